From an optimization exercise on the open Yosys and OpenROAD flow, aimed at small area; shortcuts taken in it are not production practice.
RTL that was checked went through simulation tests only; none was proved equivalent to the original.
Runs are listed by start time; runs that overlapped did not see each other's results, and the first one shown may already differ from the original design.
The series may have gaps, and a smaller design here may also do less where the tests do not look.
The RTL of runs 9 and 10 was laid out without a check of its function.
In runs 8 to 14 and 16 the design's own scripts or RTL, not TritonCTS, make the clock network.
The clock port is modelled as an ideal driver, which makes a skipped or thinned clock tree look cheaper than it is; a real chip needs a root buffer or a tree.
No activity file was given, so power comes from the tool's default toggle rates.

`config.mk`:
```
export PLATFORM = sky130hd
export DESIGN_NAME = final_eight_adc
export DESIGN_NICKNAME = final_eight_adc
export VERILOG_FILES = /design/flow/design.v
export SDC_FILE = /design/flow/constraint.sdc
export NUM_CORES = 4
export LEC_CHECK = 0
export CAP_MARGIN = 20
export CORE_MARGIN = 2
export CORE_UTILIZATION = 40
export SLEW_MARGIN = 20
```
`design.v`:
```
module final_eight_adc(
	input clk,
	input rst,
	output TxD,
	output TxD_busy,
	output SCK,
	output SS1,
	output MOSI,
	input MISO,
	output SCK1,
	output SS2,
	output MOSI1,
	input MISO1,
	output SCK2,
	output SS3,
	output MOSI2,
	input MISO2,
	output SCK3,
	output SS4,
	output MOSI3,
	input MISO3,
	output SCK4,
	output SS5,
	output MOSI4,
	input MISO4,
	output SCK5,
	output SS6,
	output MOSI5,
	input MISO5,
	output SCK6,
	output SS7,
	output MOSI6,
	input MISO6,
	output SCK7,
	output SS8,
	output MOSI7,
	input MISO7
);
reg [2:0] m;
reg [4:0] tl;
reg [10:0] th;
wire [8:0] lo_inc = {1'b0, tl, m} + 9'd1;
wire th_zero = (th == 11'd0);
wire tf_end = (th == 11'b11101110111) & (tl == 5'd22);  
wire fall = (m == 3'd7);
wire rise = (m == 3'd3);
always @(posedge clk) begin
	if (rst) begin
		m <= 3'd0;
		tl <= 5'd0;
		th <= 11'd0;
	end else begin
		m <= lo_inc[2:0];
		if (fall & tf_end) begin
			tl <= 5'd0;
			th <= 11'd0;
		end else begin
			tl <= lo_inc[7:3];
			if (lo_inc[8])
				th <= {th[9:0], ~(th[10] ^ th[8])};
		end
	end
end
assign SCK = m[2];
assign SCK1 = m[2];
assign SCK2 = m[2];
assign SCK3 = m[2];
assign SCK4 = m[2];
assign SCK5 = m[2];
assign SCK6 = m[2];
assign SCK7 = m[2];
wire tl_ge26 = tl[4] & tl[3] & (tl[2] | tl[1]);
wire ss = (~th_zero | tl_ge26) & ~(m[2] & tf_end)
	| (th_zero & (tl == 5'd25) & m[2]);
assign SS1 = ss;
assign SS2 = ss;
assign SS3 = ss;
assign SS4 = ss;
assign SS5 = ss;
assign SS6 = ss;
assign SS7 = ss;
assign SS8 = ss;
wire mosi = th_zero & ((tl == 5'd8) | (tl == 5'd9) | (tl == 5'd12));
assign MOSI = mosi;
assign MOSI1 = mosi;
assign MOSI2 = mosi;
assign MOSI3 = mosi;
assign MOSI4 = mosi;
assign MOSI5 = mosi;
assign MOSI6 = mosi;
assign MOSI7 = mosi;
wire samp = rise & th_zero & (tl >= 5'd15) & (tl <= 5'd24);
reg [9:0] mem0, mem1, mem2, mem3, mem4, mem5, mem6, mem7;
always @(posedge clk) begin
	if (samp) begin
		mem0 <= {mem0[8:0], MISO};
		mem1 <= {mem1[8:0], MISO1};
		mem2 <= {mem2[8:0], MISO2};
		mem3 <= {mem3[8:0], MISO3};
		mem4 <= {mem4[8:0], MISO4};
		mem5 <= {mem5[8:0], MISO5};
		mem6 <= {mem6[8:0], MISO6};
		mem7 <= {mem7[8:0], MISO7};
	end
end
reg [18:0] p;
wire p_end = (p == 19'b1100010011100100100);
always @(posedge clk) begin
	if (rst | p_end)
		p <= 19'd0;
	else
		p <= {p[17:0], ~(p[18] ^ p[5])};
end
reg [7:0] bd;
wire tick = (bd == 8'b00100010);
reg [3:0] st;
wire ready = (st == 4'd0);
assign TxD_busy = ~ready;
always @(posedge clk) begin
	if (ready)
		bd <= 8'd0;
	else if (tick)
		bd <= 8'd1;
	else
		bd <= {bd[6:0], ~(bd[7] ^ bd[1] ^ bd[0])};
end
reg [4:0] cnt;
wire [4:0] cnt_now = p_end ? 5'd0 : cnt;
wire start = ~cnt_now[4];
wire [9:0] word = cnt_now[3:1] == 3'd0 ? mem0 :
	cnt_now[3:1] == 3'd1 ? mem1 :
	cnt_now[3:1] == 3'd2 ? mem2 :
	cnt_now[3:1] == 3'd3 ? mem3 :
	cnt_now[3:1] == 3'd4 ? mem4 :
	cnt_now[3:1] == 3'd5 ? mem5 :
	cnt_now[3:1] == 3'd6 ? mem6 : mem7;
wire [7:0] txd_data = cnt_now[0] ? {6'b0, word[9:8]} : word[7:0];
reg [7:0] sh;
always @(posedge clk)
	if (ss & ready & start)
		sh <= txd_data;
always @(posedge clk) begin
	if (rst) begin
		cnt <= 5'd0;
		st <= 4'd0;
	end else begin
		cnt <= cnt_now;
		if (ss) begin
			case (st)
			4'b0000: if (start) st <= 4'b0100;
			4'b0100: if (tick) st <= 4'b1000;
			4'b1000: if (tick) st <= 4'b1001;
			4'b1001: if (tick) st <= 4'b1010;
			4'b1010: if (tick) st <= 4'b1011;
			4'b1011: if (tick) st <= 4'b1100;
			4'b1100: if (tick) st <= 4'b1101;
			4'b1101: if (tick) st <= 4'b1110;
			4'b1110: if (tick) st <= 4'b1111;
			4'b1111: if (tick) st <= 4'b0010;
			4'b0010: if (tick) st <= 4'b0011;
			4'b0011: if (tick) begin
				st <= 4'b0000;
				cnt <= cnt_now + 5'd1;
			end
			default: if (tick) st <= 4'b0000;
			endcase
		end
	end
end
assign TxD = (st < 4'd4) | (st[3] & sh[st[2:0]]);
endmodule
```
`constraint.sdc`:
```
create_clock -name core_clock -period 10.0 [get_ports {clk}]
set_input_delay 2.0000 -clock core_clock [delete_from_list [all_inputs] [get_ports {clk}]]
set_output_delay 2.0000 -clock core_clock [all_outputs]
set_load 0.01 [all_outputs]
```
`run.sh`:
```
#!/bin/bash
# synth_recipe.tcl (not shown) runs the flow's synth.tcl, then flattens the netlist and writes it again
# the make line also repeats each setting of config.mk as NAME=value (left out here)
make -C /OpenROAD-flow-scripts/flow DESIGN_CONFIG=/design/flow/config.mk WORK_HOME=/design/flow/orfs CLKGATE_MAP_FILE= SYNTH_SCRIPT=/design/flow/synth_recipe.tcl finish
```
==> results of run 1 <==
## synth_stat cells (all sizes together) (2+ instances only)
cell type  number  area, µm²
a2111oi         2       36.3
a211o           4       35.0
a211oi          3       22.5
a21o            3       22.5
a21oi          21        109
a221oi          8       70.1
a22oi           2       15.0
a31oi           3       18.8
a32oi           4       35.0
and2           17        106
and3            3       18.8
buf            27        194
clkbuf         12       46.3
dfxtp          55       1100
edfxtp         88       2640
ha              4       50.1
inv            12       45.0
mux2i          16        160
mux4            2       52.6
nand2          25       93.8
nand2b          5       31.3
nand3          10       50.1
nand4           4       25.0
nand4bb         2       22.5
nor2           44        165
nor2b           8       50.1
nor3            8       45.0
nor3b           2       15.0
nor4           10       68.8
nor4b           3       26.3
nor4bb          3       30.0
o2111ai         2       23.8
o21ai          26        134
o22ai           6       37.5
or3             3       18.8
or4             4       33.8
xnor2          11       96.3
xor2            2       17.5
## logic make-up (layout without fill, tap and decap cells)
logic type	count (synthesis)	count (layout)	synth area share (%)
mux	18	18	3.66
compound gates	88	88	10.3
xor+xnor	13	13	1.96
flops	143	143	64.3
fa+ha+maj	4	4	0.860
buf+inv	52	80	5.05
simple gates	152	152	13.9
## final timing paths
check                                      endpoint  slack [ns]
worst max-delay path                          MOSI6        5.26
worst min-delay path              mem3[5]$_DFFE_PP_        0.44
worst max register to register  sh[3]$_SDFFCE_PP0P_        6.92
worst min register to register    mem3[5]$_DFFE_PP_        0.44
## through the flow
step	std cells	util, %	area (µm²)
after floorplan	470	-	5820
after global placement	651	43.0	6180
after detailed placement	651	43.0	6180
after CTS	682	47.2	6780
after global routing	682	47.2	6780
final	682	47.2	6780
## layer usage
layer	global-route usage, %	share of wire [%]
met5	0	0
met4	5.68	1.5
met3	5.07	5.8
met2	22.1	45
met1	20.0	47
## worst max-delay path: stages, from the launching register on
cell,delay (ns)
dfxtp_1,0.33
nor4_1,0.41
nand3_1,0.22
a2111oi_2,0.70
clkdlybuf4s50_1,0.67
## cells in the final DEF, fill, tap and decap left out, types with 4 or more instances in the layout
master / netlist / layout
a21oi_1: 20 / 20
nand4_1: 4 / 4
clkbuf_16: 0 / 17
o21ai_0: 14 / 14
inv_1: 9 / 9
o21ai_1: 11 / 11
a211o_1: 4 / 4
mux2i_1: 16 / 16
clkdlybuf4s50_1: 0 / 35
nor4_1: 9 / 9
o22ai_1: 6 / 6
nand3_1: 10 / 10
nand2_1: 25 / 25
clkinv_2: 0 / 4
nor2b_1: 8 / 8
nor2_1: 44 / 44
and2_1: 17 / 17
dfxtp_1: 55 / 55
xnor2_1: 11 / 11
ha_1: 4 / 4
nor3_1: 7 / 6
edfxtp_1: 88 / 88
nand2b_1: 5 / 5
bufinv_16: 0 / 4
a221oi_1: 8 / 8
a32oi_1: 4 / 4
## cell type report
cell class              count  area share (%)
clock buffers              18            6.33
repair buffers             37            5.39
inverters                  12           0.664
multi-input cells         275            26.5
flip-flops and latches    143            55.2
well taps                 184            3.39
clock inverters            13            2.53
## power groups by stage
stage	clock (W)	combinational (W)	sequential (W)
after detailed placement	0	0.0000209	0.000638
after global placement	0	0.0000206	0.000638
after global routing	0.000688	0.0000229	0.000626
after floorplan	0	0.0000130	0.000638
final	0.000645	0.0000209	0.000626
after CTS	0.000658	0.0000209	0.000626
==> impl_metrics.toml, run 1 <==
[timing]
slew_headroom_pct = 30.5
setup_viol = 0
rsz0062_at_grt = "false"
fin_crit_ns = 4.74
layout_setup_ws_ns = 5.26
skew_ns = 0.0102
tightest_slew_ns = 1.04
fin_crit_sh_pct = 47.4
hold_viol = 0
final_max_slew_viol_count = 0
fin_tns_setup_ns = 0
hold_slack_ns = 0.442
clock.fmax_mhz = 211

[die]
die_h_um = 125
row_count = 44
fp.dieArea_um2 = 15500
core_area_um2 = 14400
start_util_pct = 40.5
die_w_um = 125
io_pins = 36

[synth]
synth_cell_types = 56
synthArstFlopShare_pct = 0
yosysWarnings = 1
yosysSeqAreaShare_pct = 64.3
syn_area_um2 = 5820
ys_ff_latch = 143
synth_ff_type = "edfxtp_1"
syn_avg_cell_area_um2 = 12.4
synthCells = 470
synth_edf_count = 88
syn-num-nets = 484

[critical_path]
cp-start-kind = "flip-flop"
startpoint = "th[5]$_SDFFE_PP0P_"
cp_data_arrival_time_ns = 2.74
required_ns = 8.00
crit_type = "reg -> out"
critical_path_peak_fanout = 8
worstRegToRegCells = 7
worstReg2RegStart = "p[9]$_SDFF_PP0_"
end_kind = "output port"

[power]
swShare_pct = 19.1
p_int_w = 0.00105
ir_drop_mv = 0.118
power_frac_clock_pct = 49.9
p_per_area_nw_per_um2 = 191
seqPwrFrac_pct = 48.4
switchingPower_w = 0.000246
power_w = 0.00129
pwr-share-comb_pct = 1.6
p_leak_nw = 2.18

[grt]
antenna_found_initial = 0
grt_max_degree = 81
grt_pass1_wl_mm = 18.1
gr-usage-all-layers_pct = 14.8
grt_overflow_total = 0
grt_pass1_vias = 3491

[final_layout]
largest_reg_flops = 19
multi_input_area_um2 = 1800
area_growth_pct = 16.6
fill_cells = 1258
regMostFlops = "p"
nets = 500
antenna_cells = 0
drive_gt1_share_pct = 8.63
reg_top3 = "p: 19 flops, th: 11 flops"
regArea_um2 = 3740

[cts]
cts_hold_buffers = 0
clock-sinks = 143
cts_resized = 0
clock-root-buffer = "clkbuf_16"
cts_tree = "yes"
cts_setup_buffers = 0
clk_path_buf_depth = 2
clk_pin_slew_worst_paths_ns = 0.05
clock_latency_ns = 0.42
htreeDepth = 4
numCtsBuffers = 17

[routing]
drt-total-wl_mm = 11.0
drtIter0Drc = 361
routedWlPerCell_um = 16.1
drt-pass1-iter-count = 5
ant_nets = 0
drt-vias-per-instance = 5.29
drc = 0
vias = 3609

[place]
dp_slack_ns = 5.35
gp_congestion = 0.817
io_buffers = 35
hpwl_mm = 7.30

[status]
status = "no timing/DRC/antenna violations"

[flow_run]
cap_violations = 0

[hold_path]
min-delay-start = "mem3[4]$_DFFE_PP_"
whs_path_depth = 0
hold_path.class = "reg -> reg"
==> run 2: changes to the inputs <==
--- a/design.v
+++ b/design.v
@@ -92,14 +92,23 @@
 wire samp = rise & th_zero & (tl >= 5'd15) & (tl <= 5'd24);
-reg [9:0] mem0, mem1, mem2, mem3, mem4, mem5, mem6, mem7;
+wire we_even = samp & tl[0];
+wire we_odd = samp & ~tl[0];
+reg [9:0] rg0, rg1, rg2, rg3, rg4, rg5, rg6, rg7;
 always @(posedge clk) begin
-	if (samp) begin
-		mem0 <= {mem0[8:0], MISO};
-		mem1 <= {mem1[8:0], MISO1};
-		mem2 <= {mem2[8:0], MISO2};
-		mem3 <= {mem3[8:0], MISO3};
-		mem4 <= {mem4[8:0], MISO4};
-		mem5 <= {mem5[8:0], MISO5};
-		mem6 <= {mem6[8:0], MISO6};
-		mem7 <= {mem7[8:0], MISO7};
-	end
+	rg0 <= {rg0[8:5], we_odd ? MISO : rg0[4], rg0[3:0], we_even ? MISO : rg0[9]};
+	rg1 <= {rg1[8:5], we_odd ? MISO1 : rg1[4], rg1[3:0], we_even ? MISO1 : rg1[9]};
+	rg2 <= {rg2[8:5], we_odd ? MISO2 : rg2[4], rg2[3:0], we_even ? MISO2 : rg2[9]};
+	rg3 <= {rg3[8:5], we_odd ? MISO3 : rg3[4], rg3[3:0], we_even ? MISO3 : rg3[9]};
+	rg4 <= {rg4[8:5], we_odd ? MISO4 : rg4[4], rg4[3:0], we_even ? MISO4 : rg4[9]};
+	rg5 <= {rg5[8:5], we_odd ? MISO5 : rg5[4], rg5[3:0], we_even ? MISO5 : rg5[9]};
+	rg6 <= {rg6[8:5], we_odd ? MISO6 : rg6[4], rg6[3:0], we_even ? MISO6 : rg6[9]};
+	rg7 <= {rg7[8:5], we_odd ? MISO7 : rg7[4], rg7[3:0], we_even ? MISO7 : rg7[9]};
+end
+reg [3:0] q;
+always @(posedge clk) begin
+	if (samp & (tl == 5'd15))
+		q <= 4'd0;
+	else if (q == 4'd9)
+		q <= 4'd0;
+	else
+		q <= q + 4'd1;
 end
@@ -116,3 +125,3 @@
 reg [3:0] st;
-wire ready = (st == 4'd0);
+wire ready = (st == 4'd10);
 assign TxD_busy = ~ready;
@@ -126,42 +135,26 @@
 end
-reg [4:0] cnt;
-wire [4:0] cnt_now = p_end ? 5'd0 : cnt;
+reg [4:0] c;
+reg f;
+wire [4:0] cnt_now = p_end ? 5'd0 : c;
 wire start = ~cnt_now[4];
-wire [9:0] word = cnt_now[3:1] == 3'd0 ? mem0 :
-	cnt_now[3:1] == 3'd1 ? mem1 :
-	cnt_now[3:1] == 3'd2 ? mem2 :
-	cnt_now[3:1] == 3'd3 ? mem3 :
-	cnt_now[3:1] == 3'd4 ? mem4 :
-	cnt_now[3:1] == 3'd5 ? mem5 :
-	cnt_now[3:1] == 3'd6 ? mem6 : mem7;
-wire [7:0] txd_data = cnt_now[0] ? {6'b0, word[9:8]} : word[7:0];
-reg [7:0] sh;
-always @(posedge clk)
-	if (ss & ready & start)
-		sh <= txd_data;
+wire byte_end = ss & tick & (st == 4'd9);
 always @(posedge clk) begin
 	if (rst) begin
-		cnt <= 5'd0;
-		st <= 4'd0;
+		c <= 5'd0;
+		f <= 1'b0;
+		st <= 4'd10;
 	end else begin
-		cnt <= cnt_now;
+		if (ready) begin
+			c <= cnt_now;
+			f <= 1'b0;
+		end else if (byte_end) begin
+			c <= (f | p_end) ? 5'd1 : c + 5'd1;
+			f <= 1'b0;
+		end else if (p_end)
+			f <= 1'b1;
 		if (ss) begin
-			case (st)
-			4'b0000: if (start) st <= 4'b0100;
-			4'b0100: if (tick) st <= 4'b1000;
-			4'b1000: if (tick) st <= 4'b1001;
-			4'b1001: if (tick) st <= 4'b1010;
-			4'b1010: if (tick) st <= 4'b1011;
-			4'b1011: if (tick) st <= 4'b1100;
-			4'b1100: if (tick) st <= 4'b1101;
-			4'b1101: if (tick) st <= 4'b1110;
-			4'b1110: if (tick) st <= 4'b1111;
-			4'b1111: if (tick) st <= 4'b0010;
-			4'b0010: if (tick) st <= 4'b0011;
-			4'b0011: if (tick) begin
-				st <= 4'b0000;
-				cnt <= cnt_now + 5'd1;
-			end
-			default: if (tick) st <= 4'b0000;
-			endcase
+			if (ready) begin
+				if (start) st <= 4'd15;
+			end else if (tick)
+				st <= st + 4'd1;
 		end
@@ -169,3 +162,26 @@
 end
-assign TxD = (st < 4'd4) | (st[3] & sh[st[2:0]]);
+reg cap;
+always @(posedge clk)
+	cap <= ready | (cap & ~samp);
+wire tap = c[3:1] == 3'd0 ? rg0[9] :
+	c[3:1] == 3'd1 ? rg1[9] :
+	c[3:1] == 3'd2 ? rg2[9] :
+	c[3:1] == 3'd3 ? rg3[9] :
+	c[3:1] == 3'd4 ? rg4[9] :
+	c[3:1] == 3'd5 ? rg5[9] :
+	c[3:1] == 3'd6 ? rg6[9] : rg7[9];
+reg [7:0] sh;
+always @(posedge clk) begin
+	if (cap) begin
+		if (q == (c[0] ? 4'd2 : 4'd6)) sh[0] <= tap;
+		if (q == (c[0] ? 4'd9 : 4'd3)) sh[1] <= tap;
+		if (q == 4'd0) sh[2] <= tap;
+		if (q == 4'd7) sh[3] <= tap;
+		if (q == 4'd4) sh[4] <= tap;
+		if (q == 4'd1) sh[5] <= tap;
+		if (q == 4'd8) sh[6] <= tap;
+		if (q == 4'd5) sh[7] <= tap;
+	end
+end
+assign TxD = st[3] ? ~st[2] : sh[st[2:0]] & ~(c[0] & (st[2] | st[1]));
 endmodule
--- a/config.mk
+++ b/config.mk
@@ -9,3 +9,6 @@
 export CORE_MARGIN = 2
-export CORE_UTILIZATION = 40
+export CORE_UTILIZATION = 70
+export CTS_CLUSTER_DIAMETER = 100
+export CTS_CLUSTER_SIZE = 40
+export PLACE_DENSITY = 0.8
 export SLEW_MARGIN = 20
==> run 2 against run 1 <==
Still clean on timing, DRC and antenna. Fmax up 1.6%. Cell count down 20%. Routed wire length down 11%. Global-route usage up 12 points. Non-clock buffer count down 2. Sequential share of layout area down 2.4 points. Cell area down 14%. Synthesized cell count down 11%. Die area down 49%. Critical path depth up 1. Sequential cell count up 6. Clock skew up 0.0029 ns. Largest power group is now registers.
==> impl_metrics.toml, run 2 <==
[critical_path]
crit_type = "reg -> out"
required_ns = 8.00
startpoint = "tl[1]$_SDFF_PP0_"
worstReg2RegStart = "tl[1]$_SDFF_PP0_"
cp-start-kind = "flip-flop"
end_kind = "output port"
cp_data_arrival_time_ns = 2.67
reg2reg_slack_ns = 7.73
critical_path_peak_fanout = 12

[routing]
routedWlPerCell_um = 18.0
drc = 0
drt-total-wl_mm = 9.79
drt-vias-per-instance = 5.59
ant_nets = 0
drt-pass1-iter-count = 7
drtIter0Drc = 303
vias = 3045

[timing]
rsz0062_at_grt = "false"
layout_setup_ws_ns = 5.33
final_max_slew_viol_count = 0
slew_headroom_pct = 44.7
tightest_slew_ns = 0.827
fin_crit_sh_pct = 46.7
hold_viol = 0
clock.fmax_mhz = 214
fin_crit_ns = 4.67
setup_viol = 0
fin_tns_setup_ns = 0
skew_ns = 0.0131

[die]
fp.dieArea_um2 = 7870
row_count = 30
start_util_pct = 73.2
die_w_um = 88.7
core_area_um2 = 6870
die_h_um = 88.7
io_pins = 36

[synth]
yosysWarnings = 1
yosysTopAreaCellShare_pct = 56.2
yosys.cell_count.top_type = "dfxtp_1"
yosysSeqAreaShare_pct = 61.0
synthArstFlopShare_pct = 0
synth_edf_count = 8
synthTopCellsByArea = "dfxtp_1, edfxtp_1, mux2_1"
synthTopCellsByCount = "dfxtp_1, nor2_1, buf_4"
synth_top_area_cell = "dfxtp_1"
synth_cell_types = 56
syn-num-nets = 439
synth_ff_type = "dfxtp_1"
synthCells = 418
syn_avg_cell_area_um2 = 12.0
ys_ff_latch = 149
syn_area_um2 = 5020

[grt]
grt_pass1_wl_mm = 15.4
antenna_found_initial = 0
grt_pass1_vias = 2953
grt_overflow_total = 0
gr-usage-all-layers_pct = 27.1
grt_max_degree = 22

[cts]
numCtsBuffers = 17
clk_pin_slew_worst_paths_ns = 0.07
clock-root-buffer = "clkbuf_8"
clock-sinks = 149
cts_tree = "yes"
htreeDepth = 4
clock_latency_ns = 0.52
cts_hold_buffers = 0
clk_path_buf_depth = 2
cts_setup_buffers = 0
cts_resized = 0

[final_layout]
layout_commonest_cell = "dfxtp_1"
regMostFlops = "p"
drive_gt1_share_pct = 11.1
instances_no_fill = 545
nets = 457
area_growth_pct = 15.4
reg_top3 = "p: 19 flops, th: 11 flops"
largest_reg_flops = 19
mostFrequentLayoutCells = "dfxtp_1, nor2_1, clkdlybuf4s50_1"
postLayoutCellArea_um2 = 5800
antenna_cells = 0
post-route-util_pct = 84.4

[power]
p_per_area_nw_per_um2 = 219
p_leak_nw = 2.24
ir_drop_mv = 0.181

[place]
io_buffers = 35
placed_cell_area_um2 = 5240
dp_slack_ns = 5.90
place_inst = 513
gp_congestion = 0.858
hpwl_mm = 5.68

[status]
status = "no timing/DRC/antenna violations"

[hold_path]
min-delay-start = "rg7[8]$_DFF_P_"
hold_path.class = "reg -> reg"

[flow_run]
cap_violations = 0
[run 2: cell types whose count changed in the layout (fill, tap and decap cells not counted), moves of 9 or more]
| cell | before | now |
|---|---|---|
| dfxtp_1 | 55 | 141 |
| nand2_1 | 25 | 9 |
| a21oi_1 | 20 | 5 |
| edfxtp_1 | 88 | 8 |
| nor4_1 | 9 | 0 |
| o21ai_0 | 14 | 2 |
| o21ai_1 | 11 | 1 |
| mux2_1 | 0 | 16 |
[run 2: cell families after synthesis]
logic type / Yosys count / share of synthesized area (%)
adders and majority gates: 11 / 2.74
muxes: 33 / 7.77
and+or+nand+nor: 138 / 16.5
xor gates and xnor gates: 13 / 2.27
buffers and inverters: 47 / 5.88
AOI/OAI and AO/OA: 27 / 3.86
DFF: 149 / 61.0
[run 2: worst paths after layout]
kind / to / cells after the start
max: SS1 / 5
min: rg7[9]$_DFF_P_ / 0
max reg2reg: f$_SDFFE_PP0P_ / 5
min reg2reg: rg7[9]$_DFF_P_ / 0
[run 2: critical path, stage by stage (launching register included)]
cell and delay (ns):
dfxtp_1 0.53, nand4bb_1 0.18, nor4_2 0.40, a21oi_2 0.13, or2_1 0.37, clkdlybuf4s50_1 0.53
[run 2: per-stage QoR]
stage	hold WS (ns)	total power [W]
2_1_floorplan	0.310	0.000676
3_3_place_gp	0.310	0.000686
3_5_place_dp	0.312	0.000689
4_1_cts	0.318	0.00128
5_1_grt	0.321	0.00131
6_report	0.317	0.00127
[run 2: per-layer routing]
metal  GRT usage (%)  part of all wire, %  wire length [µm]
met1            35.1                   43              4240
met2            44.3                   51              4960
met3            7.09                  4.7               459
met4            9.64                  1.2               118
met5               0                    0                 0
[run 2: where the power goes]
part | switching [W] | internal, W | total, W
Combinational | 0.0000247 | 0.0000246 | 0.0000494
Clock | 0.000272 | 0.000318 | 0.000590
Sequential | 0.0000181 | 0.000613 | 0.000631
Total | 0.000315 | 0.000956 | 0.00127
[run 2: area by class of cell]
type / count / area (µm²)
sequential: 149 / 3060
multi-input combinational: 222 / 1670
fill: 363 / 1070
clock buffer: 18 / 418
timing repair buffer: 35 / 350
clock inverter: 14 / 138
tap: 96 / 120
inverter: 11 / 41.3
==> run 3: changes to the inputs <==
--- a/config.mk
+++ b/config.mk
@@ -9,6 +9,3 @@
 export CORE_MARGIN = 2
-export CORE_UTILIZATION = 70
-export CTS_CLUSTER_DIAMETER = 100
-export CTS_CLUSTER_SIZE = 40
-export PLACE_DENSITY = 0.8
+export CORE_UTILIZATION = 40
 export SLEW_MARGIN = 20
==> run 3 against run 2 <==
Non-clock buffer count is the same. Cell area is 2.1% higher. Cell count up 13%. Sequential cell count is the same. Die area grew 71%. Fmax is 1.7% higher. Clock skew is 0.0050 ns lower. Largest cell class unchanged.
==> impl_metrics.toml, run 3 <==
[status]
status = "no timing/DRC/antenna violations"

[cts]
htreeDepth = 4
clock_latency_ns = 0.41
numCtsBuffers = 17
cts_tree = "yes"
cts_hold_buffers = 0
clock-sinks = 149
clock-root-buffer = "clkbuf_16"
cts_setup_buffers = 0
cts_resized = 0
clk_path_buf_depth = 2
clk_pin_slew_worst_paths_ns = 0.06

[timing]
fin_crit_sh_pct = 45.9
hold_viol = 0
clock.fmax_mhz = 218
fin_tns_setup_ns = 0
fin_crit_ns = 4.59
rsz0062_at_grt = "false"
skew_ns = 0.00811
slew_headroom_pct = 27.6
setup_viol = 0
hold_slack_ns = 0.325
layout_setup_ws_ns = 5.41
tightest_slew_ns = 1.08
final_max_slew_viol_count = 0

[grt]
antenna_found_initial = 0
grt_pass1_wl_mm = 13.2
grt_pass1_vias = 2774
gr-usage-all-layers_pct = 13.0
grt_overflow_total = 0
grt_max_degree = 22

[final_layout]
regArea_um2 = 3060
area_growth_pct = 17.9
antenna_cells = 0
multi_input_area_um2 = 1670
reg_top3 = "p: 19 flops, th: 11 flops"
regMostFlops = "p"
mostFrequentLayoutCells = "dfxtp_1, nor2_1, clkdlybuf4s50_1"
instances_no_fill = 617
largest_reg_flops = 19
drive_gt1_share_pct = 10.7
fill_cells = 1106
nets = 457
layout_commonest_cell = "dfxtp_1"

[die]
start_util_pct = 41.3
die_h_um = 116
fp.dieArea_um2 = 13500
io_pins = 36
row_count = 40
die_w_um = 116
core_area_um2 = 12200

[power]
ir_drop_mv = 0.139
power_frac_clock_pct = 48.1
p_leak_nw = 2.26
p_int_w = 0.00102
seqPwrFrac_pct = 48.5
p_per_area_nw_per_um2 = 220
swShare_pct = 21.8
pwr-share-comb_pct = 3.4
switchingPower_w = 0.000283

[critical_path]
crit_path_top_delay_cell = "clkdlybuf4s50_1"
reg2reg_slack_ns = 7.80
regToRegEndpoint = "st[2]$_SDFFE_PP0P_"
end_kind = "output port"
cp_data_arrival_time_ns = 2.59
crit_type = "reg -> out"
critical_path_peak_fanout = 12
cp-start-kind = "flip-flop"
required_ns = 8.00
crit_buf_inv = 1
path_delay_family = "simple AND/OR/NAND/NOR gates"
crit_chain = "nor4_4, nand3_2, nor4_4, or2_1, clkdlybuf4s50_1"
max_stage_delay_ns = 0.62
worstReg2RegStart = "st[0]$_SDFFE_PP0P_"
path_common_cell = "nor4_4"
worstRegToRegCells = 7

[place]
hpwl_mm = 5.44
io_buffers = 35
place_inst = 585
dp_slack_ns = 5.84
gp_congestion = 0.794

[routing]
drt-pass1-iter-count = 5
drt-total-wl_mm = 7.92
drt-vias-per-instance = 4.64
ant_nets = 0
drc = 0
drtIter0Drc = 141
routedWlPerCell_um = 12.8
vias = 2865

[hold_path]
hold_path.class = "reg -> reg"
whs_path_depth = 0
min-delay-start = "rg6[6]$_DFF_P_"
min_to = "rg6[7]$_DFF_P_"

[synth]
syn_area_um2 = 5020
yosysSeqAreaShare_pct = 61.0
yosysWarnings = 1
synthArstFlopShare_pct = 0
synth_edf_count = 8
synth_cell_types = 56
synth_ff_type = "dfxtp_1"
yosys.cell_count.top_type = "dfxtp_1"
yosysTopAreaCellShare_pct = 56.2
syn_avg_cell_area_um2 = 12.0
synthTopCellsByCount = "dfxtp_1, nor2_1, buf_4"
synthCells = 418
ys_ff_latch = 149
synth_top_area_cell = "dfxtp_1"
synthTopCellsByArea = "dfxtp_1, edfxtp_1, mux2_1"
syn-num-nets = 439

[flow_run]
cap_violations = 0
==> run 3: worst reg2reg max path: cells and delay by family, from the launching register on <==
family	cells	cell delay [ns]
AND/OR/NAND/NOR	2	0.58
flip-flops	1	0.51
buffers and inverters	2	0.41
AO/OA/AOI/OAI	2	0.39
adder cells (fa/ha/maj)	1	0.23
==> run 3: per-stage QoR <==
step / total power, W / area [µm²] / utilization, %
floorplan: 0.000676 / 5020 / -
detailed placement: 0.000689 / 5330 / 43.8
CTS: 0.00132 / 5920 / 48.7
finish: 0.00130 / 5920 / 48.7
global placement: 0.000687 / 5330 / 43.8
global route: 0.00135 / 5920 / 48.7
==> run 3: worst max path at each step <==
stage                                  start   to  slack [ns]  depth (start not counted)
after floorplan           th[4]$_SDFFE_PP0P_  SS2        6.28                          6
after global placement    th[9]$_SDFFE_PP0P_  SS1        5.91                          5
after detailed placement  th[9]$_SDFFE_PP0P_  SS7        5.84                          5
after CTS                 th[9]$_SDFFE_PP0P_  SS7        5.37                          5
after global routing      th[9]$_SDFFE_PP0P_  SS7        5.23                          5
final                     th[9]$_SDFFE_PP0P_  SS7        5.41                          5
==> run 3: logic make-up (layout without fill, tap and decap cells) <==
kind of cell | Yosys count | count (layout) | synth area share (%)
DFF | 149 | 149 | 61.0
xor gates and xnor gates | 13 | 13 | 2.27
AOI/OAI and AO/OA | 27 | 27 | 3.86
adders and majority gates | 11 | 11 | 2.74
and+or+nand+nor | 138 | 138 | 16.5
buffers and inverters | 47 | 78 | 5.88
muxes | 33 | 33 | 7.77
==> run 3: power groups by stage <==
stage               clock network (W)  logic (W)  registers, W
finish                       0.000625  0.0000446      0.000631
global route                 0.000669  0.0000505      0.000634
CTS                          0.000641  0.0000453      0.000631
detailed placement                  0  0.0000450      0.000644
global placement                    0  0.0000440      0.000643
floorplan                           0  0.0000437      0.000632
==> run 3: layout make-up <==
cell class | instances | area share (%)
flip-flops and latches | 149 | 51.7
multi-input cells | 222 | 28.1
clock buffers | 20 | 7.54
repair buffers | 35 | 5.91
well taps | 168 | 3.55
clock inverters | 12 | 2.45
inverters | 11 | 0.697
==> run 3: routing by layer <==
metal  GRT usage [%]  wire length (µm)  part of all wire, %
met5               0                 0                    0
met4            6.67                63                 0.80
met3            5.07               282                  3.6
met2            19.7              3820                   48
met1            16.2              3750                   47
==> run 4: changes to the inputs <==
--- a/design.v
+++ b/design.v
@@ -105,11 +105,11 @@
 end
-reg [3:0] q;
+reg [4:0] q;
 always @(posedge clk) begin
 	if (samp & (tl == 5'd15))
-		q <= 4'd0;
-	else if (q == 4'd9)
-		q <= 4'd0;
+		q <= 5'd0;
 	else
-		q <= q + 4'd1;
+		q <= {q[3:0], ~q[4]};
 end
+wire [9:0] qk = {q[4] & ~q[3], q[3] & ~q[2], q[2] & ~q[1], q[1] & ~q[0], q[4] & q[0],
+	~q[4] & q[3], ~q[3] & q[2], ~q[2] & q[1], ~q[1] & q[0], ~q[4] & ~q[0]};
 reg [18:0] p;
@@ -136,3 +136,2 @@
 reg [4:0] c;
-reg f;
 wire [4:0] cnt_now = p_end ? 5'd0 : c;
@@ -143,13 +142,8 @@
 		c <= 5'd0;
-		f <= 1'b0;
 		st <= 4'd10;
 	end else begin
-		if (ready) begin
+		if (ready)
 			c <= cnt_now;
-			f <= 1'b0;
-		end else if (byte_end) begin
-			c <= (f | p_end) ? 5'd1 : c + 5'd1;
-			f <= 1'b0;
-		end else if (p_end)
-			f <= 1'b1;
+		else if (byte_end)
+			c <= c + 5'd1;
 		if (ss) begin
@@ -175,10 +169,10 @@
 	if (cap) begin
-		if (q == (c[0] ? 4'd2 : 4'd6)) sh[0] <= tap;
-		if (q == (c[0] ? 4'd9 : 4'd3)) sh[1] <= tap;
-		if (q == 4'd0) sh[2] <= tap;
-		if (q == 4'd7) sh[3] <= tap;
-		if (q == 4'd4) sh[4] <= tap;
-		if (q == 4'd1) sh[5] <= tap;
-		if (q == 4'd8) sh[6] <= tap;
-		if (q == 4'd5) sh[7] <= tap;
+		if (c[0] ? qk[2] : qk[6]) sh[0] <= tap;
+		if (c[0] ? qk[9] : qk[3]) sh[1] <= tap;
+		if (qk[0]) sh[2] <= tap;
+		if (qk[7]) sh[3] <= tap;
+		if (qk[4]) sh[4] <= tap;
+		if (qk[1]) sh[5] <= tap;
+		if (qk[8]) sh[6] <= tap;
+		if (qk[5]) sh[7] <= tap;
 	end
==> flow/run.sh (new file) <==
#!/bin/bash
# Standard layout, with one-cell port buffers (buf_1) and a clock tree
# without dummy loads. Each tool's output goes to its own log under
# orfs/logs; the whole run's output also goes to standard.log here.
set -euo pipefail
export BUFFER_PORTS_ARGS="-buffer_cell sky130_fd_sc_hd__buf_1"
export CTS_ARGS="-sink_clustering_enable -repair_clock_nets -dont_use_dummy_load -buf_list sky130_fd_sc_hd__clkbuf_16 -sink_clustering_size 80 -sink_clustering_max_diameter 300 -sink_buffer_max_cap_derate 1.0"
bash standard.sh > standard.log 2>&1
==> standard.sh (new file) <==
#!/bin/bash
# synth_recipe.tcl (not shown) runs the flow's synth.tcl, then flattens the netlist and writes it again
# the make line also repeats each setting of config.mk as NAME=value (left out here)
make -C /OpenROAD-flow-scripts/flow DESIGN_CONFIG=/design/flow/config.mk WORK_HOME=/design/flow/orfs CLKGATE_MAP_FILE= SYNTH_SCRIPT=/design/flow/synth_recipe.tcl "${@:-finish}"
--- a/config.mk
+++ b/config.mk
@@ -9,3 +9,4 @@
 export CORE_MARGIN = 2
-export CORE_UTILIZATION = 40
+export CORE_UTILIZATION = 70
+export PLACE_DENSITY = 0.8
 export SLEW_MARGIN = 20
removed: run.sh
==> run 4 against run 3 <==
Combinational power down 64%. Sequential cell count unchanged. Die area down 43%. Still clean on timing, DRC and antenna. First-iteration DRC count up 3.5%. Setup slack better by 0.27 ns. Routed wire length up 8.1%. Sequential power down 3.5%. Power down 14%. Highest routed layer unchanged. Fmax up 6.2%. Clock skew up 0.018 ns. Cell area down 9.3%.
==> impl_metrics.toml, run 4 <==
[routing]
ant_nets = 0
drc = 0
drt-vias-per-instance = 5.48
drt-pass1-iter-count = 4
highest_layer = "met4"
drtIter0Drc = 146
wl_met3_um = 298
routed-wl-met2_mm = 4.42
wl_met1_mm = 3.72
drt-total-wl_mm = 8.56
routedWlPerCell_um = 16.5
vias = 2846

[synth]
synthTopCellsByCount = "dfxtp_1, nor2_1, and2_1"
syn_area_um2 = 4910
yosysWarnings = 1
ys_ff_latch = 149
syn-num-nets = 420
yosysTopAreaCellShare_pct = 57.5
synth_ff_type = "dfxtp_1"
syn_avg_cell_area_um2 = 12.2
synth_cell_types = 53
synth_top_area_cell = "dfxtp_1"
synthCells = 403
yosys.cell_count.top_type = "dfxtp_1"
synthArstFlopShare_pct = 0
synth_edf_count = 8
yosysSeqAreaShare_pct = 62.4
synthTopCellsByArea = "dfxtp_1, edfxtp_1, mux2_2"

[final_layout]
fill_cells = 401
layout_commonest_cell = "dfxtp_1"
regMostFlops = "p"
antenna_cells = 0
instances_no_fill = 519
nets = 442
reg_top3 = "p: 19 flops, th: 11 flops"
largest_reg_flops = 19
drive_gt1_share_pct = 11.3
area_growth_pct = 9.46
mostFrequentLayoutCells = "dfxtp_1, buf_1, nor2_1"

[power]
ir_drop_mv = 0.155
p_per_area_nw_per_um2 = 208
p_leak_nw = 2.09

[cts]
cts_setup_buffers = 0
clock-root-buffer = "clkbuf_16"
clock_latency_ns = 0.42
cts_resized = 0
clk_pin_slew_worst_paths_ns = 0.06
cts_tree = "yes"
htreeDepth = 4
clk_path_buf_depth = 2
clock-sinks = 149
numCtsBuffers = 17
cts_hold_buffers = 0

[critical_path]
required_ns = 8.00
crit_path_top_delay_cell = "nor3b_1"
critical_path_peak_fanout = 13
path_common_cell = "inv_1"
crit_chain = "inv_1, ha_1, nor3b_1, inv_1, buf_1"
end_kind = "output port"
cp-start-kind = "flip-flop"
crit_type = "reg -> out"
cp_data_arrival_time_ns = 2.33
max_stage_delay_ns = 0.65

[grt]
grt_max_degree = 24
gr-usage-all-layers_pct = 24.9
grt_overflow_total = 0
antenna_found_initial = 0
grt_pass1_wl_mm = 14.3
grt_pass1_vias = 2933

[timing]
hold_slack_ns = 0.312
clock.fmax_mhz = 231
tightest_slew_ns = 0.770
fin_crit_ns = 4.33
fin_crit_sh_pct = 43.3
slew_headroom_pct = 48.5
fin_tns_setup_ns = 0
hold_viol = 0
rsz0062_at_grt = "false"
final_max_slew_viol_count = 0
setup_viol = 0
skew_ns = 0.0258
layout_setup_ws_ns = 5.67

[die]
fp.dieArea_um2 = 7690
io_pins = 36
row_count = 30
die_h_um = 87.7
die_w_um = 87.7
core_area_um2 = 6790
start_util_pct = 72.2

[status]
status = "no timing/DRC/antenna violations"

[place]
dp_slack_ns = 6.16
gp_congestion = 0.818
place_inst = 502
io_buffers = 35
hpwl_mm = 5.32

[hold_path]
hold_path.class = "reg -> reg"

[flow_run]
cap_violations = 0
-- run 4: layer usage --
metal	vias to the layer above	global-route usage, %
met5	-	0
met2	82	42.1
li1	1394	-
met1	1356	30.2
met4	0	10.8
met3	14	6.50
-- run 4: logic make-up (layout without fill, tap and decap cells) --
kind of cell	count (synthesis)	after routing	share of synthesized area, %
buffers and inverters	38	58	4.92
adder cells (fa/ha/maj)	7	7	1.79
XOR/XNOR	10	10	1.79
multiplexers	38	38	9.00
AO/OA/AOI/OAI	30	30	4.26
AND/OR/NAND/NOR	131	131	15.8
flip-flops	149	149	62.4
-- run 4: final cells by class --
| cell class | instances | area [µm²] | share of cell area [%] |
|---|---|---|---|
| multi-input combinational | 216 | 1600 | 29.9 |
| sequential | 149 | 3060 | 57.0 |
| tap | 96 | 120 | 2.24 |
| clock buffer | 17 | 425 | 7.92 |
| inverter | 5 | 18.8 | 0.349 |
| timing repair buffer | 36 | 139 | 2.59 |
-- run 4: where the power goes --
part	switching, W	internal, W	leakage, nW
Sequential	0.00000379	0.000605	1.22
Clock	0.000196	0.000293	0.209
Combinational	0.00000903	0.00000697	0.656
-- run 4: critical path: cells and delay by family, from the launching register on --
kind	cells	cell delay (ns)
buffers and inverters	3	0.69
AND/OR/NAND/NOR	1	0.65
flip-flops	1	0.39
adder cells (fa/ha/maj)	1	0.20
-- run 4: final timing paths --
kind,start,endpoint,slack (ns),cells after the start
worst max-delay path,st[0]$_SDFFE_PP0P_,TxD_busy,5.67,5
worst min-delay path,rg0[7]$_DFF_P_,rg0[8]$_DFF_P_,0.31,0
worst max register to register,st[0]$_SDFFE_PP0P_,c[0]$_SDFFE_PP0P_,7.69,7
worst min register to register,rg0[7]$_DFF_P_,rg0[8]$_DFF_P_,0.31,0
-- run 4: stage by stage --
step | utilization (%) | power, W | area [µm²]
after floorplan | - | 0.000633 | 4910
after global placement | 72.7 | 0.000636 | 4940
after detailed placement | 72.7 | 0.000637 | 4940
after CTS | 79.0 | 0.00112 | 5370
after global routing | 79.0 | 0.00115 | 5370
final | 79.0 | 0.00111 | 5370
==> run 5: changes to the inputs <==
==> flow/run.sh (replaced) <==
#!/bin/bash
# Standard layout, with one-cell port buffers (buf_1) and a clock tree
# without dummy loads. Each tool's output goes to its own log under
# orfs/logs; the whole run's output also goes to standard.log here.
set -euo pipefail
export BUFFER_PORTS_ARGS="-buffer_cell sky130_fd_sc_hd__buf_1"
export CTS_ARGS="-sink_clustering_enable -repair_clock_nets -dont_use_dummy_load -buf_list {sky130_fd_sc_hd__clkbuf_4 sky130_fd_sc_hd__clkbuf_8 sky130_fd_sc_hd__clkbuf_16} -sink_clustering_size 50 -sink_clustering_max_diameter 200 -sink_buffer_max_cap_derate 1.0"
bash standard.sh > standard.log 2>&1
==> run 5 against run 4 <==
Still clean. Setup slack got worse by 0.26 ns. Clock skew decreased by 0.0025 ns. Cell count unchanged. Largest cell class unchanged.
==> impl_metrics.toml, run 5 <==
[critical_path]
end_kind = "output port"
crit_type = "reg -> out"
cp-start-kind = "flip-flop"
worstReg2RegStart = "st[0]$_SDFFE_PP0P_"
regToRegEndpoint = "c[0]$_SDFFE_PP0P_"
critical_path_peak_fanout = 13
required_ns = 8.00
reg2reg_slack_ns = 7.64
cp_data_arrival_time_ns = 2.59
worstRegToRegCells = 7

[routing]
drt-total-wl_mm = 8.67
routedWlPerCell_um = 16.7
drc = 0
drt-pass1-iter-count = 4
drt-vias-per-instance = 5.51
ant_nets = 0
drtIter0Drc = 130
vias = 2860

[power]
p_leak_nw = 2.08
ir_drop_mv = 0.183
p_per_area_nw_per_um2 = 205
power_w = 0.00110

[cts]
htreeDepth = 4
cts_hold_buffers = 0
cts_setup_buffers = 0
cts_tree = "yes"
clock-root-buffer = "clkbuf_4"
clk_pin_slew_worst_paths_ns = 0.07
clk_path_buf_depth = 2
clock-sinks = 149
clock_latency_ns = 0.69
numCtsBuffers = 17
cts_resized = 0

[grt]
grt_pass1_vias = 2843
grt_max_degree = 24
antenna_found_initial = 0
gr-usage-all-layers_pct = 24.7
grt_pass1_wl_mm = 14.2
grt_overflow_total = 0

[timing]
tightest_slew_ns = 0.753
clock.fmax_mhz = 218
skew_ns = 0.0233
hold_viol = 0
rsz0062_at_grt = "false"
fin_crit_sh_pct = 45.9
fin_tns_setup_ns = 0
final_max_slew_viol_count = 0
slew_headroom_pct = 49.7
fin_crit_ns = 4.59
setup_viol = 0

[final_layout]
regMostFlops = "p"
reg_top3 = "p: 19 flops, th: 11 flops"
nets = 442
drive_gt1_share_pct = 11.3
layout_commonest_cell = "dfxtp_1"
regArea_um2 = 3060
fill_cells = 413
mostFrequentLayoutCells = "dfxtp_1, buf_1, nor2_1"
antenna_cells = 0
instances_no_fill = 519
area_growth_pct = 9.10
multi_input_area_um2 = 1600
largest_reg_flops = 19

[synth]
yosysSeqAreaShare_pct = 62.4
synthArstFlopShare_pct = 0
yosys.cell_count.top_type = "dfxtp_1"
syn_avg_cell_area_um2 = 12.2
synth_cell_types = 53
synth_ff_type = "dfxtp_1"
syn-num-nets = 420
yosysTopAreaCellShare_pct = 57.5
synth_top_area_cell = "dfxtp_1"
ys_ff_latch = 149
yosysWarnings = 1
synthTopCellsByCount = "dfxtp_1, nor2_1, and2_1"
syn_area_um2 = 4910
synthCells = 403
synthTopCellsByArea = "dfxtp_1, edfxtp_1, mux2_2"
synth_edf_count = 8

[die]
io_pins = 36
start_util_pct = 72.2
fp.dieArea_um2 = 7690
die_h_um = 87.7
row_count = 30
core_area_um2 = 6790
die_w_um = 87.7

[place]
hpwl_mm = 5.32
place_inst = 502
gp_congestion = 0.818
io_buffers = 35

[hold_path]
min_to = "rg0[8]$_DFF_P_"
whs_path_depth = 0
hold_path.class = "reg -> reg"
min-delay-start = "rg0[7]$_DFF_P_"

[status]
status = "no timing/DRC/antenna violations"

[flow_run]
cap_violations = 0
==> run 5: how the worst max path moves through the flow <==
stage | slack [ns] | to | from
6_report | 5.41 | TxD_busy | st[0]$_SDFFE_PP0P_
5_1_grt | 5.20 | SS3 | tl[4]$_SDFF_PP0_
4_1_cts | 5.43 | TxD_busy | st[0]$_SDFFE_PP0P_
3_5_place_dp | 6.16 | TxD_busy | st[0]$_SDFFE_PP0P_
3_3_place_gp | 6.22 | TxD_busy | st[0]$_SDFFE_PP0P_
2_1_floorplan | 6.23 | SS2 | th[2]$_SDFFE_PP0P_
==> run 5: stage by stage <==
step | util, % | hold slack (ns) | setup slack [ns] | area, µm²
2_1_floorplan | - | 0.310 | 6.23 | 4910
3_3_place_gp | 72.7 | 0.310 | 6.22 | 4940
3_5_place_dp | 72.7 | 0.312 | 6.16 | 4940
4_1_cts | 78.7 | 0.315 | 5.43 | 5350
5_1_grt | 78.8 | 0.321 | 5.20 | 5350
6_report | 78.8 | 0.313 | 5.41 | 5350
==> run 5: cell families after synthesis <==
group                    Yosys count  share of synthesized area, %
AO/OA/AOI/OAI                     30                          4.26
XOR/XNOR                          10                          1.79
adder cells (fa/ha/maj)            7                          1.79
buffers and inverters             38                          4.92
flip-flops                       149                          62.4
multiplexers                      38                          9.00
AND/OR/NAND/NOR                  131                          15.8
==> run 5: critical path: stages, from the launching register on <==
cell,delay (ns)
dfxtp_1,0.39
inv_1,0.14
ha_1,0.20
nor3b_1,0.64
inv_1,0.35
buf_1,0.21
==> run 5: final cells by class <==
cell class	instances	share of cell area, %
multi-input cells	216	30.0
inverters	5	0.351
flip-flops and latches	149	57.2
well taps	96	2.24
repair buffers	36	2.59
clock buffers	17	7.62
==> run 5: where the power goes <==
group / switching [W] / internal, W / leakage [nW]
clock network: 0.000198 / 0.000277 / 0.202
registers: 0.00000393 / 0.000605 / 1.22
logic: 0.00000914 / 0.00000699 / 0.656
==> run 5: routing by layer <==
| layer | track usage [%] | wire [µm] | vias to the layer above |
|---|---|---|---|
| met4 | 8.67 | 121 | 0 |
| met5 | 0 | 0 | - |
| li1 | - | - | 1394 |
| met3 | 7.35 | 283 | 11 |
| met2 | 41.5 | 4450 | 62 |
| met1 | 30.4 | 3820 | 1393 |
==> run 6: changes to the inputs <==
==> flow/run.sh (replaced) <==
#!/bin/bash
# Standard layout, with one-cell port buffers (buf_1) and a clock tree
# without dummy loads. Each tool's output goes to its own log under
# orfs/logs; the whole run's output also goes to standard.log here.
set -euo pipefail
export BUFFER_PORTS_ARGS="-buffer_cell sky130_fd_sc_hd__buf_1"
export CTS_ARGS="-sink_clustering_enable -repair_clock_nets -dont_use_dummy_load -buf_list sky130_fd_sc_hd__clkbuf_8 -sink_clustering_size 30"
bash standard.sh > standard.log 2>&1
==> run 6 against run 5 <==
Still clean. Synthesized area did not move. Count of clock-buffer cells in the layout did not move. Register-to-register slack improved by 0.11 ns. Sequential share of layout area rose by 1.9 points. Cell area fell by 3.2%. Sequential power barely moved. Synthesized cell count did not move. Critical path type unchanged. Highest routed layer unchanged.
==> impl_metrics.toml, run 6 <==
[routing]
ant_nets = 0
routedWlPerCell_um = 15.0
drt-pass1-iter-count = 4
vias = 2765
drc = 0
drt-total-wl_mm = 7.76
drt-vias-per-instance = 5.33
drtIter0Drc = 131

[grt]
antenna_found_initial = 0
busiest_layer = "met2"
grt_pass1_wl_mm = 13.0
grt_pass1_vias = 2634
use_met1_pct = 29.9
grt_max_degree = 24
grtUsageMet3_pct = 6.41
grt_overflow_total = 0
gr-usage-all-layers_pct = 22.5
grt_use_met2_pct = 35.5

[critical_path]
regToRegEndpoint = "c[0]$_SDFFE_PP0P_"
max_stage_delay_ns = 0.61
cp-start-kind = "flip-flop"
crit_chain = "inv_1, ha_1, nor3b_1, inv_1, buf_1"
reg2reg_slack_ns = 7.75
required_ns = 8.00
worstRegToRegCells = 7
end_kind = "output port"
worstReg2RegStart = "st[0]$_SDFFE_PP0P_"
crit_type = "reg -> out"
path_common_cell = "inv_1"
crit_path_top_delay_cell = "nor3b_1"
critical_path_peak_fanout = 13
cp_data_arrival_time_ns = 2.29

[synth]
syn_area_um2 = 4910
yosysWarnings = 1
synth_top_area_cell = "dfxtp_1"
yosysSeqAreaShare_pct = 62.4
synthTopCellsByCount = "dfxtp_1, nor2_1, and2_1"
synthArstFlopShare_pct = 0
synthCells = 403
synthTopCellsByArea = "dfxtp_1, edfxtp_1, mux2_2"
synth_edf_count = 8
yosysTopAreaCellShare_pct = 57.5
syn-num-nets = 420
synth_ff_type = "dfxtp_1"
synth_cell_types = 53
yosys.cell_count.top_type = "dfxtp_1"
ys_ff_latch = 149
syn_avg_cell_area_um2 = 12.2

[place]
dp_slack_ns = 6.16
gp_congestion = 0.818
placed_cell_area_um2 = 4940
hpwl_mm = 5.32
io_buffers = 35

[cts]
numCtsBuffers = 17
cts_resized = 0
cts_setup_buffers = 0
clk_pin_slew_worst_paths_ns = 0.08
cts_tree = "yes"
clock-root-buffer = "clkbuf_8"
clock-sinks = 149
htreeDepth = 4
clk_path_buf_depth = 2
cts_hold_buffers = 0
clock_latency_ns = 0.43

[hold_path]
hold_path.class = "reg -> reg"
min_to = "rg0[8]$_DFF_P_"
min-delay-start = "rg0[7]$_DFF_P_"
whs_path_depth = 0

[final_layout]
postLayoutCellArea_um2 = 5180
drive_gt1_share_pct = 11.3
reg_top3 = "p: 19 flops, th: 11 flops"
antenna_cells = 0
layout_commonest_cell = "dfxtp_1"
nets = 442
largest_reg_flops = 19
area_growth_pct = 5.56
regMostFlops = "p"
mostFrequentLayoutCells = "dfxtp_1, buf_1, nor2_1"

[die]
row_count = 30
start_util_pct = 72.2
io_pins = 36
core_area_um2 = 6790
die_w_um = 87.7
fp.dieArea_um2 = 7690
die_h_um = 87.7

[timing]
hold_viol = 0
fin_crit_sh_pct = 42.9
setup_viol = 0
skew_ns = 0.0328
clock.fmax_mhz = 233
slew_headroom_pct = 52.2
layout_setup_ws_ns = 5.71
fin_crit_ns = 4.29
final_max_slew_viol_count = 0
fin_tns_setup_ns = 0
tightest_slew_ns = 0.716
rsz0062_at_grt = "false"

[power]
p_per_area_nw_per_um2 = 183
p_int_w = 0.000761
ir_drop_mv = 0.182
p_leak_nw = 2.00
pwr-share-comb_pct = 1.7
switchingPower_w = 0.000187
swShare_pct = 19.7
seqPwrFrac_pct = 64.1
power_frac_clock_pct = 34.2

[status]
status = "no timing/DRC/antenna violations"

[flow_run]
cap_violations = 0
-- run 6: cell count changes in the layout (fill, tap and decap cells not counted) --
cell       previous run  this run
clkbuf_16            16         0
clkbuf_4              1         0
clkbuf_8              0        17
-- run 6: kinds of logic (layout without fill, tap and decap cells) --
group                    count (synthesis)  after routing  share of synthesized area (%)
AO/OA/AOI/OAI                           30             30                           4.26
XOR/XNOR                                10             10                           1.79
adder cells (fa/ha/maj)                  7              7                           1.79
buffers and inverters                   38             58                           4.92
flip-flops                             149            149                           62.4
multiplexers                            38             38                           9.00
AND/OR/NAND/NOR                        131            131                           15.8
-- run 6: worst max-delay path, delay by kind of cell, from the launching register on --
kind                       cells  cell delay, ns
buffers and inverters          3            0.69
DFF                            1            0.39
and+or+nand+nor                1            0.61
adders and majority gates      1            0.20
-- run 6: area by class of cell --
| class | count | area [µm²] |
|---|---|---|
| multi-input combinational | 216 | 1600 |
| clock buffer | 17 | 234 |
| sequential | 149 | 3060 |
| inverter | 5 | 18.8 |
| timing repair buffer | 36 | 139 |
| tap | 96 | 120 |
| fill | 442 | 1620 |
-- run 6: layer usage --
metal	vias to the layer above	part of all wire, %
li1	1396	-
met1	1312	48
met2	50	48
met3	7	2.9
met4	0	1.0
met5	-	0
-- run 6: stage by stage --
stage	utilization (%)	total power (W)	cells	hold WS, ns
floorplan	-	0.000633	403	0.310
global placement	72.7	0.000636	502	0.310
detailed placement	72.7	0.000637	502	0.312
CTS	76.2	0.000956	519	0.305
global route	76.2	0.000977	519	0.315
finish	76.2	0.000948	519	0.307
-- run 6: power groups by stage --
stage / combinational [W] / sequential, W / clock [W]
2_1_floorplan: 0.0000131 / 0.000619 / 0
3_3_place_gp: 0.0000150 / 0.000621 / 0
3_5_place_dp: 0.0000159 / 0.000621 / 0
4_1_cts: 0.0000161 / 0.000608 / 0.000333
5_1_grt: 0.0000174 / 0.000608 / 0.000351
6_report: 0.0000158 / 0.000608 / 0.000324
-- run 6: worst max path at each step --
stage / start / end / slack (ns)
after floorplan: th[2]$_SDFFE_PP0P_ / SS2 / 6.23
after global placement: st[0]$_SDFFE_PP0P_ / TxD_busy / 6.22
after detailed placement: st[0]$_SDFFE_PP0P_ / TxD_busy / 6.16
after CTS: tl[4]$_SDFF_PP0_ / SS6 / 5.71
after global routing: tl[4]$_SDFF_PP0_ / SS3 / 5.49
final: st[0]$_SDFFE_PP0P_ / TxD_busy / 5.71
==> run 7: changes to the inputs <==
--- a/design.v
+++ b/design.v
@@ -96,10 +96,10 @@
 always @(posedge clk) begin
-	rg0 <= {rg0[8:5], we_odd ? MISO : rg0[4], rg0[3:0], we_even ? MISO : rg0[9]};
-	rg1 <= {rg1[8:5], we_odd ? MISO1 : rg1[4], rg1[3:0], we_even ? MISO1 : rg1[9]};
-	rg2 <= {rg2[8:5], we_odd ? MISO2 : rg2[4], rg2[3:0], we_even ? MISO2 : rg2[9]};
-	rg3 <= {rg3[8:5], we_odd ? MISO3 : rg3[4], rg3[3:0], we_even ? MISO3 : rg3[9]};
-	rg4 <= {rg4[8:5], we_odd ? MISO4 : rg4[4], rg4[3:0], we_even ? MISO4 : rg4[9]};
-	rg5 <= {rg5[8:5], we_odd ? MISO5 : rg5[4], rg5[3:0], we_even ? MISO5 : rg5[9]};
-	rg6 <= {rg6[8:5], we_odd ? MISO6 : rg6[4], rg6[3:0], we_even ? MISO6 : rg6[9]};
-	rg7 <= {rg7[8:5], we_odd ? MISO7 : rg7[4], rg7[3:0], we_even ? MISO7 : rg7[9]};
+	rg0 <= {rg0[8:5], ~(we_odd ? MISO : rg0[4]), rg0[3:0], ~(we_even ? MISO : rg0[9])};
+	rg1 <= {rg1[8:5], ~(we_odd ? MISO1 : rg1[4]), rg1[3:0], ~(we_even ? MISO1 : rg1[9])};
+	rg2 <= {rg2[8:5], ~(we_odd ? MISO2 : rg2[4]), rg2[3:0], ~(we_even ? MISO2 : rg2[9])};
+	rg3 <= {rg3[8:5], ~(we_odd ? MISO3 : rg3[4]), rg3[3:0], ~(we_even ? MISO3 : rg3[9])};
+	rg4 <= {rg4[8:5], ~(we_odd ? MISO4 : rg4[4]), rg4[3:0], ~(we_even ? MISO4 : rg4[9])};
+	rg5 <= {rg5[8:5], ~(we_odd ? MISO5 : rg5[4]), rg5[3:0], ~(we_even ? MISO5 : rg5[9])};
+	rg6 <= {rg6[8:5], ~(we_odd ? MISO6 : rg6[4]), rg6[3:0], ~(we_even ? MISO6 : rg6[9])};
+	rg7 <= {rg7[8:5], ~(we_odd ? MISO7 : rg7[4]), rg7[3:0], ~(we_even ? MISO7 : rg7[9])};
 end
@@ -114,3 +114,5 @@
 	~q[4] & q[3], ~q[3] & q[2], ~q[2] & q[1], ~q[1] & q[0], ~q[4] & ~q[0]};
-reg [18:0] p;
+localparam [18:0] P_INV = 19'b0101010101010101010;
+reg [18:0] ps;
+wire [18:0] p = ps ^ P_INV;
 wire p_end = (p == 19'b1100010011100100100);
@@ -118,7 +120,9 @@
 	if (rst | p_end)
-		p <= 19'd0;
+		ps <= P_INV;
 	else
-		p <= {p[17:0], ~(p[18] ^ p[5])};
+		ps <= {p[17:0], ~(p[18] ^ p[5])} ^ P_INV;
 end
-reg [7:0] bd;
+localparam [7:0] BD_INV = 8'b10101010;
+reg [7:0] bds;
+wire [7:0] bd = bds ^ BD_INV;
 wire tick = (bd == 8'b00100010);
@@ -129,7 +133,7 @@
 	if (ready)
-		bd <= 8'd0;
+		bds <= BD_INV;
 	else if (tick)
-		bd <= 8'd1;
+		bds <= 8'd1 ^ BD_INV;
 	else
-		bd <= {bd[6:0], ~(bd[7] ^ bd[1] ^ bd[0])};
+		bds <= {bd[6:0], ~(bd[7] ^ bd[1] ^ bd[0])} ^ BD_INV;
 end
@@ -169,9 +173,9 @@
 	if (cap) begin
-		if (c[0] ? qk[2] : qk[6]) sh[0] <= tap;
+		if (c[0] ? qk[2] : qk[6]) sh[0] <= ~tap;
 		if (c[0] ? qk[9] : qk[3]) sh[1] <= tap;
-		if (qk[0]) sh[2] <= tap;
+		if (qk[0]) sh[2] <= ~tap;
 		if (qk[7]) sh[3] <= tap;
-		if (qk[4]) sh[4] <= tap;
+		if (qk[4]) sh[4] <= ~tap;
 		if (qk[1]) sh[5] <= tap;
-		if (qk[8]) sh[6] <= tap;
+		if (qk[8]) sh[6] <= ~tap;
 		if (qk[5]) sh[7] <= tap;
==> flow/run.sh (replaced) <==
#!/bin/bash
# The standard layout (standard.sh) with three changes:
# - synthesis maps the logic with an area-oriented ABC script
#   (flow/abc_map.script, in place of ORFS's abc_speed.script) in a copy
#   of ORFS's scripts folder; everything else in synthesis is unchanged;
# - ports are buffered with buf_1 cells;
# - the clock tree uses clkbuf_8 and no dummy loads.
# Each step's full output is in orfs/logs/; the whole run's output is in
# standard.log here.
set -euo pipefail
here=$(pwd)
rm -rf "$here/scripts"
cp -r "$FLOW_HOME/scripts" "$here/scripts"
cp "$here/flow/abc_map.script" "$here/scripts/abc_speed.script"
export SCRIPTS_DIR="$here/scripts"
export BUFFER_PORTS_ARGS="-buffer_cell sky130_fd_sc_hd__buf_1"
export CTS_ARGS="-sink_clustering_enable -repair_clock_nets -dont_use_dummy_load -buf_list sky130_fd_sc_hd__clkbuf_8"
bash standard.sh > standard.log 2>&1
==> flow/abc_map.script (new file) <==
strash
dch
amap
topo
==> run 7 against run 6 <==
Still clean on timing, DRC and antenna. Cell area is 6.1% lower. First-iteration DRC count is 18% lower. Synthesized area is 7.4% lower. Hold slack better by 0.018 ns. Fmax is 1.0% higher. Sequential share of layout area is 3.9 points higher. Global-route usage is 0.86 points lower. Cell count is 2.7% higher. Combinational power is 28% lower. Power is 1.5% lower. Sequential power is 1% lower. Largest cell class unchanged. Largest power group unchanged.
==> impl_metrics.toml, run 7 <==
[place]
io_buffers = 35
gp_congestion = 0.864
hpwl_mm = 5.17
dp_slack_ns = 6.23

[routing]
drt-pass1-iter-count = 5
vias = 2954
routedWlPerCell_um = 13.7
drt-total-wl_mm = 7.30
drt-vias-per-instance = 5.54
drc = 0
drtIter0Drc = 107
ant_nets = 0

[grt]
grt_max_degree = 19
grt_pass1_vias = 2657
grt_overflow_total = 0
use_met1_pct = 28.3
grtUsageMet3_pct = 6.78
antenna_found_initial = 0
gr-usage-all-layers_pct = 21.6
grt_pass1_wl_mm = 11.9
grt_use_met2_pct = 32.9
busiest_layer = "met2"

[timing]
hold_viol = 0
hold_slack_ns = 0.324
rsz0062_at_grt = "false"
layout_setup_ws_ns = 5.76
fin_crit_ns = 4.24
tightest_slew_ns = 0.906
clock.fmax_mhz = 236
setup_viol = 0
slew_headroom_pct = 38.9
fin_tns_setup_ns = 0
final_max_slew_viol_count = 0
skew_ns = 0.0466
fin_crit_sh_pct = 42.4

[power]
pwr-share-comb_pct = 1.2
switchingPower_w = 0.000180
power_w = 0.000934
p_leak_nw = 1.77
seqPwrFrac_pct = 64.4
p_per_area_nw_per_um2 = 192
power_frac_clock_pct = 34.3
p_int_w = 0.000753
ir_drop_mv = 0.196
swShare_pct = 19.3

[critical_path]
worstRegToRegCells = 9
crit_type = "reg -> out"
required_ns = 8.00
cp-start-kind = "flip-flop"
cp_data_arrival_time_ns = 2.24
end_kind = "output port"
critical_path_peak_fanout = 10

[cts]
htreeDepth = 4
cts_tree = "yes"
cts_resized = 0
clock-sinks = 149
clock-root-buffer = "clkbuf_8"
clk_pin_slew_worst_paths_ns = 0.08
numCtsBuffers = 17
clk_path_buf_depth = 2
cts_setup_buffers = 0
cts_hold_buffers = 0
clock_latency_ns = 0.44

[synth]
synthCells = 423
synthTopCellsByArea = "dfxtp_1, edfxtp_1, nor2_1"
synthTopCellsByCount = "dfxtp_1, nor2_1, clkinv_1"
synth_ff_type = "dfxtp_1"
yosysSeqAreaShare_pct = 67.4
yosysWarnings = 1
ys_ff_latch = 149
synth_top_area_cell = "dfxtp_1"
yosysTopAreaCellShare_pct = 62.1
syn-num-nets = 440
syn_area_um2 = 4540
synthArstFlopShare_pct = 0
yosys.cell_count.top_type = "dfxtp_1"
synth_cell_types = 35
syn_avg_cell_area_um2 = 10.7
synth_edf_count = 8

[final_layout]
regMostFlops = "ps"
area_growth_pct = 7.02
largest_reg_flops = 19
regArea_um2 = 3060
drive_gt1_share_pct = 4.17
multi_input_area_um2 = 1190
nets = 475
mostFrequentLayoutCells = "dfxtp_1, nor2_1, clkinv_1"
layout_commonest_cell = "dfxtp_1"
reg_top3 = "ps: 19 flops, th: 11 flops"
antenna_cells = 0
fill_cells = 428

[status]
status = "no timing/DRC/antenna violations"

[die]
core_area_um2 = 6310
row_count = 29
die_h_um = 84.6
io_pins = 36
start_util_pct = 71.9
fp.dieArea_um2 = 7150
die_w_um = 84.6

[flow_run]
cap_violations = 0

[hold_path]
whs_path_depth = 0
hold_path.class = "reg -> reg"
-- run 7: changes by cell type in the layout (fill, tap and decap cells not counted), sizes merged, moves of 7 or more --
cell,change
clkinv,+36
o22ai,+16
nand2,+17
and2,-25
mux2i,-16
a22oi,+12
nor2,+32
mux2,-19
xnor2,-7
o21ai,+7
-- run 7: through the flow --
step	instances	instance area, µm²	utilization [%]
final	533	4860	77.0
after global routing	533	4860	77.0
after CTS	533	4860	77.0
after detailed placement	516	4630	73.3
after global placement	516	4630	73.3
after floorplan	423	4540	-
-- run 7: cells by family after synthesis --
kind of cell / count (synthesis) / share of synthesized area, %
AO/OA/AOI/OAI: 74 / 10.9
adder cells (fa/ha/maj): 7 / 1.93
buffers and inverters: 57 / 6.45
flip-flops: 149 / 67.4
AND/OR/NAND/NOR: 136 / 13.3
-- run 7: path summary, 6_finish.rpt --
check                     startpoint  slack, ns                 end
setup / recovery  th[2]$_SDFFE_PP0P_       5.76                 SS5
hold / removal        rg2[8]$_DFF_P_       0.32      rg2[9]$_DFF_P_
setup reg to reg    ps[4]$_SDFF_PP0_       6.75  st[3]$_SDFFE_PP1P_
hold reg to reg       rg2[8]$_DFF_P_       0.32      rg2[9]$_DFF_P_
-- run 7: final cells by class --
class	count	share of cell area, %
timing repair buffer	37	3.01
sequential	149	63.0
clock buffer	17	4.81
tap	77	1.98
inverter	36	2.78
multi-input combinational	217	24.4
-- run 7: layer usage --
layer	wire, µm	share of wire (%)
met1	3410	47
met3	326	4.5
met2	3460	47
met4	103	1.4
met5	0	0
-- run 7: critical path, cell delays in order, from the launching register on --
cell and delay [ns]:
dfxtp_1 0.34, nor4_1 0.32, nand3_1 0.18, o21ai_0 0.76
buf_1 0.22
-- run 7: power by group through the flow --
stage / registers (W) / clock network (W) / logic [W]
6_report: 0.000602 / 0.000321 / 0.0000114
5_1_grt: 0.000602 / 0.000352 / 0.0000127
4_1_cts: 0.000602 / 0.000328 / 0.0000115
3_5_place_dp: 0.000615 / 0 / 0.0000114
3_3_place_gp: 0.000615 / 0 / 0.0000112
2_1_floorplan: 0.000615 / 0 / 0.00000771
==> run 8: changes to the inputs <==
==> flow/run.sh (replaced) <==
#!/bin/bash
# The standard layout (standard.sh) with these changes:
# - synthesis maps the logic with an area-oriented ABC script
#   (flow/abc_map.script, in place of ORFS's abc_speed.script) in a copy
#   of ORFS's scripts folder; everything else in synthesis is unchanged;
# - ports are buffered with buf_1 cells;
# - the clock tree is built by flow/cts.tcl (clusters of flip-flops, one
#   clock buffer each, and a root buffer) in place of ORFS's CTS step.
# Each ORFS step's full output is in orfs/logs/; the output of each part
# of this script is in its own log file here.
set -euo pipefail
here=$(pwd)
rm -rf "$here/scripts"
cp -r "$FLOW_HOME/scripts" "$here/scripts"
cp "$here/flow/abc_map.script" "$here/scripts/abc_speed.script"
export SCRIPTS_DIR="$here/scripts"
export BUFFER_PORTS_ARGS="-buffer_cell sky130_fd_sc_hd__buf_1"
bash standard.sh synth floorplan place > standard_place.log 2>&1
res="$here/orfs/results/$FLOW_PLATFORM/final_eight_adc/base"
CTS_RESULTS="$res" CTS_PLATFORM_DIR="$FLOW_HOME/platforms/$FLOW_PLATFORM" \
  CTS_MAXS=16 CTS_TARGET_SLEW=0.11 \
  openroad -no_init -exit "$here/flow/cts.tcl" > cts.log 2>&1
bash standard.sh > standard_finish.log 2>&1
==> flow/cts.tcl (new file) <==
set res $::env(CTS_RESULTS)
set plat $::env(CTS_PLATFORM_DIR)
set maxs $::env(CTS_MAXS)
set target $::env(CTS_TARGET_SLEW)
read_liberty $plat/lib/sky130_fd_sc_hd__tt_025C_1v80.lib
read_db $res/3_place.odb
read_sdc $res/3_place.sdc
source $plat/setRC.tcl
set db [ord::get_db]
set block [ord::get_db_block]
set clknet [$block findNet clk]
set sizes {sky130_fd_sc_hd__clkbuf_2 sky130_fd_sc_hd__clkbuf_4 sky130_fd_sc_hd__clkbuf_8 sky130_fd_sc_hd__clkbuf_16}

set sinks {}
foreach it [$clknet getITerms] {
  set box [[$it getInst] getBBox]
  lappend sinks [list $it [expr {([$box xMin] + [$box xMax]) / 2}] [expr {([$box yMin] + [$box yMax]) / 2}]]
}
puts "clock sinks: [llength $sinks]"

proc bisect {pts maxs} {
  if {[llength $pts] <= $maxs} { return [list $pts] }
  set xs {}; set ys {}
  foreach p $pts { lappend xs [lindex $p 1]; lappend ys [lindex $p 2] }
  set dx [expr {[tcl::mathfunc::max {*}$xs] - [tcl::mathfunc::min {*}$xs]}]
  set dy [expr {[tcl::mathfunc::max {*}$ys] - [tcl::mathfunc::min {*}$ys]}]
  set idx [expr {$dx >= $dy ? 1 : 2}]
  set s [lsort -integer -index $idx $pts]
  set h [expr {[llength $s] / 2}]
  return [concat [bisect [lrange $s 0 [expr {$h - 1}]] $maxs] [bisect [lrange $s $h end] $maxs]]
}
set groups [bisect $sinks $maxs]
puts "clusters: [llength $groups]"

set leaves {}
set k 0
foreach g $groups {
  set inst [odb::dbInst_create $block [$db findMaster [lindex $sizes 1]] "clkbuf_leaf_$k"]
  set net [odb::dbNet_create $block "clknet_leaf_$k"]
  $net setSigType CLOCK
  [$inst findITerm X] connect $net
  set sx 0; set sy 0
  foreach s $g {
    set it [lindex $s 0]
    $it disconnect
    $it connect $net
    incr sx [lindex $s 1]; incr sy [lindex $s 2]
  }
  $inst setLocation [expr {$sx / [llength $g]}] [expr {$sy / [llength $g]}]
  $inst setPlacementStatus PLACED
  lappend leaves $inst
  incr k
}
if {[llength $leaves] > 4} {
  set root [odb::dbInst_create $block [$db findMaster sky130_fd_sc_hd__clkbuf_16] "clkbuf_root"]
  set rnet [odb::dbNet_create $block "clknet_root"]
  $rnet setSigType CLOCK
  [$root findITerm A] connect $clknet
  [$root findITerm X] connect $rnet
  set sx 0; set sy 0
  foreach l $leaves {
    [$l findITerm A] connect $rnet
    set loc [$l getLocation]
    incr sx [lindex $loc 0]; incr sy [lindex $loc 1]
  }
  $root setLocation [expr {$sx / [llength $leaves]}] [expr {$sy / [llength $leaves]}]
  $root setPlacementStatus PLACED
} else {
  foreach l $leaves { [$l findITerm A] connect $clknet }
}
global_connect
detailed_placement
set_propagated_clock [all_clocks]

proc worst_slew {net} {
  set w 0
  foreach p [get_pins -of_objects [get_nets $net] -filter "direction == input"] {
    foreach prop {slew_max_rise slew_max_fall} {
      set v [get_property $p $prop]
      if {$v > $w} { set w $v }
    }
  }
  return $w
}
# size each leaf up until its sinks' slew is under the target
for {set pass 0} {$pass < 4} {incr pass} {
  estimate_parasitics -placement
  set changed 0
  foreach l $leaves {
    set name [$l getName]
    set net [[$l findITerm X] getNet]
    set w [worst_slew [$net getName]]
    set m [[$l getMaster] getName]
    set i [lsearch $sizes $m]
    if {$w > $target && $i < [llength $sizes] - 1} {
      replace_cell $name [lindex $sizes [expr {$i + 1}]]
      incr changed
    } elseif {$pass == 0 && $i > 0} {
      # try one size down
      replace_cell $name [lindex $sizes [expr {$i - 1}]]
      estimate_parasitics -placement
      if {[worst_slew [$net getName]] > $target} { replace_cell $name $m }
    }
  }
  detailed_placement
  if {!$changed && $pass > 0} break
}
proc worst_clk_slew {} {
  set w 0
  foreach p [get_pins -hier */CLK] {
    foreach prop {slew_max_rise slew_max_fall} {
      set v [get_property $p $prop]
      if {$v > $w} { set w $v }
    }
  }
  return $w
}
# a smaller root buffer, if the sinks' slew stays under the target
if {[llength $leaves] > 4} {
  foreach m {sky130_fd_sc_hd__clkbuf_8 sky130_fd_sc_hd__clkbuf_4} {
    set old [[$root getMaster] getName]
    replace_cell clkbuf_root $m
    estimate_parasitics -placement
    if {[worst_clk_slew] > $target} { replace_cell clkbuf_root $old; break }
  }
  detailed_placement
}
estimate_parasitics -placement
set w 0
foreach p [get_pins -hier */CLK] {
  foreach prop {slew_max_rise slew_max_fall} {
    set v [get_property $p $prop]
    if {$v > $w} { set w $v }
  }
}
puts "worst clock pin slew: $w"
set ca 0
foreach c [get_cells clkbuf_*] { set ca [expr {$ca + [get_property [get_lib_cells -of_objects $c] area]}] }
puts "clock buffer area: $ca"
report_clock_skew
report_checks -path_delay min -digits 3
check_placement -verbose
write_db $res/4_1_cts.odb
write_sdc -no_timestamp $res/4_cts.sdc
==> run 8 against run 7 <==
Setup slack worse by 0.072 ns. Sequential share of layout area up 1.4 points. First-iteration DRC count up 5.6%. Critical path type unchanged. Synthesized area unchanged. Sequential power about the same. Sequential cell count unchanged.
==> impl_metrics.toml, run 8 <==
[timing]
skew_ns = 0.0137
fin_crit_ns = 4.32
clock.fmax_mhz = 232
hold_viol = 0
fin_tns_setup_ns = 0
fin_crit_sh_pct = 43.2
hold_slack_ns = 0.324
slew_headroom_pct = 40.8
final_max_slew_viol_count = 0
tightest_slew_ns = 0.878
rsz0062_at_grt = "false"
setup_viol = 0

[power]
p_per_area_nw_per_um2 = 179
p_int_w = 0.000681
seqPwrFrac_pct = 70.4
power_w = 0.000853
p_leak_nw = 1.73
power_frac_clock_pct = 28.2
switchingPower_w = 0.000172
pwr-share-comb_pct = 1.3
ir_drop_mv = 0.150
swShare_pct = 20.2

[final_layout]
regMostFlops = "ps"
layout_commonest_cell = "dfxtp_1"
multi_input_area_um2 = 1190
regArea_um2 = 3060
post-route-util_pct = 75.3
fill_cells = 445
nets = 475
mostFrequentLayoutCells = "dfxtp_1, nor2_1, clkinv_1"
drive_gt1_share_pct = 4.17
reg_top3 = "ps: 19 flops, th: 11 flops"
largest_reg_flops = 19
antenna_cells = 0
area_growth_pct = 4.68

[grt]
gr-usage-all-layers_pct = 21.0
grt_pass1_vias = 2778
grt_max_degree = 17
grt_overflow_total = 0
antenna_found_initial = 0
grt_pass1_wl_mm = 12.5

[die]
core_area_um2 = 6310
start_util_pct = 71.9
row_count = 29
die_h_um = 84.6
die_w_um = 84.6
fp.dieArea_um2 = 7150
io_pins = 36

[routing]
routedWlPerCell_um = 14.3
drtIter0Drc = 113
drt-vias-per-instance = 5.60
vias = 2986
drt-total-wl_mm = 7.61
drt-pass1-iter-count = 4
drc = 0
ant_nets = 0

[synth]
yosysWarnings = 1
synthTopCellsByCount = "dfxtp_1, nor2_1, clkinv_1"
syn_avg_cell_area_um2 = 10.7
synth_top_area_cell = "dfxtp_1"
synth_ff_type = "dfxtp_1"
syn-num-nets = 440
synthTopCellsByArea = "dfxtp_1, edfxtp_1, nor2_1"
yosysSeqAreaShare_pct = 67.4
syn_area_um2 = 4540
yosys.area_share.simple_pct = 13.3
synthArstFlopShare_pct = 0
yosys.cell_count.top_type = "dfxtp_1"
synth_cell_types = 35
synth-compound-area-share_pct = 10.9
synthCells = 423
synthAdderAreaFrac_pct = 1.93
yosys-mux-area-fraction_pct = 0
synth_xor_area_share_pct = 0
ys_ff_latch = 149
synth_top_family_by_area = "simple AND/OR/NAND/NOR gates"
yosysTopAreaCellShare_pct = 62.1
synth_edf_count = 8

[critical_path]
cp-start-kind = "flip-flop"
crit_path_top_delay_cell = "o21ai_0"
max_stage_delay_ns = 0.74
cp_data_arrival_time_ns = 2.32
crit_chain = "nor4_1, nand3_1, o21ai_0, buf_1"
reg2reg_slack_ns = 6.73
end_kind = "output port"
critical_path_peak_fanout = 10
required_ns = 8.00
crit_type = "reg -> out"

[cts]
clock_latency_ns = 0.51
clk_pin_slew_worst_paths_ns = 0.10

[hold_path]
hold_path.class = "reg -> reg"

[flow_run]
cap_violations = 0

[place]
hpwl_mm = 5.17
gp_congestion = 0.864
io_buffers = 35

[status]
status = "no timing/DRC/antenna violations"
run 8: cells by family (layout without fill, tap and decap cells):
logic type | after synthesis | count (layout)
DFF | 149 | 149
and+or+nand+nor | 136 | 136
AOI/OAI and AO/OA | 74 | 74
buffers and inverters | 57 | 90
adders and majority gates | 7 | 7
run 8: worst paths after layout:
kind / startpoint / to / cells after the start
max: th[2]$_SDFFE_PP0P_ / SS5 / 4
min: rg0[5]$_DFF_P_ / rg0[6]$_DFF_P_ / 0
max reg2reg: ps[6]$_SDFF_PP0_ / st[3]$_SDFFE_PP1P_ / 9
min reg2reg: rg0[5]$_DFF_P_ / rg0[6]$_DFF_P_ / 0
run 8: metal layers:
metal  up-vias  wire length (µm)  global-route usage (%)
met1      1381              3470                    28.3
li1       1512                 -                       -
met5         -                 0                       0
met2        78              3670                    35.9
met4         0               155                    6.35
met3        15               309                    2.36
run 8: layout make-up:
type                       count  area share, %
sequential                   149           64.4
tap                           77           2.03
buffer                        17           2.68
multi-input combinational    217           24.9
timing repair buffer          37           3.08
inverter                      36           2.84
run 8: worst max-delay path, delay by kind of cell, from the launching register on:
kind | cells | cell delay (ns)
AO/OA/AOI/OAI | 1 | 0.74
AND/OR/NAND/NOR | 2 | 0.51
flip-flops | 1 | 0.35
buffers and inverters | 1 | 0.22
run 8: power by group through the flow:
stage	Combinational, W	Clock (W)	Sequential (W)
after floorplan	0.00000771	0	0.000615
after global placement	0.0000112	0	0.000615
after detailed placement	0.0000114	0	0.000615
after global routing	0.0000127	0.000270	0.000601
final	0.0000114	0.000241	0.000601
run 8: metrics by stage:
stage               area [µm²]  setup WS, ns  instances
global placement          4630          6.29        516
floorplan                 4540          6.27        423
global route              4750          5.41        533
detailed placement        4630          6.23        516
finish                    4750          5.68        533
==> run 9: changes to the inputs <==
--- a/design.v
+++ b/design.v
@@ -105,11 +105,15 @@
 end
-reg [4:0] q;
+reg [2:0] q5;
 always @(posedge clk) begin
 	if (samp & (tl == 5'd15))
-		q <= 5'd0;
+		q5 <= 3'b000;
 	else
-		q <= {q[3:0], ~q[4]};
+		q5 <= {q5[1:0], ~(q5[2] | q5[1])};
 end
-wire [9:0] qk = {q[4] & ~q[3], q[3] & ~q[2], q[2] & ~q[1], q[1] & ~q[0], q[4] & q[0],
-	~q[4] & q[3], ~q[3] & q[2], ~q[2] & q[1], ~q[1] & q[0], ~q[4] & ~q[0]};
+wire [4:0] q5k = {q5[2] & ~q5[1], q5[2] & q5[1], q5[1] & q5[0], ~q5[1] & q5[0], ~q5[2] & ~q5[0]};
+wire [9:0] qk;
+genvar gk;
+generate for (gk = 0; gk < 10; gk = gk + 1) begin : g_qk
+	assign qk[gk] = q5k[gk % 5] & (m[0] == gk[0]);
+end endgenerate
 localparam [18:0] P_INV = 19'b0101010101010101010;
@@ -140,20 +144,18 @@
 reg [4:0] c;
-wire [4:0] cnt_now = p_end ? 5'd0 : c;
-wire start = ~cnt_now[4];
+wire start = ~c[4] | p_end;
 wire byte_end = ss & tick & (st == 4'd9);
 always @(posedge clk) begin
-	if (rst) begin
+	if (rst | p_end)
 		c <= 5'd0;
+	else if (byte_end)
+		c <= c + 5'd1;
+end
+always @(posedge clk) begin
+	if (rst)
 		st <= 4'd10;
-	end else begin
-		if (ready)
-			c <= cnt_now;
-		else if (byte_end)
-			c <= c + 5'd1;
-		if (ss) begin
-			if (ready) begin
-				if (start) st <= 4'd15;
-			end else if (tick)
-				st <= st + 4'd1;
-		end
+	else if (ss) begin
+		if (ready) begin
+			if (start) st <= 4'd15;
+		end else if (tick)
+			st <= st + 4'd1;
 	end
--- a/flow/run.sh
+++ b/flow/run.sh
@@ -7,3 +7,5 @@
 # - the clock tree is built by flow/cts.tcl (clusters of flip-flops, one
-#   clock buffer each, and a root buffer) in place of ORFS's CTS step.
+#   clock buffer each, and a root buffer) in place of ORFS's CTS step; it
+#   is tried with several cluster sizes and the tree with the least buffer
+#   area whose clock pin slew is under the target is kept.
 # Each ORFS step's full output is in orfs/logs/; the output of each part
@@ -19,5 +21,27 @@
 res="$here/orfs/results/$FLOW_PLATFORM/final_eight_adc/base"
-CTS_RESULTS="$res" CTS_PLATFORM_DIR="$FLOW_HOME/platforms/$FLOW_PLATFORM" \
-  CTS_MAXS=16 CTS_TARGET_SLEW=0.11 \
-  openroad -no_init -exit "$here/flow/cts.tcl" > cts.log 2>&1
+target=0.115
+best=""
+best_area=""
+for s in 10 12 13 16 19 25; do
+  CTS_RESULTS="$res" CTS_PLATFORM_DIR="$FLOW_HOME/platforms/$FLOW_PLATFORM" \
+    CTS_MAXS=$s CTS_TARGET_SLEW=$target CTS_OUT="$here/cts_try_$s" \
+    openroad -no_init -exit "$here/flow/cts.tcl" > "cts_$s.log" 2>&1 || continue
+  read -r area slew < "$here/cts_try_$s.txt"
+  echo "cluster size $s: buffer area $area, worst slew $slew" >> cts_choice.log
+  if awk -v s="$slew" -v t="$target" 'BEGIN { exit !(s <= t) }'; then
+    if [[ -z "$best" ]] || awk -v a="$area" -v b="$best_area" 'BEGIN { exit !(a < b) }'; then
+      best=$s
+      best_area=$area
+    fi
+  fi
+done
+if [[ -z "$best" ]]; then
+  echo "no clock tree met the target; using ORFS's CTS" >> cts_choice.log
+  export CTS_ARGS="-sink_clustering_enable -repair_clock_nets -dont_use_dummy_load -buf_list sky130_fd_sc_hd__clkbuf_8"
+else
+  echo "chosen cluster size: $best" >> cts_choice.log
+  cp "$here/cts_try_$best.odb" "$res/4_1_cts.odb"
+  cp "$here/cts_try_$best.sdc" "$res/4_cts.sdc"
+fi
+rm -f "$here"/cts_try_*.odb
 bash standard.sh > standard_finish.log 2>&1
--- a/flow/cts.tcl
+++ b/flow/cts.tcl
@@ -20,4 +20,6 @@
 
-proc bisect {pts maxs} {
-  if {[llength $pts] <= $maxs} { return [list $pts] }
+# recursive bisection into k clusters of nearly equal size, each cut
+# across the longer side of the points' bounding box
+proc bisect {pts k} {
+  if {$k <= 1} { return [list $pts] }
   set xs {}; set ys {}
@@ -28,6 +30,8 @@
   set s [lsort -integer -index $idx $pts]
-  set h [expr {[llength $s] / 2}]
-  return [concat [bisect [lrange $s 0 [expr {$h - 1}]] $maxs] [bisect [lrange $s $h end] $maxs]]
+  set k1 [expr {$k / 2}]
+  set h [expr {[llength $s] * $k1 / $k}]
+  return [concat [bisect [lrange $s 0 [expr {$h - 1}]] $k1] [bisect [lrange $s $h end] [expr {$k - $k1}]]]
 }
-set groups [bisect $sinks $maxs]
+set nclusters [expr {([llength $sinks] + $maxs - 1) / $maxs}]
+set groups [bisect $sinks $nclusters]
 puts "clusters: [llength $groups]"
@@ -142,3 +146,7 @@
 check_placement -verbose
-write_db $res/4_1_cts.odb
-write_sdc -no_timestamp $res/4_cts.sdc
+set out $::env(CTS_OUT)
+write_db $out.odb
+write_sdc -no_timestamp $out.sdc
+set f [open $out.txt w]
+puts $f "$ca $w"
+close $f
==> run 9 against run 8 <==
Combinational power grew 4%. Critical path depth is the same. Register-to-register slack improved by 0.26 ns. Hold slack better by 0.0041 ns. Cell count fell by 4.7%. Highest routed layer unchanged. Routed wire length down 9.0%. Largest cell class unchanged. Setup slack lost 0.068 ns. Via count shrank 4.3%. Clock skew increased by 0.022 ns. Cell area down 1.7%. Synthesized cell count is 5.0% lower.
==> impl_metrics.toml, run 9 <==
[hold_path]
whs_path_depth = 0
min-delay-start = "rg4[3]$_DFF_P_"
hold_path.class = "reg -> reg"
min_to = "rg4[4]$_DFF_P_"

[status]
status = "no timing/DRC/antenna violations"

[final_layout]
nets = 450
regMostFlops = "ps"
instances_no_fill = 508
largest_reg_flops = 19
layout_commonest_cell = "dfxtp_1"
antenna_cells = 0
reg_top3 = "ps: 19 flops, th: 11 flops"
drive_gt1_share_pct = 3.48
mostFrequentLayoutCells = "dfxtp_1, nor2_1, buf_1"
area_growth_pct = 4.36
post-route-util_pct = 74.5

[timing]
clock.fmax_mhz = 228
tightest_slew_ns = 1.01
skew_ns = 0.0358
fin_crit_ns = 4.38
fin_crit_sh_pct = 43.8
hold_viol = 0
final_max_slew_viol_count = 0
rsz0062_at_grt = "false"
fin_tns_setup_ns = 0
slew_headroom_pct = 32.0
setup_viol = 0
layout_setup_ws_ns = 5.62

[critical_path]
cp-start-kind = "flip-flop"
reg2reg_slack_ns = 6.99
crit_path_top_delay_cell = "o21ai_0"
required_ns = 8.00
crit_chain = "nor4_1, nand3_1, o21ai_0, buf_1"
end_kind = "output port"
regToRegEndpoint = "sh[1]$_DFFE_PP_"
worstRegToRegCells = 15
max_stage_delay_ns = 0.84
cp_data_arrival_time_ns = 2.38
crit_type = "reg -> out"
critical_path_peak_fanout = 11
worstReg2RegStart = "c[3]$_SDFFE_PP0P_"

[power]
ir_drop_mv = 0.171
p_per_area_nw_per_um2 = 179
swShare_pct = 20.0
p_leak_nw = 1.69
power_frac_clock_pct = 27.5
p_int_w = 0.000669
switchingPower_w = 0.000167
seqPwrFrac_pct = 71.1
pwr-share-comb_pct = 1.4

[synth]
yosys-mux-area-fraction_pct = 0
synth_ff_type = "dfxtp_1"
syn_avg_cell_area_um2 = 11.1
synth-compound-area-share_pct = 12.5
ys_ff_latch = 147
synth_top_family_by_area = "compound AO/OA/AOI/OAI gates"
syn_area_um2 = 4480
synthArstFlopShare_pct = 0
synthCells = 402
synth_xor_area_share_pct = 0
syn-num-nets = 419
synth_top_area_cell = "dfxtp_1"
yosysSeqAreaShare_pct = 67.5
yosys.area_share.simple_pct = 11.8
synthTopCellsByArea = "dfxtp_1, edfxtp_1, nor2_1"
synthAdderAreaFrac_pct = 1.96
yosysWarnings = 1
yosys.cell_count.top_type = "dfxtp_1"
synth_edf_count = 8
synthTopCellsByCount = "dfxtp_1, nor2_1, clkinv_1"
synth_cell_types = 36
yosysTopAreaCellShare_pct = 62.1

[routing]
drt-vias-per-instance = 5.63
ant_nets = 0
vias = 2859
drt-pass1-iter-count = 4
drtIter0Drc = 87
drt-total-wl_mm = 6.92
drc = 0
routedWlPerCell_um = 13.6

[cts]
clock_latency_ns = 0.49
clk_pin_slew_worst_paths_ns = 0.11

[die]
die_w_um = 84.0
io_pins = 36
die_h_um = 84.0
start_util_pct = 71.4
row_count = 29
core_area_um2 = 6280
fp.dieArea_um2 = 7060

[grt]
gr-usage-all-layers_pct = 19.6
antenna_found_initial = 0
grt_max_degree = 14
grt_overflow_total = 0
grt_pass1_vias = 2711
grt_pass1_wl_mm = 11.8

[flow_run]
cap_violations = 0

[place]
gp_congestion = 0.830
hpwl_mm = 4.82
dp_slack_ns = 6.17
io_buffers = 35
place_inst = 494
## run 9: cell count changes in the layout (fill, tap and decap cells not counted), sizes merged, moves of 3 or more
cell / delta
clkinv: -3
o221a: +11
a21oi: +3
o31ai: +6
nor2: -19
clkbuf: -3
a22oi: -11
## run 9: cells by family after synthesis
logic type | after synthesis
flip-flops | 147
adder cells (fa/ha/maj) | 7
AO/OA/AOI/OAI | 78
buffers and inverters | 54
AND/OR/NAND/NOR | 116
## run 9: power groups by stage
stage          combinational (W)  sequential, W  clock, W
6_report               0.0000118       0.000595  0.000230
2_1_floorplan         0.00000909       0.000608         0
3_3_place_gp           0.0000117       0.000608         0
3_5_place_dp           0.0000119       0.000608         0
5_1_grt                0.0000135       0.000595  0.000257
## run 9: worst max path at each step
stage	to	slack, ns	start	depth (start not counted)
floorplan	MOSI1	5.61	th[2]$_SDFFE_PP0P_	4
global placement	SS1	6.23	th[8]$_SDFFE_PP0P_	8
detailed placement	SS2	6.17	th[6]$_SDFFE_PP0P_	4
global route	SS3	5.42	th[6]$_SDFFE_PP0P_	4
finish	SS3	5.62	th[6]$_SDFFE_PP0P_	4
## run 9: per-stage QoR
step,total power [W],area [µm²],hold WS [ns]
after floorplan,0.000617,4480,0.310
after global placement,0.000620,4560,0.311
after global routing,0.000865,4670,0.332
final,0.000837,4670,0.328
after detailed placement,0.000620,4560,0.312
## run 9: layout make-up
cell class / instances / area [µm²]
Tap cell: 77 / 96.3
Buffer: 14 / 118
Sequential cell: 147 / 3020
Multi-Input combinational cell: 201 / 1170
Timing Repair Buffer: 36 / 139
Fill cell: 449 / 1600
Inverter: 33 / 124
## run 9: metal layers
layer / GRT usage [%] / routed length [µm] / vias up
li1: - / - / 1446
met1: 26.7 / 3290 / 1331
met2: 34.3 / 3230 / 70
met3: 2.47 / 306 / 12
met4: 3.23 / 97 / 0
met5: 0 / 0 / -
## run 9: worst max-delay path: cells and delay by family, from the launching register on
kind	cells	cell delay (ns)
buf+inv	1	0.22
compound gates	1	0.84
flops	1	0.34
simple gates	2	0.53
==> run 10: changes to the inputs <==
==> flow/abc_map.script (replaced) <==
strash
dch -f
amap
strash
dch
amap
topo
==> run 10 against run 9 <==
Clock power about the same. Sequential power about the same. Synthesized area down 1.4%. Routed wire length down 0.22%. Hold slack better by 0.0022 ns. Clock skew up 0.0010 ns. Cell count down 2.2%. Utilization up 1.9 points. Cell area down 1.6%. Critical path type unchanged. Largest power group unchanged. Highest routed layer unchanged.
==> impl_metrics.toml, run 10 <==
[status]
status = "no timing/DRC/antenna violations"

[routing]
ant_nets = 0
wl_met1_mm = 3.22
drt-total-wl_mm = 6.91
routedWlPerCell_um = 13.9
wl_met3_um = 337
routed-wl-met2_mm = 3.23
vias = 2842
highest_layer = "met4"
drc = 0
drt-vias-per-instance = 5.72
drt-pass1-iter-count = 4
drtIter0Drc = 126

[grt]
antenna_found_initial = 0
grt_overflow_total = 0
grt_max_degree = 14
grt_pass1_vias = 2654
gr-usage-all-layers_pct = 20.0
grt_pass1_wl_mm = 11.8

[final_layout]
nets = 441
fill_cells = 390
layout_commonest_cell = "dfxtp_1"
regMostFlops = "ps"
reg_top3 = "ps: 19 flops, th: 11 flops"
largest_reg_flops = 19
antenna_cells = 0
mostFrequentLayoutCells = "dfxtp_1, nor2_1, buf_1"
area_growth_pct = 4.19
drive_gt1_share_pct = 3.32

[power]
p_per_area_nw_per_um2 = 181
p_leak_nw = 1.66
ir_drop_mv = 0.161

[die]
io_pins = 36
row_count = 28
fp.dieArea_um2 = 6960
core_area_um2 = 6030
die_h_um = 83.4
die_w_um = 83.4
start_util_pct = 73.3

[hold_path]
whs_path_depth = 0
min-delay-start = "rg7[1]$_DFF_P_"
min_to = "rg7[2]$_DFF_P_"
hold_path.class = "reg -> reg"

[cts]
clk_pin_slew_worst_paths_ns = 0.11
clock_latency_ns = 0.40

[timing]
layout_setup_ws_ns = 5.69
slew_headroom_pct = 48.2
tightest_slew_ns = 0.774
rsz0062_at_grt = "false"
fin_crit_sh_pct = 43.1
fin_crit_ns = 4.31
hold_viol = 0
clock.fmax_mhz = 232
final_max_slew_viol_count = 0
setup_viol = 0
fin_tns_setup_ns = 0
skew_ns = 0.0368

[critical_path]
crit_chain = "nor4_1, nand4_1, nor4_1, o21ai_0, o21ai_0, nand2_1, buf_1"
max_stage_delay_ns = 0.41
crit_buf_inv = 1
reg2reg_slack_ns = 6.87
crit_cells = 7
regToRegEndpoint = "rg7[0]$_DFF_P_"
worstReg2RegStart = "th[2]$_SDFFE_PP0P_"
cp-start-kind = "flip-flop"
end_kind = "output port"
path_delay_family = "simple AND/OR/NAND/NOR gates"
crit_path_top_delay_cell = "nor4_1"
crit_type = "reg -> out"
cp_data_arrival_time_ns = 2.31
worstRegToRegCells = 8
critical_path_peak_fanout = 11
required_ns = 8.00

[synth]
yosys.area_share.simple_pct = 11.7
synth-compound-area-share_pct = 11.6
synth_top_family_by_area = "simple AND/OR/NAND/NOR gates"
ys_ff_latch = 147
synthTopCellsByCount = "dfxtp_1, nor2_1, clkinv_1"
yosysWarnings = 1
synth_cell_types = 31
synthTopCellsByArea = "dfxtp_1, edfxtp_1, nor2_1"
synth_top_area_cell = "dfxtp_1"
syn_area_um2 = 4420
yosys.cell_count.top_type = "dfxtp_1"
synthCells = 394
synthAdderAreaFrac_pct = 1.98
synth_ff_type = "dfxtp_1"
synth_edf_count = 8
yosysTopAreaCellShare_pct = 63.0
yosysSeqAreaShare_pct = 68.4
yosys-mux-area-fraction_pct = 0
syn-num-nets = 411
synthArstFlopShare_pct = 0
syn_avg_cell_area_um2 = 11.2
synth_xor_area_share_pct = 0

[place]
io_buffers = 35
gp_congestion = 0.867
dp_slack_ns = 6.20
hpwl_mm = 4.92

[flow_run]
cap_violations = 0
==> run 10: cell count changes after synthesis, sizes merged, moves of 3 or more <==
| cell | change |
|---|---|
| o21ai | -5 |
| nand2 | -6 |
| nor3 | +3 |
| nand4 | +5 |
| a21oi | +6 |
| nand3 | -3 |
| o31ai | -4 |
| o221a | -4 |
==> run 10: final cells by class <==
type                       count  area (µm²)  share of cell area (%)
inverter                      32         120                    2.61
buffer                        14         118                    2.56
tap                           75        93.8                    2.04
sequential                   147        3020                    65.7
timing repair buffer          35         131                    2.85
multi-input combinational    194        1120                    24.3
==> run 10: cell families after synthesis <==
family	Yosys count
compound gates	75
simple gates	112
fa+ha+maj	7
flops	147
buf+inv	53
==> run 10: through the flow <==
step           instance area [µm²]  hold WS [ns]  utilization (%)  total power, W  std cells
2_1_floorplan                 4420         0.310                -        0.000616        394
3_3_place_gp                  4480         0.310             74.4        0.000619        483
3_5_place_dp                  4480         0.312             74.4        0.000620        483
5_1_grt                       4600         0.341             76.4        0.000868        497
6_report                      4600         0.330             76.4        0.000835        497
==> run 10: layer usage <==
metal  vias up  track usage, %
met1      1327            28.5
met5         -               0
met4         0            4.40
met2        74            33.5
li1       1429               -
met3        12            2.19
==> run 10: how the worst max path moves through the flow <==
stage                             from                to  slack (ns)
finish              th[2]$_SDFFE_PP0P_               SS2        5.69
floorplan           th[2]$_SDFFE_PP0P_               SS2        6.41
detailed placement                 rst  ps[0]$_SDFF_PP0_        6.20
global placement                   rst  ps[0]$_SDFF_PP0_        6.27
global route        th[2]$_SDFFE_PP0P_               SS3        5.47
==> run 10: power by group <==
group	internal, W	switching [W]	leakage [nW]
clock	0.0000742	0.000154	0.0696
sequential	0.000592	0.00000203	1.21
combinational	0.00000401	0.00000780	0.379
total	0.000670	0.000164	1.66
==> run 11: changes to the inputs <==
--- a/design.v
+++ b/design.v
@@ -38,13 +38,12 @@
 );
-reg [2:0] m;
+reg [2:0] mr;
 reg [4:0] tl;
 reg [10:0] th;
-wire [8:0] lo_inc = {1'b0, tl, m} + 9'd1;
+wire [8:0] lo_inc = {1'b0, tl, mr} + 9'd1;
 wire th_zero = (th == 11'd0);
-wire tf_end = (th == 11'b11101110111) & (tl == 5'd22);  
-wire fall = (m == 3'd7);
-wire rise = (m == 3'd3);
+wire tr_end = (th == 11'b11101110111) & (tl == 5'd22);  
+wire rise = (mr == 3'd7);
 always @(posedge clk) begin
 	if (rst) begin
-		m <= 3'd0;
+		mr <= 3'd4;
 		tl <= 5'd0;
@@ -52,4 +51,4 @@
 	end else begin
-		m <= lo_inc[2:0];
-		if (fall & tf_end) begin
+		mr <= lo_inc[2:0];
+		if (rise & tr_end) begin
 			tl <= 5'd0;
@@ -63,13 +62,12 @@
 end
-assign SCK = m[2];
-assign SCK1 = m[2];
-assign SCK2 = m[2];
-assign SCK3 = m[2];
-assign SCK4 = m[2];
-assign SCK5 = m[2];
-assign SCK6 = m[2];
-assign SCK7 = m[2];
-wire tl_ge26 = tl[4] & tl[3] & (tl[2] | tl[1]);
-wire ss = (~th_zero | tl_ge26) & ~(m[2] & tf_end)
-	| (th_zero & (tl == 5'd25) & m[2]);
+wire sck = ~mr[2];
+assign SCK = sck;
+assign SCK1 = sck;
+assign SCK2 = sck;
+assign SCK3 = sck;
+assign SCK4 = sck;
+assign SCK5 = sck;
+assign SCK6 = sck;
+assign SCK7 = sck;
+wire ss = ~th_zero | (tl[4] & tl[3] & (tl[2] | tl[1]));
 assign SS1 = ss;
@@ -82,3 +80,4 @@
 assign SS8 = ss;
-wire mosi = th_zero & ((tl == 5'd8) | (tl == 5'd9) | (tl == 5'd12));
+wire mosi = th_zero & (sck ? ((tl == 5'd9) | (tl == 5'd10) | (tl == 5'd13))
+	: ((tl == 5'd8) | (tl == 5'd9) | (tl == 5'd12)));
 assign MOSI = mosi;
@@ -116,3 +115,3 @@
 generate for (gk = 0; gk < 10; gk = gk + 1) begin : g_qk
-	assign qk[gk] = q5k[gk % 5] & (m[0] == gk[0]);
+	assign qk[gk] = q5k[gk % 5] & (mr[0] == gk[0]);
 end endgenerate
--- a/flow/run.sh
+++ b/flow/run.sh
@@ -21,3 +21,3 @@
 res="$here/orfs/results/$FLOW_PLATFORM/final_eight_adc/base"
-target=0.115
+target=0.105
 best=""
==> run 11 against run 10 <==
Still clean. Synthesized cell count rose by 1.3%. First-iteration DRC count is 1.6% higher. Die area decreased by 0.66%. Fmax grew 0.51%. Routed wire length increased by 0.58%. Sequential share of layout area grew 0.21 points. Largest power group unchanged.
==> impl_metrics.toml, run 11 <==
[critical_path]
critical_path_peak_fanout = 8
max_stage_delay_ns = 0.60
cp_data_arrival_time_ns = 2.29
crit_buf_inv = 1
crit_path_top_delay_cell = "nor3b_1"
required_ns = 8.00
path_delay_family = "simple AND/OR/NAND/NOR gates"
path_common_cell = "nor4_1"
crit_type = "reg -> out"
end_kind = "output port"
cp-start-kind = "flip-flop"
crit_chain = "nor4_1, nand3_1, nor4_1, nor3b_1, buf_1"

[timing]
tightest_slew_ns = 1.04
rsz0062_at_grt = "false"
fin_crit_sh_pct = 42.9
final_max_slew_viol_count = 0
hold_viol = 0
fin_tns_setup_ns = 0
hold_slack_ns = 0.324
fin_crit_ns = 4.29
clock.fmax_mhz = 233
layout_setup_ws_ns = 5.71
slew_headroom_pct = 29.9
setup_viol = 0
skew_ns = 0.0340

[routing]
vias = 2779
routedWlPerCell_um = 13.8
ant_nets = 0
drtIter0Drc = 128
drt-total-wl_mm = 6.95
drc = 0
drt-pass1-iter-count = 4
drt-vias-per-instance = 5.51

[final_layout]
reg_top3 = "ps: 19 flops, th: 11 flops"
antenna_cells = 0
regMostFlops = "ps"
largest_reg_flops = 19
nets = 447
mostFrequentLayoutCells = "dfxtp_1, nor2_1, buf_1"
fill_cells = 402
area_growth_pct = 4.56
drive_gt1_share_pct = 3.73
layout_commonest_cell = "dfxtp_1"

[synth]
synth_top_area_cell = "dfxtp_1"
syn_avg_cell_area_um2 = 11.0
synth_edf_count = 8
synth_cell_types = 32
yosysTopAreaCellShare_pct = 63.4
yosysWarnings = 1
synth_ff_type = "dfxtp_1"
synthTopCellsByCount = "dfxtp_1, nor2_1, clkinv_1"
synthTopCellsByArea = "dfxtp_1, edfxtp_1, nor2_1"
synthArstFlopShare_pct = 0
synthCells = 399
syn-num-nets = 415
ys_ff_latch = 147
yosys.cell_count.top_type = "dfxtp_1"
syn_area_um2 = 4390
yosysSeqAreaShare_pct = 68.9

[power]
ir_drop_mv = 0.140
p_per_area_nw_per_um2 = 184
p_leak_nw = 1.66
power_w = 0.000846

[die]
fp.dieArea_um2 = 6920
io_pins = 36
die_w_um = 83.2
die_h_um = 83.2
core_area_um2 = 5990
row_count = 28
start_util_pct = 73.2

[grt]
grt_overflow_total = 0
grt_pass1_wl_mm = 11.5
grt_pass1_vias = 2570
gr-usage-all-layers_pct = 19.7
grt_max_degree = 17
antenna_found_initial = 0

[place]
dp_slack_ns = 6.20
hpwl_mm = 4.84
gp_congestion = 0.917
io_buffers = 35

[cts]
clock_latency_ns = 0.50
clk_pin_slew_worst_paths_ns = 0.10

[status]
status = "no timing/DRC/antenna violations"

[hold_path]
hold_path.class = "reg -> reg"

[flow_run]
cap_violations = 0
==> run 11: changes by cell type after synthesis, sizes merged, moves of 2 or more <==
cell    previous run  this run
o21ai              9         7
o22ai             18        30
o221a              7         0
nand2             26        28
o221ai             5         2
nand4              8         3
nand4b             2         0
a31oi              2         0
nor2              44        57
o311ai             0         2
a21oi             17        13
==> run 11: cell families after synthesis <==
group | count (synthesis) | share of synthesized area, %
AO/OA/AOI/OAI | 74 | 11.1
adder cells (fa/ha/maj) | 6 | 1.71
buffers and inverters | 52 | 6.25
AND/OR/NAND/NOR | 120 | 12.0
flip-flops | 147 | 68.9
==> run 11: power breakdown <==
part           switching (W)  leakage [nW]  internal [W]
Sequential        0.00000181          1.21      0.000592
Clock               0.000157        0.0788     0.0000817
Combinational     0.00000913         0.362    0.00000432
Total               0.000168          1.66      0.000678
==> run 11: final cells by class <==
cell class	instances	area, µm²	area share [%]
inverters	31	116	2.54
multi-input cells	200	1090	23.8
plain buffers	16	133	2.89
flip-flops and latches	147	3020	65.9
repair buffers	35	131	2.86
well taps	75	93.8	2.05
==> run 11: through the flow <==
stage	instances	utilization (%)	area, µm²
2_1_floorplan	399	-	4390
3_3_place_gp	488	74.4	4450
3_5_place_dp	488	74.4	4450
5_1_grt	504	76.6	4590
6_report	504	76.6	4590
==> run 11: metal layers <==
layer  GRT usage [%]  wire (µm)  up-vias
met4            6.56        153        0
met5               0          0        -
met3            2.19        318       16
met2            32.3       3220       82
met1            27.8       3250     1258
li1                -          -     1423
==> run 11: path summary, 6_finish.rpt <==
path                    end  depth (start not counted)  slack (ns)                from
max                   MOSI6                          5        5.71  th[6]$_SDFFE_PP0P_
min          rg0[8]$_DFF_P_                          0        0.32      rg0[7]$_DFF_P_
max reg2reg  rg0[0]$_DFF_P_                          8        6.68  th[6]$_SDFFE_PP0P_
min reg2reg  rg0[8]$_DFF_P_                          0        0.32      rg0[7]$_DFF_P_
==> run 12: changes to the inputs <==
--- a/config.mk
+++ b/config.mk
@@ -9,4 +9,4 @@
 export CORE_MARGIN = 2
-export CORE_UTILIZATION = 70
-export PLACE_DENSITY = 0.8
+export CORE_UTILIZATION = 85
+export PLACE_DENSITY = 0.92
 export SLEW_MARGIN = 20
==> run 12 against run 11 <==
Still clean on timing, DRC and antenna. Combinational power up 13%. Sequential share of layout area up 0.27 points. Clock skew down 0.017 ns. Critical endpoint is now MOSI5.
==> impl_metrics.toml, run 12 <==
[hold_path]
hold_path.class = "reg -> reg"
min-delay-start = "rg1[8]$_DFF_P_"

[critical_path]
required_ns = 8.00
worstReg2RegStart = "th[6]$_SDFFE_PP0P_"
cp-start-kind = "flip-flop"
end_kind = "output port"
reg2reg_slack_ns = 6.51
crit_type = "reg -> out"
crit_chain = "nor4_1, nand3_1, nor4_1, nor3b_1, buf_1"
critPathCapture = "MOSI5"
critical_path_peak_fanout = 8
regToRegEndpoint = "rg0[5]$_DFF_P_"
startpoint = "th[6]$_SDFFE_PP0P_"
max_stage_delay_ns = 0.61
path_common_cell = "nor4_1"
crit_path_top_delay_cell = "nor3b_1"
worstRegToRegCells = 8
cp_data_arrival_time_ns = 2.40

[status]
status = "no timing/DRC/antenna violations"

[final_layout]
instances_no_fill = 499
reg_top3 = "ps: 19 flops, th: 11 flops"
layout_commonest_cell = "dfxtp_1"
nets = 447
drive_gt1_share_pct = 3.73
post-route-util_pct = 90.6
regMostFlops = "ps"
antenna_cells = 0
area_growth_pct = 4.14
postLayoutCellArea_um2 = 4570
largest_reg_flops = 19
mostFrequentLayoutCells = "dfxtp_1, nor2_1, buf_1"

[timing]
fin_tns_setup_ns = 0
skew_ns = 0.0166
rsz0062_at_grt = "false"
final_max_slew_viol_count = 0
hold_viol = 0
clock.fmax_mhz = 227
setup_viol = 0
slew_headroom_pct = 42.9
fin_crit_ns = 4.40
tightest_slew_ns = 0.843
fin_crit_sh_pct = 44.0

[place]
hpwl_mm = 6.24
io_buffers = 35
place_inst = 483
placed_cell_area_um2 = 4450
gp_congestion = 0.914

[routing]
ant_nets = 0
drtIter0Drc = 306
drt-total-wl_mm = 10.5
drc = 0
drt-pass1-iter-count = 5
routedWlPerCell_um = 21.1
drt-vias-per-instance = 6.54
vias = 3265

[synth]
yosys.cell_count.top_type = "dfxtp_1"
synthTopCellsByCount = "dfxtp_1, nor2_1, clkinv_1"
yosysTopAreaCellShare_pct = 63.4
syn_avg_cell_area_um2 = 11.0
synth_edf_count = 8
synthTopCellsByArea = "dfxtp_1, edfxtp_1, nor2_1"
syn-num-nets = 415
synth_ff_type = "dfxtp_1"
ys_ff_latch = 147
synthArstFlopShare_pct = 0
yosysWarnings = 1
synthCells = 399
syn_area_um2 = 4390
synth_top_area_cell = "dfxtp_1"
synth_cell_types = 32
yosysSeqAreaShare_pct = 68.9

[grt]
grt_pass1_wl_mm = 15.8
gr-usage-all-layers_pct = 37.4
antenna_found_initial = 0
grt_max_degree = 17
grt_pass1_vias = 3039
grt_overflow_total = 0

[cts]
clk_pin_slew_worst_paths_ns = 0.11
clock_latency_ns = 0.53

[die]
core_area_um2 = 5040
row_count = 26
start_util_pct = 87.0
fp.dieArea_um2 = 5750
io_pins = 36
die_h_um = 75.8
die_w_um = 75.8

[power]
ir_drop_mv = 0.160
p_per_area_nw_per_um2 = 186
p_leak_nw = 1.65

[flow_run]
cap_violations = 0
==> run 12: routing by layer <==
metal,up-vias,track usage (%),wire length [µm]
met5,-,0,0
li1,1429,-,-
met2,256,65.6,5310
met4,0,17.3,563
met1,1529,45.1,3730
met3,51,6.08,916
==> run 12: per-stage QoR <==
step	hold slack, ns	setup slack (ns)	power (W)
final	0.319	5.60	0.000851
after global routing	0.322	5.29	0.000873
after detailed placement	0.312	6.02	0.000622
after global placement	0.310	6.27	0.000620
after floorplan	0.310	6.19	0.000617
==> run 12: kinds of logic after synthesis <==
| family | Yosys count | synth area share [%] |
|---|---|---|
| buffers and inverters | 52 | 6.25 |
| AO/OA/AOI/OAI | 74 | 11.1 |
| adder cells (fa/ha/maj) | 6 | 1.71 |
| flip-flops | 147 | 68.9 |
| AND/OR/NAND/NOR | 120 | 12.0 |
==> run 12: cell type report <==
cell class	count	area, µm²
plain buffers	16	120
fillers	165	474
inverters	31	116
multi-input cells	200	1090
flip-flops and latches	147	3020
well taps	70	87.6
repair buffers	35	131
==> run 12: critical path: cells and delay by family (launching register included) <==
family,cells,cell delay (ns)
AND/OR/NAND/NOR,4,1.30
buffers and inverters,1,0.21
flip-flops,1,0.36
==> run 12: worst min-delay path by stage <==
stage / end / slack, ns / depth (start not counted)
detailed placement: rg7[6]$_DFF_P_ / 0.31 / 0
floorplan: rg0[1]$_DFF_P_ / 0.31 / 0
global placement: rg4[3]$_DFF_P_ / 0.31 / 0
global route: rg1[9]$_DFF_P_ / 0.32 / 0
finish: rg1[9]$_DFF_P_ / 0.32 / 0
==> run 12: where the power goes <==
part / internal [W] / leakage [nW] / total, W / switching (W)
Clock: 0.0000732 / 0.0736 / 0.000241 / 0.000168
Sequential: 0.000592 / 1.21 / 0.000595 / 0.00000247
Combinational: 0.00000437 / 0.362 / 0.0000152 / 0.0000109
==> run 13: changes to the inputs <==
==> flow/abc_map.script (replaced) <==
strash
dch -f
amap
strash
dch
amap
strash
dch
amap
topo
--- a/flow/cts.tcl
+++ b/flow/cts.tcl
@@ -11,3 +11,3 @@
 set clknet [$block findNet clk]
-set sizes {sky130_fd_sc_hd__clkbuf_2 sky130_fd_sc_hd__clkbuf_4 sky130_fd_sc_hd__clkbuf_8 sky130_fd_sc_hd__clkbuf_16}
+set sizes {sky130_fd_sc_hd__clkbuf_2 sky130_fd_sc_hd__clkbuf_4 sky130_fd_sc_hd__buf_6 sky130_fd_sc_hd__clkbuf_8 sky130_fd_sc_hd__clkbuf_16}
 
@@ -88,25 +88,2 @@
 }
-# size each leaf up until its sinks' slew is under the target
-for {set pass 0} {$pass < 4} {incr pass} {
-  estimate_parasitics -placement
-  set changed 0
-  foreach l $leaves {
-    set name [$l getName]
-    set net [[$l findITerm X] getNet]
-    set w [worst_slew [$net getName]]
-    set m [[$l getMaster] getName]
-    set i [lsearch $sizes $m]
-    if {$w > $target && $i < [llength $sizes] - 1} {
-      replace_cell $name [lindex $sizes [expr {$i + 1}]]
-      incr changed
-    } elseif {$pass == 0 && $i > 0} {
-      # try one size down
-      replace_cell $name [lindex $sizes [expr {$i - 1}]]
-      estimate_parasitics -placement
-      if {[worst_slew [$net getName]] > $target} { replace_cell $name $m }
-    }
-  }
-  detailed_placement
-  if {!$changed && $pass > 0} break
-}
 proc worst_clk_slew {} {
@@ -120,2 +97,29 @@
   return $w
+}
+# each leaf gets the smallest size whose sinks' slew is under the target
+estimate_parasitics -placement
+foreach l $leaves {
+  set name [$l getName]
+  set net [[[$l findITerm X] getNet] getName]
+  foreach m $sizes {
+    replace_cell $name $m
+    estimate_parasitics -placement
+    if {[worst_slew $net] <= $target} break
+  }
+}
+detailed_placement
+# legalizing may have moved cells: size up any leaf now over the target
+for {set pass 0} {$pass < 3} {incr pass} {
+  estimate_parasitics -placement
+  set changed 0
+  foreach l $leaves {
+    set net [[[$l findITerm X] getNet] getName]
+    set i [lsearch $sizes [[$l getMaster] getName]]
+    if {[worst_slew $net] > $target && $i < [llength $sizes] - 1} {
+      replace_cell [$l getName] [lindex $sizes [expr {$i + 1}]]
+      incr changed
+    }
+  }
+  if {!$changed} break
+  detailed_placement
 }
==> run 13 against run 12 <==
Hold slack improved by 0.0063 ns. Power decreased by 0.27%. Cell count decreased by 0.80%. Routed wire length decreased by 3.9%. Cell area decreased by 0.27%. Critical path type unchanged. Largest power group unchanged.
==> impl_metrics.toml, run 13 <==
[critical_path]
cp-start-kind = "flip-flop"
worstRegToRegCells = 8
critical_path_peak_fanout = 8
end_kind = "output port"
cp_data_arrival_time_ns = 2.25
required_ns = 8.00
crit_type = "reg -> out"
worstReg2RegStart = "th[2]$_SDFFE_PP0P_"
reg2reg_slack_ns = 6.75
regToRegEndpoint = "rg0[5]$_DFF_P_"

[synth]
synth_top_area_cell = "dfxtp_1"
syn-num-nets = 411
synthArstFlopShare_pct = 0
synth_ff_type = "dfxtp_1"
syn_avg_cell_area_um2 = 11.1
synthTopCellsByCount = "dfxtp_1, nor2_1, o22ai_1"
syn_area_um2 = 4370
yosysSeqAreaShare_pct = 69.1
synthCells = 395
synth_cell_types = 32
yosys.cell_count.top_type = "dfxtp_1"
ys_ff_latch = 147
synthTopCellsByArea = "dfxtp_1, edfxtp_1, nor2_1"
yosysWarnings = 1
synth_edf_count = 8
yosysTopAreaCellShare_pct = 63.6

[routing]
routedWlPerCell_um = 20.4
vias = 3231
drt-pass1-iter-count = 5
drt-vias-per-instance = 6.53
drtIter0Drc = 416
drt-total-wl_mm = 10.1
ant_nets = 0
drc = 0

[power]
p_leak_nw = 1.66
p_per_area_nw_per_um2 = 186
ir_drop_mv = 0.183

[grt]
grt_pass1_vias = 3083
gr-usage-all-layers_pct = 36.6
antenna_found_initial = 0
grt_max_degree = 17
grt_pass1_wl_mm = 15.6
grt_overflow_total = 0

[timing]
layout_setup_ws_ns = 5.75
setup_viol = 0
tightest_slew_ns = 1.11
rsz0062_at_grt = "false"
hold_slack_ns = 0.326
fin_tns_setup_ns = 0
final_max_slew_viol_count = 0
hold_viol = 0
slew_headroom_pct = 25.4
clock.fmax_mhz = 235
fin_crit_ns = 4.25
fin_crit_sh_pct = 42.5
skew_ns = 0.0121

[final_layout]
mostFrequentLayoutCells = "dfxtp_1, nor2_1, buf_1"
layout_commonest_cell = "dfxtp_1"
drive_gt1_share_pct = 3.76
largest_reg_flops = 19
area_growth_pct = 4.15
instances_no_fill = 495
regMostFlops = "ps"
antenna_cells = 0
postLayoutCellArea_um2 = 4560
reg_top3 = "ps: 19 flops, th: 11 flops"
nets = 443

[die]
io_pins = 36
die_w_um = 75.7
core_area_um2 = 5040
row_count = 26
die_h_um = 75.7
fp.dieArea_um2 = 5740
start_util_pct = 86.7

[flow_run]
cap_violations = 0

[cts]
clock_latency_ns = 0.50
clk_pin_slew_worst_paths_ns = 0.10

[place]
dp_slack_ns = 6.13
placed_cell_area_um2 = 4440
io_buffers = 35
hpwl_mm = 5.63
gp_congestion = 0.905
place_inst = 479

[hold_path]
hold_path.class = "reg -> reg"
min_to = "rg6[6]$_DFF_P_"
min-delay-start = "rg6[5]$_DFF_P_"
whs_path_depth = 0

[status]
status = "no timing/DRC/antenna violations"
-- run 13: changes by cell type after synthesis, moves of 2 or more --
cell,change
nor3_1,-2
a21oi_1,-2
a311oi_1,-2
a22oi_1,-2
nand2_1,-3
clkinv_1,-4
a211oi_1,+3
nand4_1,+4
-- run 13: cell type report --
cell class              count  area (µm²)
inverters                  27         101
multi-input cells         200        1090
repair buffers             35         131
well taps                  70        87.6
plain buffers              16         120
fillers                   180         487
flip-flops and latches    147        3020
-- run 13: metrics by stage --
| stage | power, W | util [%] |
|---|---|---|
| finish | 0.000849 | 90.3 |
| global route | 0.000871 | 90.3 |
| detailed placement | 0.000621 | 88.0 |
| global placement | 0.000620 | 88.0 |
| floorplan | 0.000617 | - |
-- run 13: cell families (layout without fill, tap and decap cells) --
group                    Yosys count  after routing  synth area share [%]
AO/OA/AOI/OAI                     73             73                  11.0
adder cells (fa/ha/maj)            6              6                  1.72
buffers and inverters             48             78                  5.92
flip-flops                       147            147                  69.1
AND/OR/NAND/NOR                  121            121                  12.3
-- run 13: power breakdown --
group	internal, W	total, W	switching, W
Sequential	0.000592	0.000595	0.00000286
Combinational	0.00000453	0.0000152	0.0000107
Clock	0.0000734	0.000238	0.000165
Total	0.000670	0.000849	0.000179
-- run 13: critical path, stage by stage (launching register included) --
cell and delay [ns]:
dfxtp_1 0.49, clkinv_1 0.27, a221oi_1 0.40, o2111a_1 0.38, buf_1 0.20
-- run 13: how the worst max path moves through the flow --
stage          slack [ns]               start                 to  cells past startpoint
2_1_floorplan        6.41  th[2]$_SDFFE_PP0P_                SS2                      5
3_3_place_gp         6.36  th[2]$_SDFFE_PP0P_                SS1                      5
5_1_grt              5.63  st[0]$_SDFFE_PP0P_                TxD                      6
3_5_place_dp         6.13                 rst  c[3]$_SDFFE_PP0P_                      4
6_report             5.75    tl[0]$_SDFF_PP0_              MOSI4                      4
-- run 13: metal layers --
metal / up-vias / track usage [%] / part of all wire (%)
met1: 1517 / 47.5 / 38
met5: - / 0 / 0
met4: 0 / 12.5 / 4.1
met2: 236 / 63.3 / 49
met3: 63 / 5.42 / 8.5
li1: 1415 / - / -
==> run 14: changes to the inputs <==
--- a/flow/run.sh
+++ b/flow/run.sh
@@ -21,3 +21,3 @@
 res="$here/orfs/results/$FLOW_PLATFORM/final_eight_adc/base"
-target=0.105
+target=0.11
 best=""
==> run 14 against run 13 <==
Still clean. Combinational power about the same. Clock power grew 3%. Via count up 0.90%. Critical path type unchanged. Critical endpoint is now MOSI6. Largest cell class unchanged. Highest routed layer unchanged.
==> impl_metrics.toml, run 14 <==
[critical_path]
crit_type = "reg -> out"
cp_data_arrival_time_ns = 2.08
end_kind = "output port"
cp-start-kind = "flip-flop"
critical_path_peak_fanout = 8
required_ns = 8.00

[final_layout]
area_growth_pct = 4.41
antenna_cells = 0
reg_top3 = "ps: 19 flops, th: 11 flops"
regMostFlops = "ps"
mostFrequentLayoutCells = "dfxtp_1, nor2_1, buf_1"
nets = 437
layout_commonest_cell = "dfxtp_1"
drive_gt1_share_pct = 2.15
largest_reg_flops = 19

[timing]
hold_slack_ns = 0.313
clock.fmax_mhz = 245
setup_viol = 0
skew_ns = 0.0333
slew_headroom_pct = 46.1
fin_crit_ns = 4.08
final_max_slew_viol_count = 0
fin_crit_sh_pct = 40.8
rsz0062_at_grt = "false"
tightest_slew_ns = 0.805
fin_tns_setup_ns = 0
hold_viol = 0

[synth]
syn_avg_cell_area_um2 = 11.1
synthTopCellsByArea = "dfxtp_1, edfxtp_1, nor2_1"
syn-num-nets = 411
yosysWarnings = 1
ys_ff_latch = 147
yosys.cell_count.top_type = "dfxtp_1"
syn_area_um2 = 4370
yosysTopAreaCellShare_pct = 63.6
yosysSeqAreaShare_pct = 69.1
synth_ff_type = "dfxtp_1"
synthCells = 395
synth_cell_types = 32
synth_top_area_cell = "dfxtp_1"
synthTopCellsByCount = "dfxtp_1, nor2_1, o22ai_1"
synthArstFlopShare_pct = 0
synth_edf_count = 8

[routing]
ant_nets = 0
drt-pass1-iter-count = 7
drt-vias-per-instance = 6.67
drc = 0
routedWlPerCell_um = 21.7
drt-total-wl_mm = 10.6
drtIter0Drc = 335
vias = 3260

[place]
io_buffers = 35
hpwl_mm = 5.63
gp_congestion = 0.905

[grt]
antenna_found_initial = 0
grt_overflow_total = 0
grt_pass1_vias = 3043
gr-usage-all-layers_pct = 37.8
grt_pass1_wl_mm = 16.0
grt_max_degree = 20

[die]
core_area_um2 = 5040
start_util_pct = 86.7
die_h_um = 75.7
die_w_um = 75.7
fp.dieArea_um2 = 5740
io_pins = 36
row_count = 26

[hold_path]
hold_path.class = "reg -> reg"

[flow_run]
cap_violations = 0

[power]
ir_drop_mv = 0.200
p_per_area_nw_per_um2 = 187
p_leak_nw = 1.65

[status]
status = "no timing/DRC/antenna violations"

[cts]
clk_pin_slew_worst_paths_ns = 0.11
clock_latency_ns = 0.39
==> run 14: cell counts after synthesis <==
Identical to the previous run, type by type.
==> run 14: kinds of logic (layout without fill, tap and decap cells) <==
| logic type | count (synthesis) | after routing | synth area share [%] |
|---|---|---|---|
| DFF | 147 | 147 | 69.1 |
| AOI/OAI and AO/OA | 73 | 73 | 11.0 |
| buffers and inverters | 48 | 72 | 5.92 |
| and+or+nand+nor | 121 | 121 | 12.3 |
| adders and majority gates | 6 | 6 | 1.72 |
==> run 14: report_power, final <==
part           leakage, nW  switching [W]   total, W  internal (W)
Combinational        0.375      0.0000105  0.0000151    0.00000457
Clock               0.0624       0.000164   0.000244     0.0000795
Sequential            1.21     0.00000281   0.000595      0.000592
Total                 1.65       0.000178   0.000854      0.000676
==> run 14: final cells by class <==
| class | instances | area, µm² |
|---|---|---|
| buffer | 9 | 119 |
| fill | 186 | 475 |
| inverter | 27 | 101 |
| multi-input combinational | 200 | 1090 |
| sequential | 147 | 3020 |
| tap | 70 | 87.6 |
| timing repair buffer | 36 | 144 |
==> run 14: per-stage QoR <==
stage,instances,setup slack [ns],area [µm²],utilization (%),total power [W]
2_1_floorplan,395,6.41,4370,-,0.000617
3_3_place_gp,479,6.36,4440,88.0,0.000620
3_5_place_dp,479,6.13,4440,88.0,0.000621
5_1_grt,489,5.77,4570,90.6,0.000871
6_report,489,5.92,4570,90.6,0.000854
==> run 14: final timing paths <==
check                                 endpoint               start  slack [ns]  depth (start not counted)
worst max register to register  rg6[5]$_DFF_P_  th[2]$_SDFFE_PP0P_        6.62                          8
worst min register to register  rg2[2]$_DFF_P_      rg2[1]$_DFF_P_        0.31                          0
worst max-delay path                     MOSI6  th[2]$_SDFFE_PP0P_        5.92                          5
worst min-delay path            rg2[2]$_DFF_P_      rg2[1]$_DFF_P_        0.31                          0
==> run 14: critical path, cell delays in order, from the launching register on <==
cell	delay (ns)
dfxtp_1	0.35
nor4_1	0.34
nand4_1	0.15
nor4_1	0.25
o2111a_1	0.40
buf_1	0.21
==> run 14: per-layer routing <==
metal,track usage [%],part of all wire (%),vias up
met5,0,0,-
met4,16.0,5.9,0
met3,4.37,9.3,70
met2,66.9,49,264
met1,47.0,36,1522
li1,-,-,1404
==> run 15: changes to the inputs <==
--- a/flow/run.sh
+++ b/flow/run.sh
@@ -21,6 +21,6 @@
 res="$here/orfs/results/$FLOW_PLATFORM/final_eight_adc/base"
-target=0.11
+target=0.105
 best=""
 best_area=""
-for s in 10 12 13 16 19 25; do
+for s in 8 9 10 11 12 13 14 16 19 22 25 30; do
   CTS_RESULTS="$res" CTS_PLATFORM_DIR="$FLOW_HOME/platforms/$FLOW_PLATFORM" \
--- a/config.mk
+++ b/config.mk
@@ -9,4 +9,4 @@
 export CORE_MARGIN = 2
-export CORE_UTILIZATION = 85
-export PLACE_DENSITY = 0.92
+export CORE_UTILIZATION = 90
+export PLACE_DENSITY = 0.95
 export SLEW_MARGIN = 20
==> run 15 against run 14 <==
The flow now stops in global routing (5_1_grt). Synthesized cell count is the same. Synthesized area is the same.
==> impl_metrics.toml, run 15 <==
[die]
io_pins = 36
start_util_pct = 93.2
row_count = 25
die_h_um = 73.7
die_w_um = 73.7

[grt]
grt_max_degree = 17
grt_overflow_total = 23
gr-usage-all-layers_pct = 73.5

[place]
placed_cell_area_um2 = 4420
dp_slack_ns = 6.13
gp_congestion = 0.947
hpwl_mm = 7.31
place_inst = 463
io_buffers = 35

[synth]
yosys.cell_count.top_type = "dfxtp_1"
syn-num-nets = 411
synthTopCellsByCount = "dfxtp_1, nor2_1, o22ai_1"
synth_ff_type = "dfxtp_1"
syn_area_um2 = 4370
ys_ff_latch = 147
synthCells = 395
synth_edf_count = 8
yosysSeqAreaShare_pct = 69.1
yosysWarnings = 1
yosysTopAreaCellShare_pct = 63.6
synthTopCellsByArea = "dfxtp_1, edfxtp_1, nor2_1"
synthArstFlopShare_pct = 0
synth_cell_types = 32
synth_top_area_cell = "dfxtp_1"
syn_avg_cell_area_um2 = 11.1

[status]
tool.error = "[ERROR GRT-0232] Routing congestion too high. Check the congestion heatmap in the GUI."
status = "aborted with a tool error"
haltStage = "global routing (5_1_grt)"
[run 15: logic make-up after synthesis]
| group | Yosys count | share of synthesized area (%) |
|---|---|---|
| flops | 147 | 69.1 |
| simple gates | 121 | 12.3 |
| compound gates | 73 | 11.0 |
| buf+inv | 48 | 5.92 |
| fa+ha+maj | 6 | 1.72 |
[run 15: how the worst min path moves through the flow]
stage                         startpoint              to  slack [ns]  cells after the start
after floorplan           rg0[0]$_DFF_P_  rg0[1]$_DFF_P_        0.31                      0
after global placement    rg2[0]$_DFF_P_  rg2[1]$_DFF_P_        0.31                      0
after detailed placement  rg4[6]$_DFF_P_  rg4[7]$_DFF_P_        0.31                      0
[run 15: metrics by stage]
step           hold slack (ns)  total power [W]
2_1_floorplan            0.310         0.000617
3_3_place_gp             0.310         0.000620
3_5_place_dp             0.312         0.000622
[run 15: routing by layer]
| metal | GRT overflow | track usage (%) |
|---|---|---|
| met1 | 0 | 72.8 |
| met2 | 14 | 89.9 |
| met3 | 1 | 61.0 |
| met4 | 8 | 73.1 |
| met5 | 0 | 9.09 |
[run 15: power by group through the flow]
stage | logic, W | registers (W) | clock network [W]
global placement | 0.0000127 | 0.000608 | 0
detailed placement | 0.0000145 | 0.000608 | 0
floorplan | 0.0000104 | 0.000607 | 0
==> run 16: changes to the inputs <==
--- a/config.mk
+++ b/config.mk
@@ -9,4 +9,4 @@
 export CORE_MARGIN = 2
-export CORE_UTILIZATION = 90
-export PLACE_DENSITY = 0.95
+export CORE_UTILIZATION = 85
+export PLACE_DENSITY = 0.92
 export SLEW_MARGIN = 20
==> run 16 against run 15 <==
Now clean on timing, DRC and antenna. Synthesized area did not move. Synthesized cell count unchanged.
==> impl_metrics.toml, run 16 <==
[status]
status = "no timing/DRC/antenna violations"

[final_layout]
mostFrequentLayoutCells = "dfxtp_1, nor2_1, buf_1"
regMostFlops = "ps"
post-route-util_pct = 90.3
postLayoutCellArea_um2 = 4560
layout_commonest_cell = "dfxtp_1"
reg_top3 = "ps: 19 flops, th: 11 flops"
drive_gt1_share_pct = 3.76
instances_no_fill = 495
antenna_cells = 0
nets = 443
area_growth_pct = 4.15
largest_reg_flops = 19

[hold_path]
whs_path_depth = 0
min_to = "rg6[6]$_DFF_P_"
min-delay-start = "rg6[5]$_DFF_P_"
hold_path.class = "reg -> reg"

[power]
ir_drop_mv = 0.183
switchingPower_w = 0.000179
seqPwrFrac_pct = 70.1
p_int_w = 0.000670
power_frac_clock_pct = 28.1
pwr-share-comb_pct = 1.8
p_per_area_nw_per_um2 = 186
swShare_pct = 21.0
p_leak_nw = 1.66

[critical_path]
cp_data_arrival_time_ns = 2.25
critical_path_peak_fanout = 8
reg2reg_slack_ns = 6.75
max_stage_delay_ns = 0.49
regToRegEndpoint = "rg0[5]$_DFF_P_"
cp-start-kind = "flip-flop"
crit_type = "reg -> out"
crit_chain = "clkinv_1, a221oi_1, o2111a_1, buf_1"
crit_path_top_delay_cell = "dfxtp_1"
worstRegToRegCells = 8
required_ns = 8.00
worstReg2RegStart = "th[2]$_SDFFE_PP0P_"
end_kind = "output port"

[synth]
syn_avg_cell_area_um2 = 11.1
yosys.area_share.simple_pct = 12.3
yosys-mux-area-fraction_pct = 0
synthArstFlopShare_pct = 0
syn-num-nets = 411
synth_top_family_by_area = "simple AND/OR/NAND/NOR gates"
synth_xor_area_share_pct = 0
synthTopCellsByCount = "dfxtp_1, nor2_1, o22ai_1"
synth-compound-area-share_pct = 11.0
synth_top_area_cell = "dfxtp_1"
ys_ff_latch = 147
synth_edf_count = 8
synthTopCellsByArea = "dfxtp_1, edfxtp_1, nor2_1"
yosys.cell_count.top_type = "dfxtp_1"
syn_area_um2 = 4370
yosysSeqAreaShare_pct = 69.1
synthCells = 395
yosysWarnings = 1
synth_cell_types = 32
synth_ff_type = "dfxtp_1"
yosysTopAreaCellShare_pct = 63.6
synthAdderAreaFrac_pct = 1.72

[place]
placed_cell_area_um2 = 4440
io_buffers = 35
gp_congestion = 0.905
hpwl_mm = 5.63
place_inst = 479

[grt]
antenna_found_initial = 0
grt_pass1_wl_mm = 15.6
grt_max_degree = 17
gr-usage-all-layers_pct = 36.6
grt_overflow_total = 0
grt_pass1_vias = 3083

[die]
core_area_um2 = 5040
io_pins = 36
row_count = 26
start_util_pct = 86.7
die_h_um = 75.7
fp.dieArea_um2 = 5740
die_w_um = 75.7

[timing]
fin_crit_ns = 4.25
fin_crit_sh_pct = 42.5
fin_tns_setup_ns = 0
tightest_slew_ns = 1.11
setup_viol = 0
slew_headroom_pct = 25.4
clock.fmax_mhz = 235
rsz0062_at_grt = "false"
skew_ns = 0.0121
hold_slack_ns = 0.326
hold_viol = 0
final_max_slew_viol_count = 0

[cts]
clk_pin_slew_worst_paths_ns = 0.10
clock_latency_ns = 0.50

[routing]
routedWlPerCell_um = 20.4
vias = 3231
ant_nets = 0
drt-vias-per-instance = 6.53
drc = 0
drt-total-wl_mm = 10.1
drtIter0Drc = 416
drt-pass1-iter-count = 5

[flow_run]
cap_violations = 0
## run 16: power groups by stage
stage	clock, W	sequential (W)	combinational, W
floorplan	0	0.000607	0.0000104
global placement	0	0.000608	0.0000127
detailed placement	0	0.000608	0.0000137
global route	0.000260	0.000595	0.0000164
finish	0.000238	0.000595	0.0000152
## run 16: layer usage
metal	global-route usage [%]	up-vias	wire length, µm	part of all wire, %
met5	0	-	0	0
met4	12.5	0	417	4.1
met3	5.42	63	855	8.5
met2	63.3	236	4950	49
met1	47.5	1517	3880	38
li1	-	1415	-	-
## run 16: through the flow
stage / total power [W] / setup WS (ns)
final: 0.000849 / 5.75
after floorplan: 0.000617 / 6.41
after global routing: 0.000871 / 5.63
after global placement: 0.000620 / 6.36
after detailed placement: 0.000621 / 6.13
## run 16: worst max-delay path by stage
stage | from | end | slack [ns]
floorplan | th[2]$_SDFFE_PP0P_ | SS2 | 6.41
global placement | th[2]$_SDFFE_PP0P_ | SS1 | 6.36
detailed placement | rst | c[3]$_SDFFE_PP0P_ | 6.13
global route | st[0]$_SDFFE_PP0P_ | TxD | 5.63
finish | tl[0]$_SDFF_PP0_ | MOSI4 | 5.75
## run 16: cell families (layout without fill, tap and decap cells)
kind of cell    count (synthesis)  in the layout
simple gates                  121            121
buf+inv                        48             78
fa+ha+maj                       6              6
compound gates                 73             73
flops                         147            147
## run 16: layout make-up
type,instances,area [µm²]
multi-input cells,200,1090
plain buffers,16,120
flip-flops and latches,147,3020
repair buffers,35,131
inverters,27,101
well taps,70,87.6
fillers,180,487
## run 16: worst max-delay path, delay by kind of cell (launching register included)
kind,cells,cell delay [ns]
compound gates,2,0.78
flops,1,0.49
buf+inv,2,0.47

re-timing with driven ports:
In the flow no input, the clock included, has a driving cell. The finished layouts below were timed again as built, in two steps.
Step 1 sets driving cells, clkbuf_16 on the clock port and buf_2 on the other inputs (assumed; they add their load-dependent delay and slew).
Step 2 also shifts input and output timing later by t, the mid clock arrival at the registers, as if the neighbouring blocks saw the same clock.
a / b / c = ideal ports / drivers / drivers and shift; a / b = the first two.
run	t (ns)	setup slack, ns	worst hold slack (ns)	worst data-port slew with drivers (ns)	cell pins on the clock port's net
run 1	0.454	5.256 / 5.215 / 5.669	0.442 / 0.442 / 0.442	0.03	1
run 2	0.546	5.331 / 5.298 / 5.843	0.317 / 0.317 / 0.317	0.04	1
run 3	0.447	5.407 / 5.368 / 5.814	0.325 / 0.325 / 0.325	0.03	1
run 4	0.434	5.674 / 5.639 / 6.073	0.312 / 0.312 / 0.312	0.03	1
run 5	0.708	5.412 / 5.381 / 6.090	0.313 / 0.313 / 0.313	0.04	1
run 6	0.439	5.714 / 5.684 / 6.122	0.307 / 0.307 / 0.307	0.03	1
run 7	0.445	5.757 / 5.727 / 6.171	0.324 / 0.324 / 0.324	0.03	1
run 8	0.533	5.685 / 5.658 / 6.191	0.324 / 0.324 / 0.324	0.03	1
run 9	0.494	5.616 / 5.591 / 6.086	0.328 / 0.328 / 0.328	0.03	1
run 10	0.412	5.687 / 5.658 / 6.070	0.330 / 0.330 / 0.330	0.03	1
run 11	0.513	5.709 / 5.682 / 6.191	0.324 / 0.324 / 0.324	0.04	1
run 12	0.546	5.602 / 5.574 / 5.843	0.319 / 0.319 / 0.319	0.05	1
run 13	0.524	5.751 / 5.723 / 5.914	0.326 / 0.326 / 0.326	0.04	1
run 14	0.402	5.916 / 5.884 / 5.962	0.313 / 0.313 / 0.313	0.04	1
run 16	0.524	5.751 / 5.723 / 5.914	0.326 / 0.326 / 0.326	0.04	1
After both steps every run listed still meets setup and hold.
